What follows belongs to an exercise in optimizing a design on an open flow for a short achievable clock period and few clock cycles; a production flow would make more cautious choices. Function was checked by simulation only, so behaviour that the tests miss may differ from the original. Order is by start time. A run may have started before the one above it ended, and the first run may already hold edits. Not every run is shown, and edits may drop behaviour that the tests do not exercise.

==> design/flow/design.v <==
`timescale 1ns / 1ps
module ADD4(
    input [31:0] in,
    output [31:0] out
    );
	assign out=in+4;
endmodule
`timescale 1ns / 1ps
module PC(
    input [31:0] in,
    input clk,
	 input reset,
    output [31:0] out,
	 input en
    );
	reg[31:0] pc_reg;
	assign out=pc_reg;
	always @(posedge clk)begin
		if(reset==1) pc_reg<=32'h00003000;
		else if(en==1) pc_reg<=in;
	end
endmodule
`timescale 1ns / 1ps
module MUX32(
    input [1:0] sel,
    input [31:0] a,
    input [31:0] b,
    input [31:0] c,
	 output reg [31:0] out
    );
	always @(*)begin
		case(sel)
		0:out<=a;
		1:out<=b;
		2:out<=c;
		default:out<=a;
		endcase
	end
endmodule
`timescale 1ns / 1ps
module MUX5(
    input [1:0] sel,
    input [4:0] a,
    input [4:0] b,
    input [4:0] c,
	 output reg [4:0] out
    );
	always @(*)begin
		case(sel)
		0:out<=a;
		1:out<=b;
		2:out<=c;
		default:out<=a;
		endcase
	end
endmodule
`timescale 1ns / 1ps
module F(
    input pc_sel1_D,
    input clk,
    input reset,
    input [31:0] npc_D,
    output [31:0] PC4,
    output [31:0] IR,
	 input stall,
	 output [31:0] i_addr,
	 input [31:0] i_data
    );
	wire [31:0] npc,pc_out;
	PC pc(npc,clk,reset,pc_out,!stall );
	ADD4 add4(pc_out,PC4);
	assign i_addr=pc_out;
	assign IR=i_data;
	MUX32 pc_sel({1'b0,pc_sel1_D},PC4,npc_D,32'b0,npc);
endmodule
`timescale 1ns / 1ps
module F_D_pipe(
    input [31:0] IR_in,
    input [31:0] ADD4_out,
    output [31:0] IR_D,
    output [31:0] PC4_D,
	 output [31:0] PC8_D,
    input clk,
	 input en,
	 input reset,
	 output excode_D,
	 input bd,
	 output reg BD_D
    );
	reg [31:0] IR,PC4;
	assign IR_D=IR;
	assign PC4_D=PC4;
	assign PC8_D=PC4+4;
	always @(posedge clk)begin
		if(reset==1)begin
			IR<=0;
			PC4<=0;
		end
		else if(en==1)begin
			IR<=IR_in;
			PC4<=ADD4_out;
			BD_D<=bd;
		end
	end
	wire RI; 
	assign RI = (IR_D[31:26]==6'b000010)||(IR_D[31:26]==6'b000011)
	||(IR_D[31:26]==6'b000100)||(IR_D[31:26]==6'b000101)||(IR_D[31:26]==6'b000110)||(IR_D[31:26]==6'b000111)||(IR_D[31:26]==6'b000001&&IR_D[20:16]==5'b00000)||(IR_D[31:26]==6'b000001&&IR_D[20:16]==5'b00001)	
	||IR_D[31:26]==6'b001111||IR_D[31:26]==6'b001101||IR_D[31:26]==6'b001000||IR_D[31:26]==6'b001001||IR_D[31:26]==6'b001100||IR_D[31:26]==6'b001110||IR_D[31:26]==6'b001010||IR_D[31:26]==6'b001011
	||IR_D[31:26]==6'b100011||IR_D[31:26]==6'b100000||IR_D[31:26]==6'b100100||IR_D[31:26]==6'b100001||IR_D[31:26]==6'b100101
	||IR_D[31:26]==6'b101011||IR_D[31:26]==6'b101001||IR_D[31:26]==6'b101000
	||(IR_D[31:26]==6'b010000&&(IR_D[25:21]==5'b00000||IR_D[25:21]==5'b00100))
	||(IR_D==32'h42000018)
	||(IR_D[31:26]==6'b000000&&(IR_D[5:0]==6'b001000||IR_D[5:0]==6'b001001||IR_D[5:0]==6'b100001||IR_D[5:0]==6'b100011||IR_D[5:0]==6'b100000||IR_D[5:0]==6'b100010||IR_D[5:0]==6'b000000||IR_D[5:0]==6'b000010||IR_D[5:0]==6'b000011
		||IR_D[5:0]==6'b000100||IR_D[5:0]==6'b000110||IR_D[5:0]==6'b000111||IR_D[5:0]==6'b100100||IR_D[5:0]==6'b100101||IR_D[5:0]==6'b100111||IR_D[5:0]==6'b100110||IR_D[5:0]==6'b101010||IR_D[5:0]==6'b101011
		||IR_D[5:0]==6'b011000||IR_D[5:0]==6'b011001||IR_D[5:0]==6'b011010||IR_D[5:0]==6'b011011||IR_D[5:0]==6'b010000||IR_D[5:0]==6'b010010||IR_D[5:0]==6'b010001||IR_D[5:0]==6'b010011));		  
	assign excode_D = (RI===0) ? 10 : 0; 
endmodule
`timescale 1ns / 1ps
module control(
    input [31:0] IR,
    output reg [1:0] RegDst,
    output reg ALUSrc,
    output reg MemtoReg,
    output reg RegWrite,
    output reg MemWrite,
    output reg [1:0] Extop,
    output reg [3:0] ALUop,
    output reg pc_sel1,
    output reg [1:0] pc_sel2,
    output reg Cal_r,
    output reg Cal_i,
    output reg B,
    output reg Load,
    output reg Save,
    output reg J
    );
	always @(*)begin
		case(IR[31:26])
		6'b000000:
			begin
			RegDst<=1;
			ALUSrc<=0;
			MemtoReg<=0;
			RegWrite<=1;
			MemWrite<=0;
			Extop<=0;
			if(IR[5:0]==6'b100001||IR[5:0]==6'b100000) ALUop <= 0; 
			else if(IR[5:0]==6'b100011||IR[5:0]==6'b100010) ALUop<=1; 
			else if(IR[5:0]==6'b000000) ALUop<=4; 
			else if(IR[5:0]==6'b000010) ALUop<=5; 
			else if(IR[5:0]==6'b000011) ALUop<=6; 
			else if(IR[5:0]==6'b000100) ALUop<=7; 
			else if(IR[5:0]==6'b000110) ALUop<=8; 
			else if(IR[5:0]==6'b000111) ALUop<=9; 
			else if(IR[5:0]==6'b100100) ALUop<=10; 
			else if(IR[5:0]==6'b100101) ALUop<=2; 
			else if(IR[5:0]==6'b100110) ALUop<=11; 
			else if(IR[5:0]==6'b100111) ALUop<=12; 
			else if(IR[5:0]==6'b101010) ALUop<=13; 
			else if(IR[5:0]==6'b101011) ALUop<=14; 
			else ALUop<=0;
			pc_sel1<=0;
			pc_sel2<=0;
			if(IR[15:11]==0)Cal_r<=0;
			else Cal_r<=1;
			Cal_i<=0;
			B<=0;
			Load<=0;
			Save<=0;
			J<=0;
			if(IR[5:0]==6'b001000)begin 
				RegDst<=2;
				ALUSrc<=0;
				MemtoReg<=0;
				RegWrite<=0;
				MemWrite<=0;
				Extop<=0;
				ALUop<=3;
				pc_sel1<=1;
				pc_sel2<=2;
				Cal_r<=1;
				Cal_i<=0;
				B<=1;
				Load<=0;
				Save<=0;
				J<=1;
			 end
			 if(IR[5:0]==6'b001001)begin 
				RegDst<=1;
				ALUSrc<=0;
				MemtoReg<=0;
				RegWrite<=1;
				MemWrite<=0;
				Extop<=0;
				ALUop<=3;
				pc_sel1<=1;
				pc_sel2<=2;
				Cal_r<=1;
				Cal_i<=0;
				B<=1;
				Load<=1;
				Save<=0;
				J<=1;
			 end
			 if(IR[5:0]==6'b011000||IR[5:0]==6'b011001||IR[5:0]==6'b011010||IR[5:0]==6'b011011)begin 
				RegDst<=1;
				ALUSrc<=0;
				MemtoReg<=0;
				RegWrite<=0;
				MemWrite<=0;
				Extop<=0;
				ALUop<=3;
				pc_sel1<=0;
				pc_sel2<=0;
				Cal_r<=1;
				Cal_i<=0;
				B<=0;
				Load<=0;
				Save<=0;
				J<=0;
			 end
			 if(IR[5:0]==6'b010000||IR[5:0]==6'b010010)begin 
				RegDst<=1;
				ALUSrc<=0;
				MemtoReg<=0;
				RegWrite<=1;
				MemWrite<=0;
				Extop<=0;
				ALUop<=3;
				pc_sel1<=0;
				pc_sel2<=0;
				Cal_r<=1;
				Cal_i<=0;
				B<=0;
				Load<=0;
				Save<=0;
				J<=0;
			 end
			 if(IR[5:0]==6'b010001||IR[5:0]==6'b010011)begin 
				RegDst<=1;
				ALUSrc<=0;
				MemtoReg<=0;
				RegWrite<=0;
				MemWrite<=0;
				Extop<=0;
				ALUop<=3;
				pc_sel1<=0;
				pc_sel2<=0;
				Cal_r<=1;
				Cal_i<=0;
				B<=0;
				Load<=0;
				Save<=0;
				J<=0;
			 end
			end
		6'b001101: 
			begin
			RegDst<=0;
			ALUSrc<=1;
			MemtoReg<=0;
			RegWrite<=1;
			MemWrite<=0;
			Extop<=0;
			ALUop<=2;
			pc_sel1<=0;
			pc_sel2<=0;
			Cal_r<=0;
			Cal_i<=1;
			B<=0;
			Load<=0;
			Save<=0;
			J<=0;
			end
		6'b001110: 
			begin
			RegDst<=0;
			ALUSrc<=1;
			MemtoReg<=0;
			RegWrite<=1;
			MemWrite<=0;
			Extop<=0;
			ALUop<=11;
			pc_sel1<=0;
			pc_sel2<=0;
			Cal_r<=0;
			Cal_i<=1;
			B<=0;
			Load<=0;
			Save<=0;
			J<=0;
			end
		6'b001010: 
			begin
			RegDst<=0;
			ALUSrc<=1;
			MemtoReg<=0;
			RegWrite<=1;
			MemWrite<=0;
			Extop<=1;
			ALUop<=13;
			pc_sel1<=0;
			pc_sel2<=0;
			Cal_r<=0;
			Cal_i<=1;
			B<=0;
			Load<=0;
			Save<=0;
			J<=0;
			end
		6'b001011: 
			begin
			RegDst<=0;
			ALUSrc<=1;
			MemtoReg<=0;
			RegWrite<=1;
			MemWrite<=0;
			Extop<=1;
			ALUop<=14;
			pc_sel1<=0;
			pc_sel2<=0;
			Cal_r<=0;
			Cal_i<=1;
			B<=0;
			Load<=0;
			Save<=0;
			J<=0;
			end
		6'b001000: 
			begin
			RegDst<=0;
			ALUSrc<=1;
			MemtoReg<=0;
			RegWrite<=1;
			MemWrite<=0;
			Extop<=1;
			ALUop<=0;
			pc_sel1<=0;
			pc_sel2<=0;
			Cal_r<=0;
			Cal_i<=1;
			B<=0;
			Load<=0;
			Save<=0;
			J<=0;
			end
		6'b001001: 
			begin
			RegDst<=0;
			ALUSrc<=1;
			MemtoReg<=0;
			RegWrite<=1;
			MemWrite<=0;
			Extop<=1;
			ALUop<=0;
			pc_sel1<=0;
			pc_sel2<=0;
			Cal_r<=0;
			Cal_i<=1;
			B<=0;
			Load<=0;
			Save<=0;
			J<=0;
			end
		6'b001100: 
			begin
			RegDst<=0;
			ALUSrc<=1;
			MemtoReg<=0;
			RegWrite<=1;
			MemWrite<=0;
			Extop<=0;
			ALUop<=10;
			pc_sel1<=0;
			pc_sel2<=0;
			Cal_r<=0;
			Cal_i<=1;
			B<=0;
			Load<=0;
			Save<=0;
			J<=0;
			end
		6'b100011: 
			begin
			RegDst<=0;
			ALUSrc<=1;
			MemtoReg<=1;
			RegWrite<=1;
			MemWrite<=0;
			Extop<=1;
			ALUop<=0;
			pc_sel1<=0;
			pc_sel2<=0;
			Cal_r<=0;
			Cal_i<=0;
			B<=0;
			Load<=1;
			Save<=0;
			J<=0;
			end
		6'b101011: 
			begin
			RegDst<=0;
			ALUSrc<=1;
			MemtoReg<=0;
			RegWrite<=0;
			MemWrite<=1;
			Extop<=1;
			ALUop<=0;
			pc_sel1<=0;
			pc_sel2<=0;
			Cal_r<=0;
			Cal_i<=0;
			B<=0;
			Load<=0;
			Save<=1;
			J<=0;
			end
		6'b000101, 
		6'b000001, 
		6'b000110, 
		6'b000111, 
		6'b000100: 
			begin
			RegDst<=0;
			ALUSrc<=0;
			MemtoReg<=0;
			RegWrite<=0;
			MemWrite<=0;
			Extop<=1;
			ALUop<=0;
			pc_sel1<=1;
			pc_sel2<=1;
			Cal_r<=0;
			Cal_i<=0;
			B<=1;
			Load<=0;
			Save<=0;
			J<=0;
			end
		6'b001111: 
			begin
			RegDst<=0;
			ALUSrc<=1;
			MemtoReg<=0;
			RegWrite<=1;
			MemWrite<=0;
			Extop<=2;
			ALUop<=0;
			pc_sel1<=0;
			pc_sel2<=0;
			Cal_r<=0;
			Cal_i<=1;
			B<=0;
			Load<=0;
			Save<=0;
			J<=0;
			end
		6'b000011: 
			begin
			RegDst<=2;
			ALUSrc<=0;
			MemtoReg<=0;
			RegWrite<=1;
			MemWrite<=0;
			Extop<=0;
			ALUop<=0;
			pc_sel1<=1;
			pc_sel2<=0;
			Cal_r<=0;
			Cal_i<=0;
			B<=0;
			Load<=1;
			Save<=0;
			J<=1;
			end
		6'b000010: 
			begin
			RegDst<=0;
			ALUSrc<=0;
			MemtoReg<=0;
			RegWrite<=0;
			MemWrite<=0;
			Extop<=0;
			ALUop<=0;
			pc_sel1<=1;
			pc_sel2<=0;
			Cal_r<=0;
			Cal_i<=0;
			B<=0;
			Load<=0;
			Save<=0;
			J<=1;
			end
		6'b100000: 
			begin
			RegDst<=0;
			ALUSrc<=1;
			MemtoReg<=1;
			RegWrite<=1;
			MemWrite<=0;
			Extop<=1;
			ALUop<=0;
			pc_sel1<=0;
			pc_sel2<=0;
			Cal_r<=0;
			Cal_i<=0;
			B<=0;
			Load<=1;
			Save<=0;
			J<=0;
			end
		6'b100100: 
			begin
			RegDst<=0;
			ALUSrc<=1;
			MemtoReg<=1;
			RegWrite<=1;
			MemWrite<=0;
			Extop<=1;
			ALUop<=0;
			pc_sel1<=0;
			pc_sel2<=0;
			Cal_r<=0;
			Cal_i<=0;
			B<=0;
			Load<=1;
			Save<=0;
			J<=0;
			end
		6'b100001: 
			begin
			RegDst<=0;
			ALUSrc<=1;
			MemtoReg<=1;
			RegWrite<=1;
			MemWrite<=0;
			Extop<=1;
			ALUop<=0;
			pc_sel1<=0;
			pc_sel2<=0;
			Cal_r<=0;
			Cal_i<=0;
			B<=0;
			Load<=1;
			Save<=0;
			J<=0;
			end
		6'b100101: 
			begin
			RegDst<=0;
			ALUSrc<=1;
			MemtoReg<=1;
			RegWrite<=1;
			MemWrite<=0;
			Extop<=1;
			ALUop<=0;
			pc_sel1<=0;
			pc_sel2<=0;
			Cal_r<=0;
			Cal_i<=0;
			B<=0;
			Load<=1;
			Save<=0;
			J<=0;
			end
		6'b101000: 
			begin
			RegDst<=0;
			ALUSrc<=1;
			MemtoReg<=0;
			RegWrite<=0;
			MemWrite<=1;
			Extop<=1;
			ALUop<=0;
			pc_sel1<=0;
			pc_sel2<=0;
			Cal_r<=0;
			Cal_i<=0;
			B<=0;
			Load<=0;
			Save<=1;
			J<=0;
			end
		6'b101001: 
			begin
			RegDst<=0;
			ALUSrc<=1;
			MemtoReg<=0;
			RegWrite<=0;
			MemWrite<=1;
			Extop<=1;
			ALUop<=0;
			pc_sel1<=0;
			pc_sel2<=0;
			Cal_r<=0;
			Cal_i<=0;
			B<=0;
			Load<=0;
			Save<=1;
			J<=0;
			end
		default:
			begin
			RegDst<=0;
			ALUSrc<=0;
			MemtoReg<=0;
			RegWrite<=0;
			MemWrite<=0;
			Extop<=0;
			ALUop<=0;
			pc_sel1<=0;
			pc_sel2<=0;
			Cal_r<=0;
			Cal_i<=0;
			B<=0;
			Load<=0;
			Save<=0;
			J<=0;
			end
		endcase
	end
endmodule
`timescale 1ns / 1ps
module RF(
    input [31:0] IR_W,
	 input reset,
    input we,
    input [4:0] a1,
    input [4:0] a2,
    input [4:0] a3,
    input [31:0] WD,
    input clk,
	 input [31:0] wpc,
    output [31:0] RD1,
    output [31:0] RD2
    );
	reg [1023:0] grf;
	assign RD1=grf[a1*32 +: 32];
	assign RD2=grf[a2*32 +: 32];
	integer k;
	always @(posedge clk)begin
		if(reset==1) grf<=0;
		else if(we==1&&a3!=0) grf[a3*32 +: 32]<=WD;
	end
endmodule
`timescale 1ns / 1ps
module EXT(
    input [31:0] data,
    input [1:0] Extop,
    output [31:0] out
    );
	wire [15:0] one,two;
	wire [31:0] zero_ext,sign_ext,lui_ext,three;
	assign {one,two}=data;
	assign zero_ext={16'h0000,two};
	assign sign_ext={{16{two[15]}},two};
	assign lui_ext={two,16'h0000};
	MUX32 extMux(Extop,zero_ext,sign_ext,lui_ext,out);
endmodule
`timescale 1ns / 1ps
module NPC_beq(
    input [31:0] ins,
    input [31:0] extended,
    input [31:0] PC4_D,
    input zero,
    output reg [31:0] npc_beq
    );
	always @(*)begin
		if(zero==1) npc_beq<= PC4_D+extended*4;
		else  npc_beq<= PC4_D+4;
	end
endmodule
`timescale 1ns / 1ps
module NPC_j(
    input [31:0] IR,
    input [31:0] PC4_D,
    output [31:0] npc_j
    );
	assign npc_j={PC4_D[31:26],IR[25:0],2'b00};
endmodule
`timescale 1ns / 1ps
module CMP(
	 input [31:0] IR,
    input [31:0] RFRD1,
    input [31:0] RFRD2,
    output reg equal
    );
	always @(*)begin
		if(IR[31:26]==6'b000100) equal<=(RFRD1==RFRD2); 
		else if(IR[31:26]==6'b000101) equal<=~(RFRD1==RFRD2); 
		else if(IR[31:26]==6'b000110) equal<=($signed(RFRD1)<=0); 
		else if(IR[31:26]==6'b000111) equal<=($signed(RFRD1)>0); 
		else if(IR[31:26]==6'b000001) begin
			if(IR[20:16]==5'b00000)
				equal<=($signed(RFRD1)<0); 
			else if(IR[20:16]==5'b00001)
				equal<=($signed(RFRD1)>=0); 
			else equal<=0;
		end
		else equal<=0;
	end
endmodule
`timescale 1ns / 1ps
module D(
    input [31:0] IR_W,
	 input [31:0] IR,
	 input [31:0] PC4_W,
	 input [31:0] PC4_D,
	 input [31:0] PC8_D,
	 input clk,
	 input reset,
	 input RF_we,
    input [4:0] RF_a3,
    input [31:0] RF_WD,
    output [31:0] RF_D_RD1out,
    output [31:0] RF_D_RD2out,
	 output [31:0] EXT_D_out,
	 output [31:0] NPC_D_out,
	 output [31:0] PC4,
	 output [31:0] PC8,
	 output [31:0] IRout,
	 output pc_sel1,
	 output Cal_r,
	 output Cal_i,
	 output B,
	 output Load, 
	 output Save,
	 output J,
	 input [31:0]rs_F_mD,
	 input [31:0]rt_F_mD,
	 input interrupt
    );
	 wire ALUSrc,MemtoReg,RegWrite,MemWrite,zero;
	 wire [1:0] RegDst, Extop,pc_sel2;
	 wire [3:0] ALUop;
	 wire [31:0] npc_beq,npc_j,npc_nor;
	control D_control(IR,RegDst,ALUSrc,MemtoReg,RegWrite,MemWrite, Extop,ALUop,pc_sel1,pc_sel2, Cal_r,Cal_i, B,Load, Save, J);
	RF rf(IR_W,reset,RF_we,IR[25:21],IR[20:16],RF_a3,RF_WD,clk,PC4_W-4, RF_D_RD1out, RF_D_RD2out);
	EXT extender(IR, Extop,EXT_D_out);
	NPC_beq pc_beq(IR,EXT_D_out,PC4_D,zero,npc_beq);
	NPC_j pc_j(IR,PC4_D,npc_j);
	MUX32 npc_D(pc_sel2,npc_j,npc_beq,rs_F_mD,npc_nor);
	assign NPC_D_out=(interrupt)?32'h00004180:npc_nor;
	CMP cmp(IR,rs_F_mD, rt_F_mD,zero);
	assign PC4=PC4_D;
	assign PC8=PC8_D;
	assign IRout=IR;
endmodule
`timescale 1ns / 1ps
module D_E_pipe(
    input clk,
    input reset,
    input stall,
    input [31:0] IR,
    input [31:0] PC_4_Ein,
    input [31:0] PC_8Ein,
    input [31:0] rs_Ein,
    input [31:0] rt_Ein,
    input [31:0] EXT_Ein,
    output reg [31:0] IR_E,
    output reg[31:0] PC4_E,
    output reg[31:0] PC8_E,
    output reg [31:0] rs_E,
    output reg [31:0] rt_E,
    output reg  [31:0] EXT_E
    );
	always @(posedge clk)begin
		if(reset==1)begin
			 IR_E<=0;
			 PC4_E<=0;
			 PC8_E<=0;
			 rs_E<= 0;
			 rt_E<=0;
			 EXT_E<=0;
		end
		else begin
			 IR_E<=IR;
			 PC4_E<=PC_4_Ein;
			 PC8_E<=PC_8Ein;
			 rs_E<= rs_Ein;
			 rt_E<=rt_Ein;
			 EXT_E<=EXT_Ein;
		end
	end
endmodule
`timescale 1ns / 1ps
module ALU(
	 input [31:0] IR,
    input [31:0] A,
    input [31:0] B,
    input [3:0] ALUop,
    output reg [31:0] result
    );
	always @(*)begin
		case(ALUop)
		0:result<=A+B;
		1:result<=A-B;
		2:result<=A|B;
		3:result<=A;
		4:result<=B<<IR[10:6];
		5:result<=B>>IR[10:6];
		6:result<=$signed(B)>>>IR[10:6];
		7:result<=B<<A[4:0];
		8:result<=B>>A[4:0];
		9:result<=$signed(B)>>>A[4:0];
		10:result<=A&B;
		11:result<=A^B;
		12:result<=~(A|B);
		13:result<=($signed(A)<$signed(B))?1:0;
		14:result<=({1'b0,A}<{1'b0,B})?1:0;
		default:result<=A+B;
		endcase
	end
endmodule
`timescale 1ns / 1ps
module mul_div(
	 input reset,
    input [31:0] data11,
    input [31:0] data22,
    input [31:0] IR,
	 input start,
	 input clk,
	 output reg busy,
    output [31:0] out
    );
	reg working_q,busy_q;
	reg [3:0] t_q;
	reg [1:0] option_q;
	reg [31:0] hi_q,lo_q,data1_q,data2_q;
	reg working;
	reg [3:0] t;
	reg [1:0] option;
	reg [31:0] hi,lo,data1,data2,hi0,lo0;
	wire is_r=(IR[31:26]==6'b000000);
	wire [32:0] m_a={option_q==2'd0 ? data1_q[31] : 1'b0, data1_q};
	wire [32:0] m_b={option_q==2'd0 ? data2_q[31] : 1'b0, data2_q};
	wire [65:0] prod=$signed(m_a)*$signed(m_b);
	wire d_sgn=(option_q==2'd2);
	wire neg1=d_sgn&data1_q[31];
	wire neg2=d_sgn&data2_q[31];
	wire [31:0] ua=neg1 ? -data1_q : data1_q;
	wire [31:0] ub=neg2 ? -data2_q : data2_q;
	reg [31:0] uq,ur;
	reg [32:0] rem;
	integer k;
	always @(*)begin
		rem=0;
		uq=0;
		for(k=31;k>=0;k=k-1)begin
			rem={rem[31:0],ua[k]};
			if(rem>={1'b0,ub})begin
				rem=rem-{1'b0,ub};
				uq[k]=1'b1;
			end
		end
		ur=rem[31:0];
	end
	wire [31:0] q_res=(data2_q==0) ? 32'hffffffff : ((neg1^neg2) ? -uq : uq);
	wire [31:0] r_res=(data2_q==0) ? data1_q : (neg1 ? -ur : ur);
	assign out=(IR[5:0]==6'b010000) ? hi0 : lo0;
	always @(*)begin
		hi=hi_q;
		lo=lo_q;
		busy=busy_q;
		working=working_q;
		t=t_q;
		option=option_q;
		data1=data1_q;
		data2=data2_q;
		if(reset==1)begin
			hi=0;
			lo=0;
			busy=0;
			working=0;
		end
		hi0=hi;
		lo0=lo;
		if(reset==0&&is_r&&IR[5:0]==6'b010001) hi=data11;
		else if(reset==0&&is_r&&IR[5:0]==6'b010011) lo=data11;
		if(reset==0&&start==1)begin
			data1=data11;
			data2=data22;
			working=1;
			if(IR[5:0]==6'b011000)  option=0; 
			else if(IR[5:0]==6'b011001) option=1; 
			else if(IR[5:0]==6'b011010)  option=2; 
			else option=3; 
			t=0;
			busy=1;
		end
		else if(working==1) begin
			t=t+1;
			if(option_q[1]==1'b0&&t==5)begin
				{hi,lo}=prod[63:0];
				working=0;
				busy=0;
			end
			if(option_q[1]==1'b1&&t==10)begin
				lo=q_res;
				hi=r_res;
				working=0;
				busy=0;
			end
		end
	end
	always @(posedge clk)begin
		hi_q<=hi;
		lo_q<=lo;
		busy_q<=busy;
		working_q<=working;
		t_q<=t;
		option_q<=option;
		data1_q<=data1;
		data2_q<=data2;
	end
endmodule
`timescale 1ns / 1ps
module E(
	 input reset,
	 input clk,
    input [31:0] IR_E,
    input [31:0] PC4_E,
    input [31:0] PC8_E,
    input [31:0] rs_E,
    input [31:0] rt_E,
    input [31:0] EXT_E,
    output [31:0] ALU_E_out,
    output [31:0] rt_E_out,
    output [4:0] RDst_E_out,
    output [31:0] PC4_E_out,
    output [31:0] PC8_E_out,
	 output [31:0] IR_E_out,
	 output Cal_r,
	 output Cal_i,
	 output B,
	 output Load, 
	 output Save,
	 output J,
	 output busy
    );
	 wire ALUSrc,MemtoReg,MemWrite,pc_sel1,RegWrite,start,mf_sign;
	 wire [1:0] RegDst, Extop,pc_sel2;
	 wire [31:0] ALU_in2,ALU_out,m_dout,alu1;
	 wire [3:0] ALUop;
	assign mf_sign=((IR_E[5:0]==6'b010000||IR_E[5:0]==6'b010010)&&(IR_E[31:26]==6'b000000));
	assign start=(IR_E[31:26]==6'b000000&&(IR_E[5:0]==6'b011000||IR_E[5:0]==6'b011001||IR_E[5:0]==6'b011010||IR_E[5:0]==6'b011011));
	control D_control(IR_E,RegDst,ALUSrc,MemtoReg,RegWrite,MemWrite, Extop,ALUop,pc_sel1,pc_sel2, Cal_r,Cal_i, B,Load, Save, J);
	MUX32 alu_in2({1'b0,ALUSrc},rt_E,EXT_E,32'b0,ALU_in2);
	ALU alu(IR_E,rs_E,ALU_in2,ALUop,ALU_out );
	MUX32 alu_out({1'b0,J},ALU_out,PC8_E,32'b0,alu1);
	MUX32 alu2({1'b0,mf_sign},alu1,m_dout,32'b0,ALU_E_out);
	mul_div m_d(reset,rs_E,ALU_in2,IR_E,start,clk,busy,m_dout );
	MUX5 rDst(RegDst,IR_E[20:16],IR_E[15:11],5'b11111,RDst_E_out);
	assign rt_E_out=rt_E;
	assign PC4_E_out=PC4_E;
	assign PC8_E_out=PC8_E;
	assign IR_E_out=IR_E;
endmodule
`timescale 1ns / 1ps
module E_M_pipe(
    input clk,
    input reset,
    input [31:0] IR,
    input [31:0] PC4,
    input [31:0] PC8,
    input [31:0] ALUout,
    input [31:0] rt,
    input [4:0] RDst,
    output reg [31:0] IR_M,
    output reg [31:0] PC4_M,
    output reg [31:0] PC8_M,
    output reg [31:0] ALUout_M,
    output reg [31:0] rt_M,
    output reg [4:0] RDst_M
    );
	always @(posedge clk)begin
		if(reset==1)begin
			 IR_M<=0;
			 PC4_M<=0;
			 PC8_M<=0;
			 ALUout_M<=0;
			 rt_M<=0;
			 RDst_M<=5'b00000;
		end
		else begin
			 IR_M<=IR;
			 PC4_M<=PC4;
			 PC8_M<=PC8;
			 ALUout_M<=ALUout;
			 rt_M<=rt;
			 RDst_M<=RDst;
		end
	end
endmodule
`timescale 1ns / 1ps
module DM(
	input [31:0]IR,
    input clk,
    input reset,
    input [31:0] pc4,
    input [31:0] addr,
    input en,
    input [31:0] MemData,
    output reg [31:0] DMout,
	 output [31:0] d_addr,
	 output reg [31:0] d_wdata,
	 output reg [3:0] d_be,
	 input [31:0] d_rdata
    );
	wire [31:0] temp_D=d_rdata;
	assign d_addr=addr;
	always @(*)begin
		if(IR[31:26]==6'b100000||IR[31:26]==6'b100100)begin 
			DMout=temp_D>>(addr[1:0]*8);
			if(IR[31:26]==6'b100000) DMout={{24{DMout[7]}},DMout[7:0]};
			else DMout={24'h000000,DMout[7:0]};
		end
		else if(IR[31:26]==6'b100001||IR[31:26]==6'b100101)begin 
			DMout=temp_D>>(addr[1]*16);
			if(IR[31:26]==6'b100001) DMout={{16{DMout[15]}},DMout[15:0]};
			else DMout={16'h0000,DMout[15:0]};
		end
		else	DMout=temp_D;
	end
	always @(*)begin
		d_be=4'b0000;
		d_wdata=MemData;
		if(en==1&&reset==0)begin
			if(IR[31:26]==6'b101011)begin 
				d_be=4'b1111;
				d_wdata=MemData;
			end
			else if(IR[31:26]==6'b101000)begin 
				d_be=4'b0001<<addr[1:0];
				d_wdata={4{MemData[7:0]}};
			end
			else if(IR[31:26]==6'b101001)begin 
				d_be=addr[1] ? 4'b1100 : 4'b0011;
				d_wdata={2{MemData[15:0]}};
			end
		end
	end
endmodule
`timescale 1ns / 1ps
module M(
    input clk,
    input reset,
    input [31:0] IR_M,
    input [31:0] PC4_M,
    input [31:0] PC8_M,
    input [31:0] ALUout_M,
    input [31:0] rt_M,
    input [4:0] RDst_M,
    output [31:0] IR,
    output [31:0] PC4,
    output [31:0] PC8,
    output [31:0] ALUout,
    output [31:0] DMout,
    output [4:0] RDst,
	 output Cal_r,
	 output Cal_i,
	 output B,
	 output Load, 
	 output Save,
	 output J,
	 output RegWrite,
	 output [31:0] d_addr,
	 output [31:0] d_wdata,
	 output [3:0] d_be,
	 input [31:0] d_rdata
    );
	 wire ALUSrc,MemtoReg,MemWrite,pc_sel1;
	 wire [1:0] RegDst, Extop,pc_sel2;
	 wire [3:0] ALUop;
	control D_control(IR,RegDst,ALUSrc,MemtoReg,RegWrite,MemWrite, Extop,ALUop,pc_sel1,pc_sel2, Cal_r,Cal_i, B,Load, Save, J);
	DM dm(IR_M,clk,reset,PC4_M,ALUout_M,MemWrite, rt_M,DMout,d_addr,d_wdata,d_be,d_rdata);
	assign IR=IR_M;
	assign PC4=PC4_M;
	assign PC8=PC8_M;
	assign ALUout=ALUout_M;
	assign RDst=RDst_M;
endmodule
`timescale 1ns / 1ps
module M_W_pipe(
    input clk,
    input reset,
    input [31:0] IR,
    input [31:0] PC4,
    input [31:0] PC8,
    input [31:0] ALUout,
    input [31:0] DMout,
    input [4:0] RDst,
    output reg [31:0] IR_W,
    output  reg[31:0] PC4_W,
    output reg [31:0] PC8_W,
    output reg [31:0] ALUout_W,
    output reg [31:0] DMout_W,
    output reg [4:0] RDst_W
    );
	always @(posedge clk)begin
		if(reset==1)begin
			IR_W<=0;
			PC4_W<=0;
			PC8_W<=0;
			ALUout_W<=0;
			DMout_W<=0;
			RDst_W<=5'b00000;
		end
		else begin
			IR_W<=IR;
			PC4_W<=PC4;
			PC8_W<=PC8;
			ALUout_W<=ALUout;
			DMout_W<=DMout;
			RDst_W<=RDst;
		end
	end
endmodule
`timescale 1ns / 1ps
module W(
    input [31:0] IR,
    input [31:0] PC4,
    input [31:0] PC8,
    input [31:0] ALUout,
    input [31:0] DMout,
    input [4:0] RDst,
    input clk,
    output [31:0] WB_data,
    output regwrite,
    output [4:0] RDst_out,
	 output Cal_r,
	 output Cal_i,
	 output B,
	 output Load, 
	 output Save,
	 output J,
	 output RegWrite
    );
	 wire ALUSrc,MemtoReg,MemWrite,pc_sel1;
	 wire [1:0] RegDst, Extop,pc_sel2;
	 wire [3:0] ALUop;
	control D_control(IR,RegDst,ALUSrc,MemtoReg,RegWrite,MemWrite, Extop,ALUop,pc_sel1,pc_sel2, Cal_r,Cal_i, B,Load, Save, J);
	MUX32 WB_MUX({J,MemtoReg},ALUout,DMout,PC8,WB_data);
	assign regwrite=RegWrite;
	assign RDst_out=RDst;
endmodule
`timescale 1ns / 1ps
module Forward(
    input [31:0] ALUout_M,
	 input [31:0] rs_mD,
	 input [31:0] rt_mD,
	 input [31:0] rs_E,
	 input [31:0] rt_E,
    input [4:0] rsst_D,
    input [31:0] WB_mW,
    input [4:0] rtst_D,
    input [4:0] RDst_M,
    input [4:0] RDst_mW,
    input [4:0] rsst_E,
    input [4:0] rtst_E,
	 input reg1,
	 input reg2,
    output reg [31:0] rs_F_mD,
    output reg [31:0] rt_F_mD,
    output reg [31:0] rt_F_E,
    output reg [31:0] rs_F_E,
	 input [31:0] rt_M,
	 output reg [31:0] rt_F_M,
	 input [4:0] rtst_M
    );
	always @(*)begin
		if(rsst_D==RDst_M&&reg1==1&&RDst_M!=0) rs_F_mD<=ALUout_M;
		else if(rsst_D==RDst_mW&&reg2==1&&RDst_mW!=0) rs_F_mD<=WB_mW;
		else rs_F_mD<= rs_mD;
		if(rtst_D==RDst_M&&reg1==1&&RDst_M!=0) rt_F_mD<=ALUout_M;
		else if(rtst_D==RDst_mW&&reg2==1&&RDst_mW!=0) rt_F_mD<=WB_mW;
		else rt_F_mD<= rt_mD;
		if(rsst_E==RDst_M&&reg1==1&&RDst_M!=0) rs_F_E<=ALUout_M;
		else if(rsst_E==RDst_mW&&reg2==1&&RDst_mW!=0) rs_F_E<=WB_mW;
		else rs_F_E<= rs_E;
		if(rtst_E==RDst_M&&reg1==1&&RDst_M!=0) rt_F_E<=ALUout_M;
		else if(rtst_E==RDst_mW&&reg2==1&&RDst_mW!=0) rt_F_E<=WB_mW;
		else rt_F_E<= rt_E;
		if(rtst_M==RDst_mW&&reg2==1&&RDst_mW!=0) rt_F_M<=WB_mW;
		else rt_F_M<= rt_M;
	end
endmodule
`timescale 1ns / 1ps
module mips(
    input clk,
    input reset,
    output [31:0] i_addr,
    input [31:0] i_data,
    output [31:0] d_addr,
    output [31:0] d_wdata,
    output [3:0] d_be,
    input [31:0] d_rdata,
    output wb_en,
    output [4:0] wb_reg,
    output [31:0] wb_data,
    output [31:0] wb_pc
    );
	wire [31:0] npc_D,PC4_mF,IR_mF,IR_D,PC4_D,PC8_D,RF_D_RD1out,RF_D_RD2out,EXT_mD,NPC_mD,PC4_mD,PC8_mD,IR_mD;
	wire [31:0] IR_E,PC4_E,PC8_E,rs_E,rt_E,EXT_E,ALU_mE, rt_mE, PC4_mE, PC8_mE, IR_mE;
	wire [31:0] IR_M, PC4_M, PC8_M, ALUout_M, rt_M,IR_mM, PC4_mM, PC8_mM, ALUout_mM, DMout_mM;
	wire [31:0] IR_W, PC4_W, PC8_W, ALUout_W,DMout_W,WB_mW,rs_F_mD,rt_F_mD,rt_F_E,rs_F_E,rt_F_M;
	wire pc_sel1_mD,regwrite_mW,reg1,reg2,busy;
	wire [4:0]  RDst_mE, RDst_M,RDst_mM,RDst_W,RDst_mW;
	wire Cal_r_D,Cal_i_D, B_D,Load_D, Save_D, J_D;
	wire Cal_r_E,Cal_i_E, B_E,Load_E, Save_E, J_E;
	wire Cal_r_M,Cal_i_M, B_M,Load_M, Save_M, J_M;
	wire Cal_r_W,Cal_i_W, B_W,Load_W, Save_W, J_W;
	wire excode_D,BD_D;
	wire D_stall=1'b0;
	wire bd=1'b0;
	wire interrupt=1'b0;
	reg stall,stall_md,stall_B_Calr,stall_B_Cali,stall_B_Load1,stall_B_Load2,stall_Calr_Load,stall_Cali_Load,stall_Load_Load,stall_Save_Load ;
	F f(pc_sel1_mD,clk,reset,NPC_mD,PC4_mF,IR_mF,stall,i_addr,i_data);
	F_D_pipe f_d(IR_mF,PC4_mF,IR_D,PC4_D,PC8_D,clk,(!stall),reset, excode_D,bd,BD_D);
	D d(IR_W,IR_D,PC4_W,PC4_D,PC8_D,clk,reset,regwrite_mW,RDst_mW,WB_mW,RF_D_RD1out,RF_D_RD2out,EXT_mD,NPC_mD,PC4_mD,PC8_mD,IR_mD,pc_sel1_mD,Cal_r_D,Cal_i_D, B_D,Load_D, Save_D, J_D,rs_F_mD,rt_F_mD,interrupt);
	D_E_pipe d_e(clk,reset|stall,D_stall,IR_mD,PC4_mD,PC8_mD,rs_F_mD,rt_F_mD,EXT_mD,IR_E,PC4_E,PC8_E,rs_E,rt_E,EXT_E );
	E e(reset,clk,IR_E,PC4_E, PC8_E,rs_F_E, rt_F_E, EXT_E, ALU_mE, rt_mE, RDst_mE, PC4_mE, PC8_mE, IR_mE,Cal_r_E,Cal_i_E, B_E,Load_E, Save_E, J_E,busy);
	E_M_pipe e_m(clk,reset, IR_mE, PC4_mE, PC8_mE, ALU_mE, rt_mE, RDst_mE,IR_M, PC4_M, PC8_M, ALUout_M, rt_M, RDst_M );
	M m(clk, reset,IR_M, PC4_M, PC8_M, ALUout_M, rt_F_M, RDst_M, IR_mM, PC4_mM, PC8_mM, ALUout_mM, DMout_mM,RDst_mM ,Cal_r_M,Cal_i_M, B_M,Load_M, Save_M, J_M,reg1,d_addr,d_wdata,d_be,d_rdata);
	M_W_pipe m_w(clk, reset, IR_mM, PC4_mM, PC8_mM, ALUout_mM, DMout_mM, RDst_mM, IR_W, PC4_W, PC8_W, ALUout_W,DMout_W,RDst_W );
	W w(IR_W,PC4_W,PC8_W,ALUout_W,DMout_W,RDst_W,clk,WB_mW,regwrite_mW,RDst_mW,Cal_r_W,Cal_i_W, B_W,Load_W, Save_W, J_W,reg2);
	Forward forwarder(ALUout_M,RF_D_RD1out,RF_D_RD2out,rs_E,rt_E, IR_D[25:21],WB_mW,IR_D[20:16],RDst_M,RDst_mW,IR_E[25:21],IR_E[20:16],reg1,reg2,rs_F_mD,rt_F_mD,rt_F_E,rs_F_E,rt_M,rt_F_M ,IR_M[20:16]);
	assign wb_en=(!reset)&&regwrite_mW&&(RDst_mW!=0);
	assign wb_reg=RDst_mW;
	assign wb_data=WB_mW;
	assign wb_pc=PC4_W-4;
	 always @(*)begin
		 stall_B_Calr =(B_D&&Cal_r_E&&((IR_D[25:21]==IR_E[15:11])|(IR_D[20:16]==IR_E[15:11])));
		 stall_B_Cali=(B_D&&Cal_i_E&&((IR_D[25:21]==IR_E[20:16])|(IR_D[20:16]==IR_E[20:16])));
		 stall_B_Load1=(B_D&&Load_E&&((IR_D[25:21]==IR_E[20:16])|(IR_D[20:16]==IR_E[20:16])));
		 stall_B_Load2=(B_D&&Load_M&&((IR_D[25:21]==IR_M[20:16])|(IR_D[20:16]==IR_M[20:16])));
		 stall_Calr_Load=(Cal_r_D&&Load_E&&((IR_D[25:21]==IR_E[20:16])|(IR_D[20:16]==IR_E[20:16])));
		 stall_Cali_Load=(Cal_i_D&&Load_E&&(IR_D[25:21]==IR_E[20:16]));
		 stall_Load_Load =(Load_D&&Load_E&&(IR_D[25:21]==IR_E[20:16]));
		 stall_Save_Load =(Save_D&&Load_E&&(IR_D[25:21]==IR_E[20:16]));	  
		 stall_md=(busy&&((IR_D[5:0]==6'b011000||IR_D[5:0]==6'b011001||IR_D[5:0]==6'b011010||IR_D[5:0]==6'b011011)||(IR_D[5:0]==6'b010000||IR_D[5:0]==6'b010010)||(IR_D[5:0]==6'b010001||IR_D[5:0]==6'b010011)));
		 stall=1'b1&(stall_B_Calr|stall_B_Cali|stall_B_Load1|stall_B_Load2|stall_Calr_Load|stall_Cali_Load|stall_Load_Load|stall_Save_Load| stall_md);
	 end
endmodule
==> design/flow/run.sh <==
#!/bin/bash
# synth_recipe.tcl (not shown) runs the flow's synth.tcl, then flattens the netlist and writes it again
# the make line also repeats each setting of config.mk as NAME=value (left out here)
make -C /OpenROAD-flow-scripts/flow DESIGN_CONFIG=/design/flow/config.mk WORK_HOME=/design/flow/orfs CLKGATE_MAP_FILE= SYNTH_SCRIPT=/design/flow/synth_recipe.tcl finish
==> design/flow/config.mk <==
export PLATFORM = sky130hd
export DESIGN_NAME = mips
export DESIGN_NICKNAME = mips
export VERILOG_FILES = /design/flow/design.v
export SDC_FILE = /design/flow/constraint.sdc
export NUM_CORES = 4
export LEC_CHECK = 0
export CAP_MARGIN = 20
export CELL_PAD_IN_SITES_DETAIL_PLACEMENT = 1
export CELL_PAD_IN_SITES_GLOBAL_PLACEMENT = 2
export CORE_MARGIN = 2
export CORE_UTILIZATION = 30
export PLACE_DENSITY = 0.45
export SLEW_MARGIN = 20
==> design/flow/constraint.sdc <==
create_clock -name core_clock -period 200.0 [get_ports {clk}]
set_input_delay 40.0000 -clock core_clock [delete_from_list [all_inputs] [get_ports {clk}]]
set_output_delay 40.0000 -clock core_clock [all_outputs]
set_load 0.01 [all_outputs]
==> reports/results.ini, run 1 <==
[synth]
synth_seq_cells=1737
netlist_instances=23900
ys_seq_area_frac=0.184
synth-edff-count=66
synth_nets=26500
synthesis.area_sq_um=193000
avgSynthCellArea_sq_um=8.06
yosys-top-cells-area=dfxtp_1, fa_1, ha_1
yosysTopAreaCell=dfxtp_1
ys.flop_type=dfxtp_1
yosysWarnings=16
yosys.area.top_type_share=0.174
async_flop_share=0
ys_types=129

[clock_network]
htreeDepth=4
clock_path_buffers=4
clock-root-buffer=clkbuf_16
cts_made_buffers=210
cts.sinks=1737
postCtsHoldBufs=0
clkTransAtPathRegs_ns=0.07
clkLatencyLatePin_ns=1.00
cts_tree=yes

[critical_path]
rrSetupSlack_ns=19.47
crit_cells=917
cp.arrival_ns=181.29
crit_path_end_kind=flip-flop
ff2ff_path_depth=787
r2r-start=e.m_d.data1_q[5]
critPathMaxStageDelay_ns=0.89
worstPathRequired_ns=200.76
crit_path_end=e.m_d.lo_q[16]
crit_slowest_cell=xor2_1
crit_top_cell=o21ai_0
worst-path-buf-inv=56
critPathTopFamily=compound AO/OA/AOI/OAI gates
crit_type=flip-flop to flip-flop
cp-startpoint=e.m_d.data1_q[5]
path_max_fanout=67
startpoint_type=flip-flop
r2r_end=e.m_d.lo_q[16]

[placement]
routabilityCongestion=0.903
io_buffer_count=235
dp.final_hpwl_mm=781
dpl-instance-area_sq_um=207000

[route]
drtPass1Iterations=5
vias=179000
via_per_inst=5.54
routed_wl_mm=1030
first_iter_violations=12100
wl_per_cell_um=31.9
post-route-drc-count=0
antenna_left=0

[sta]
setup_viol=0
hold_slack_ns=0.432
skew_ns=0.103
finalMaxSlewViolations=0
fin_tns_setup_ns=0
max_freq_mhz=5.54
worst_pin_slew_ns=1.29
rsz0062_at_grt=no
slew_headroom=0.136
post-route-min-period_ns=180.53
period_share=0.903
final_hold_viol_count=0

[final_layout]
layout.nets=26200
layout.cells.most_common_list=nor2_1, a21oi_1, nand2_1
syn2layout_area_growth_pct=11.1
finalInstanceArea_sq_um=214000
largest_reg_flops=1024
regMostFlops=d.rf.grf
layout-drive-gt1-share=0.105
layout_commonest_cell=nor2_1
post-route-util=0.334

[hold_path]
holdPathEnd=m_w.PC8_W[7]
worst_hold_path_type=flip-flop to flip-flop
hold_start=e_m.PC8_M[7]
holdPathStages=1

[die]
core_area_sq_um=640000
rows=294
die_h_um=806
dieArea_sq_um=649000
start_util=0.301
pin_count=236
die_w_um=806

[grt]
grtUsageTotal=0.309
grt_pass1_vias=184000
grt_remaining_overflow=0
grt_pass1_wl_mm=1450
grt_max_degree=159
use_met1=0.401
grt.busiest_layer=met2
use_met2=0.537
antenna_found_initial=62
gr-usage-met3=0.0261

[flow_run]
max_cap_violations=0

[status]
status=finished clean

routing by layer:
metal	up-vias	share of wire
met5	-	0.00015
met4	24	0.045
met3	1092	0.034
met2	3655	0.48
met1	92500	0.44
li1	82000	-
kinds of logic after synthesis:
kind of cell / Yosys count / share of synthesized area
flops: 1737 / 0.184
mux: 1773 / 0.137
fa+ha+maj: 2511 / 0.208
compound gates: 5471 / 0.174
simple gates: 8143 / 0.186
buf+inv: 3263 / 0.0641
xor+xnor: 1026 / 0.0466
through the flow:
stage,setup WS (ns),cells
3_5_place_dp,15.40,32000
4_1_cts,13.88,32400
5_1_grt,0.176,32400
6_report,19.47,32400
3_3_place_gp,17.22,32000
2_1_floorplan,43.36,23900
area by class of cell:
| class | count | area (sq um) |
|---|---|---|
| repair buffers | 909 | 7590 |
| diodes | 28 | 70.1 |
| clock inverters | 65 | 683 |
| well taps | 8584 | 10700 |
| flip-flops and latches | 1737 | 35500 |
| fillers | 75700 | 426000 |
| inverters | 1826 | 6860 |
| multi-input cells | 18900 | 147000 |
| clock buffers | 316 | 6200 |
cell usage after synthesis (168+ instances only):
library cell  number
dfxtp_1         1671
xnor2_1          691
a211oi_1         267
a21o_1           311
nor3_1           286
nand4_1          220
and3_1           253
nand3_1          246
xor2_1           335
mux2_2           476
nor2b_1          384
nand2_1         2170
nor2_1          3739
o21ai_0          974
o21a_1           168
mux4_2           648
and2_1           302
clkbuf_1        1181
ha_1            1352
buf_1            202
fa_1            1159
a21oi_1         2283
inv_1           1819
a21boi_0         269
mux2i_1          638
what timing repair did:
action | in CTS | in global routing
setup buffers | 0 | 3
endpoints found under the setup margin | 0 | 64
gates resized for setup | 0 | 45
hold endpoints to repair | 0 | 0
Testbench counts, summed over its fixed seeds: cycles 81,102.
Power of run 1 is not shown: the default activity estimate is doubtful for this run.
==> inputs of run 2 (changes only) <==
==> design/flow/design.v (replaced) <==
`timescale 1ns / 1ps
module mul_div #(parameter DSTEP = 8) (
    input clk,
    input rst,
    input start,             
    input [1:0] op,          
    input [31:0] a,
    input [31:0] b,
    input mthi,
    input mtlo,
    output reg [31:0] hi,
    output reg [31:0] lo,
    output reg hi_pend,
    output reg lo_pend
    );
    reg mul_busy;
    reg [32:0] ma, mb;
    wire [65:0] prod = $signed(ma) * $signed(mb);
    localparam NIT = 32 / DSTEP;
    reg div_busy, div_fix;
    reg [5:0] dcnt;
    reg [31:0] drem, dq, dd;
    reg dnegq, dnegr, dzero;
    wire sgn = (op == 2'd2);
    wire neg1 = sgn & a[31];
    wire neg2 = sgn & b[31];
    wire [31:0] ua = neg1 ? -a : a;
    wire [31:0] ub = neg2 ? -b : b;
    reg [31:0] nrem, nq;
    reg [32:0] t;
    integer k;
    always @(*) begin
        nrem = drem;
        nq = dq;
        for (k = 0; k < DSTEP; k = k + 1) begin
            t = {nrem, nq[31]};
            nq = {nq[30:0], 1'b0};
            if (t >= {1'b0, dd}) begin
                t = t - {1'b0, dd};
                nq[0] = 1'b1;
            end
            nrem = t[31:0];
        end
    end
    always @(posedge clk) begin
        if (rst) begin
            hi <= 0; lo <= 0;
            hi_pend <= 0; lo_pend <= 0;
            mul_busy <= 0; div_busy <= 0; div_fix <= 0;
            dcnt <= 0;
        end else begin
            if (mul_busy) begin
                if (hi_pend) hi <= prod[63:32];
                if (lo_pend) lo <= prod[31:0];
                hi_pend <= 0; lo_pend <= 0;
                mul_busy <= 0;
            end
            if (div_busy) begin
                drem <= nrem;
                dq <= nq;
                dcnt <= dcnt - 1;
                if (dcnt == 1) begin
                    div_busy <= 0;
                    div_fix <= 1;
                end
            end
            if (div_fix) begin
                div_fix <= 0;
                if (hi_pend) hi <= dnegr ? -drem : drem;
                if (lo_pend) lo <= dzero ? 32'hffffffff : (dnegq ? -dq : dq);
                hi_pend <= 0; lo_pend <= 0;
            end
            if (mthi) begin hi <= a; hi_pend <= 0; end
            if (mtlo) begin lo <= a; lo_pend <= 0; end
            if (start) begin
                hi_pend <= 1; lo_pend <= 1;
                mul_busy <= ~op[1];
                div_busy <= op[1];
                div_fix <= 0;
                ma <= {~op[0] & a[31], a};
                mb <= {~op[0] & b[31], b};
                dcnt <= NIT;
                drem <= 0;
                dq <= ua;
                dd <= ub;
                dnegq <= neg1 ^ neg2;
                dnegr <= neg1;
                dzero <= (b == 0);
            end
        end
    end
endmodule
`timescale 1ns / 1ps
module mips(
    input clk,
    input reset,
    output [31:0] i_addr,
    input [31:0] i_data,
    output [31:0] d_addr,
    output [31:0] d_wdata,
    output [3:0] d_be,
    input [31:0] d_rdata,
    output wb_en,
    output [4:0] wb_reg,
    output [31:0] wb_data,
    output [31:0] wb_pc
    );
    reg rst;
    always @(posedge clk) rst <= reset;
    wire rst_out = reset | rst;
    reg [31:0] fpc;
    assign i_addr = fpc;
    reg x_valid;
    reg [31:0] x_ir, x_pc;
    wire [5:0] op = x_ir[31:26];
    wire [4:0] rs = x_ir[25:21];
    wire [4:0] rt = x_ir[20:16];
    wire [4:0] rd = x_ir[15:11];
    wire [4:0] sa = x_ir[10:6];
    wire [5:0] fn = x_ir[5:0];
    wire [15:0] imm = x_ir[15:0];
    wire is_r   = (op == 6'b000000);
    wire f_sll  = is_r & (fn == 6'b000000);
    wire f_srl  = is_r & (fn == 6'b000010);
    wire f_sra  = is_r & (fn == 6'b000011);
    wire f_sllv = is_r & (fn == 6'b000100);
    wire f_srlv = is_r & (fn == 6'b000110);
    wire f_srav = is_r & (fn == 6'b000111);
    wire f_jr   = is_r & (fn == 6'b001000);
    wire f_jalr = is_r & (fn == 6'b001001);
    wire f_mfhi = is_r & (fn == 6'b010000);
    wire f_mthi = is_r & (fn == 6'b010001);
    wire f_mflo = is_r & (fn == 6'b010010);
    wire f_mtlo = is_r & (fn == 6'b010011);
    wire f_md   = is_r & (fn[5:2] == 4'b0110);
    wire f_sub  = is_r & (fn[5:1] == 5'b10001);
    wire f_and  = is_r & (fn == 6'b100100);
    wire f_or   = is_r & (fn == 6'b100101);
    wire f_xor  = is_r & (fn == 6'b100110);
    wire f_nor  = is_r & (fn == 6'b100111);
    wire f_slt  = is_r & (fn == 6'b101010);
    wire f_sltu = is_r & (fn == 6'b101011);
    wire o_j     = (op == 6'b000010);
    wire o_jal   = (op == 6'b000011);
    wire o_beq   = (op == 6'b000100);
    wire o_bne   = (op == 6'b000101);
    wire o_blez  = (op == 6'b000110);
    wire o_bgtz  = (op == 6'b000111);
    wire o_rimm  = (op == 6'b000001);
    wire o_ialu  = (op[5:3] == 3'b001);
    wire o_slti  = (op == 6'b001010);
    wire o_sltiu = (op == 6'b001011);
    wire o_andi  = (op == 6'b001100);
    wire o_ori   = (op == 6'b001101);
    wire o_xori  = (op == 6'b001110);
    wire o_lui   = (op == 6'b001111);
    wire o_load  = (op[5:3] == 3'b100);
    wire o_store = (op[5:3] == 3'b101);
    wire shift_imm = f_sll | f_srl | f_sra;
    wire use_rs = ~(o_j | o_jal | o_lui | shift_imm | f_mfhi | f_mflo);
    wire use_rt = (is_r & ~(f_jr | f_jalr | f_mfhi | f_mflo | f_mthi | f_mtlo)) | o_store | o_beq | o_bne;
    wire wr_rd = is_r & ~(f_jr | f_md | f_mthi | f_mtlo);
    wire [4:0] dst = wr_rd ? rd : o_jal ? 5'd31 : rt;
    wire writes = (wr_rd | o_ialu | o_load | o_jal) & (dst != 5'd0);
    reg [1023:0] rf;
    wire [31:0] rf_rs = rf[rs*32 +: 32];
    wire [31:0] rf_rt = rf[rt*32 +: 32];
    reg m_we, m_load;
    reg [4:0] m_rd;
    reg [31:0] m_res, m_pc;
    reg [2:0] m_lt;
    reg [31:0] d_addr_r, d_wdata_r;
    reg [3:0] d_be_r;
    reg w_we, w_load;
    reg [4:0] w_rd;
    reg [31:0] w_res, w_pc, w_raw;
    reg [2:0] w_lt;
    reg [1:0] w_al;
    reg [31:0] w_val;
    always @(*) begin
        case (w_lt)
            3'b000: w_val = {{24{w_raw[w_al*8+7]}}, w_raw[w_al*8 +: 8]};
            3'b100: w_val = {24'd0, w_raw[w_al*8 +: 8]};
            3'b001: w_val = w_al[1] ? {{16{w_raw[31]}}, w_raw[31:16]} : {{16{w_raw[15]}}, w_raw[15:0]};
            3'b101: w_val = w_al[1] ? {16'd0, w_raw[31:16]} : {16'd0, w_raw[15:0]};
            default: w_val = w_raw;
        endcase
        if (!w_load) w_val = w_res;
    end
    wire [31:0] rs_v = (m_we & (m_rd == rs)) ? m_res : (w_we & (w_rd == rs)) ? w_val : rf_rs;
    wire [31:0] rt_v = (m_we & (m_rd == rt)) ? m_res : (w_we & (w_rd == rt)) ? w_val : rf_rt;
    wire [31:0] hi, lo;
    wire hi_pend, lo_pend;
    wire ld_haz = m_we & m_load & ((use_rs & (m_rd == rs)) | (use_rt & (m_rd == rt)));
    wire md_haz = (f_mfhi & hi_pend) | (f_mflo & lo_pend);
    wire stall = x_valid & (ld_haz | md_haz);
    wire go = x_valid & ~stall;
    wire [31:0] simm = {{16{imm[15]}}, imm};
    wire [31:0] zimm = {16'd0, imm};
    wire [31:0] bop = is_r ? rt_v : (o_andi | o_ori | o_xori) ? zimm : simm;
    wire [31:0] sum = rs_v + bop;
    wire [31:0] dif = rs_v - bop;
    wire lt_s = $signed(rs_v) < $signed(bop);
    wire lt_u = rs_v < bop;
    wire [4:0] shamt = shift_imm ? sa : rs_v[4:0];
    wire [31:0] pc8 = x_pc + 32'd8;
    reg [31:0] res;
    always @(*) begin
        if (f_sll | f_sllv) res = rt_v << shamt;
        else if (f_srl | f_srlv) res = rt_v >> shamt;
        else if (f_sra | f_srav) res = $signed(rt_v) >>> shamt;
        else if (f_sub) res = dif;
        else if (f_and | o_andi) res = rs_v & bop;
        else if (f_or | o_ori) res = rs_v | bop;
        else if (f_xor | o_xori) res = rs_v ^ bop;
        else if (f_nor) res = ~(rs_v | bop);
        else if (f_slt | o_slti) res = {31'd0, lt_s};
        else if (f_sltu | o_sltiu) res = {31'd0, lt_u};
        else if (o_lui) res = {imm, 16'd0};
        else if (f_jalr | o_jal) res = pc8;
        else if (f_mfhi) res = hi;
        else if (f_mflo) res = lo;
        else res = sum;
    end
    wire eq = (rs_v == rt_v);
    wire rs_z = (rs_v == 32'd0);
    wire cond = (o_beq & eq) | (o_bne & ~eq) | (o_blez & (rs_v[31] | rs_z)) |
                (o_bgtz & ~rs_v[31] & ~rs_z) |
                (o_rimm & (rt == 5'd0) & rs_v[31]) | (o_rimm & (rt == 5'd1) & ~rs_v[31]);
    wire jump = o_j | o_jal | f_jr | f_jalr;
    wire taken = x_valid & (cond | jump);
    wire [31:0] pc4 = x_pc + 32'd4;
    wire [31:0] btarget = pc4 + {simm[29:0], 2'b00};
    wire [31:0] target = (f_jr | f_jalr) ? rs_v : (o_j | o_jal) ? {pc4[29:26], x_ir[25:0], 2'b00} : btarget;
    wire [31:0] addr = sum;
    reg [3:0] be;
    reg [31:0] wdata;
    always @(*) begin
        case (op[1:0])
            2'b00: begin be = 4'b0001 << addr[1:0]; wdata = {4{rt_v[7:0]}}; end
            2'b01: begin be = addr[1] ? 4'b1100 : 4'b0011; wdata = {2{rt_v[15:0]}}; end
            default: begin be = 4'b1111; wdata = rt_v; end
        endcase
    end
    mul_div md(
        .clk(clk), .rst(rst),
        .start(go & f_md), .op(fn[1:0]), .a(rs_v), .b(rt_v),
        .mthi(go & f_mthi), .mtlo(go & f_mtlo),
        .hi(hi), .lo(lo), .hi_pend(hi_pend), .lo_pend(lo_pend));
    always @(posedge clk) begin
        if (rst) begin
            fpc <= 32'h00003000;
            x_valid <= 1'b0;
            x_ir <= 32'd0;
            x_pc <= 32'd0;
        end else if (!stall) begin
            fpc <= taken ? target : fpc + 32'd4;
            x_ir <= i_data;
            x_pc <= fpc;
            x_valid <= 1'b1;
        end
    end
    always @(posedge clk) begin
        if (rst) begin
            m_we <= 1'b0;
            m_load <= 1'b0;
        end else begin
            m_we <= go & writes;
            m_load <= o_load;
        end
        m_rd <= dst;
        m_res <= res;
        m_pc <= x_pc;
        m_lt <= op[2:0];
        d_addr_r <= addr;
        d_wdata_r <= wdata;
        d_be_r <= (rst_out | ~(go & o_store)) ? 4'b0000 : be;
    end
    assign d_addr = d_addr_r;
    assign d_wdata = d_wdata_r;
    assign d_be = d_be_r;
    always @(posedge clk) begin
        if (rst) w_we <= 1'b0;
        else w_we <= m_we;
        w_load <= m_load;
        w_rd <= m_rd;
        w_res <= m_res;
        w_pc <= m_pc;
        w_lt <= m_lt;
        w_al <= d_addr_r[1:0];
        w_raw <= d_rdata;
    end
    always @(posedge clk) begin
        if (rst) rf <= 1024'd0;
        else if (w_we) rf[w_rd*32 +: 32] <= w_val;
    end
    reg t_en;
    reg [4:0] t_reg;
    reg [31:0] t_data, t_pc;
    always @(posedge clk) begin
        t_en <= rst_out ? 1'b0 : w_we;
        t_reg <= w_rd;
        t_data <= w_val;
        t_pc <= w_pc;
    end
    assign wb_en = t_en;
    assign wb_reg = t_reg;
    assign wb_data = t_data;
    assign wb_pc = t_pc;
endmodule
==> reports/results.ini, run 2 <==
[critical_path]
worstPathRequired_ns=160.00
crit_path_end_kind=primary output
crit_path_cell_trace=clkdlybuf4s50_1
critPathTopFamily=buffers and inverters
rrSetupSlack_ns=166.18
crit_slowest_cell=clkdlybuf4s50_1
worst-path-buf-inv=1
critPathMaxStageDelay_ns=0.66
ff2ff_path_depth=103
cp.arrival_ns=2.08
crit_type=flip-flop to primary output
startpoint_type=flip-flop
path_max_fanout=7
r2r_end=md.drem[21]
r2r-start=md.dd[1]
cp-startpoint=fpc[23]

[die]
rows=252
core_area_sq_um=471000
pin_count=236
start_util=0.301
dieArea_sq_um=478000
die_w_um=692
die_h_um=692

[clock_network]
cts.sinks=1681
clock-root-buffer=clkbuf_16
cts_made_buffers=214
cts_tree=yes
postCtsSetupBuffers=0
htreeDepth=4
postCtsHoldBufs=0
cts_resized=0
clkLatencyLatePin_ns=0.99
clock_path_buffers=4
clkTransAtPathRegs_ns=0.06

[synth]
yosysTopAreaCell=dfxtp_1
ys.flop_type=dfxtp_1
synth_top_family_by_area=adder cells
synth_mux_area_frac=0.127
avgSynthCellArea_sq_um=9.01
yosys.area.top_type_share=0.214
synth_nets=17600
async_flop_share=0
synth_xor_xnor_area_share=0.0372
ys_seq_area_frac=0.249
synth_compound_area_frac=0.153
synth-edff-count=164
netlist_instances=15700
synth_seq_cells=1681
ys_types=108
yosys-top-cells-area=dfxtp_1, fa_1, mux4_2
yosysMostFrequentCell=nand2_1
synthAdderAreaFrac=0.214
yosys-top-cells-count=nand2_1, dfxtp_1, nor2_1, inv_1, fa_1
yosys.area_share.simple=0.154
synthesis.area_sq_um=142000
yosysWarnings=2

[final_layout]
layout.cells.most_common_list=nand2_1, dfxtp_1, nor2_1
largest_reg_flops=1024
seq_area_sq_um=35300
final_cells=21900
layout_commonest_cell=nand2_1
layout-drive-gt1-share=0.118
syn2layout_area_growth_pct=12.5
regMostFlops=rf
nFillCells=53700
post-route-util=0.339
layout.nets=17300
multi_input_area_sq_um=98200

[sta]
finalMaxSlewViolations=0
final_hold_viol_count=0
max_freq_mhz=23.8
fin_tns_setup_ns=0
period_share=0.210
worst_pin_slew_ns=1.24
rsz0062_at_grt=no
post-route-min-period_ns=42.08
hold_slack_ns=0.269
slew_headroom=0.150
skew_ns=0.151
setup_viol=0

[route]
vias=123000
drtPass1Iterations=6
first_iter_violations=9099
routed_wl_mm=723
wl_per_cell_um=33.0
via_per_inst=5.60
post-route-drc-count=0
antenna_left=0

[placement]
io_buffer_count=235
dp.cells=21500
dp.final_hpwl_mm=530
routabilityCongestion=0.935

[flow_run]
max_cap_violations=0

[grt]
grtUsageTotal=0.296
grt_max_degree=203
antenna_found_initial=77
grt_remaining_overflow=0
grt_pass1_vias=131000
grt_pass1_wl_mm=1020

[hold_path]
holdPathStages=0
holdPathEnd=w_pc[22]
worst_hold_path_type=flip-flop to flip-flop
hold_start=m_pc[22]

[status]
status=finished clean

## run 2: cell count changes in the layout (fill, tap and decap cells not counted), moves of 257 or more
cell | previous run | this run
a211oi_1 | 265 | 861
a21boi_0 | 269 | 12
a21oi_1 | 2276 | 1030
ha_1 | 1349 | 604
inv_1 | 1816 | 1291
mux2_2 | 475 | 140
mux2i_1 | 611 | 177
nor2_1 | 3727 | 1458
nor2b_1 | 384 | 84
o21ai_0 | 955 | 398
xnor2_1 | 677 | 374
## run 2: worst max-delay path by stage
stage / end / cells past startpoint
after floorplan: d_be_r[0] / 3
after global placement: d_be_r[2] / 4
after detailed placement: d_be_r[2] / 4
after CTS: i_addr[23] / 1
after global routing: i_addr[23] / 1
final: i_addr[23] / 1
## run 2: per-stage QoR
| step | cell area, sq um | setup WS, ns |
|---|---|---|
| CTS | 159000 | 157.84 |
| global route | 160000 | 157.83 |
| detailed placement | 152000 | 157.57 |
| floorplan | 142000 | 159.40 |
| finish | 160000 | 157.92 |
| global placement | 152000 | 157.61 |
## run 2: final cells by class
type / count / share of cell area
inverter: 1295 / 0.0305
clock inverter: 104 / 0.00779
clock buffer: 291 / 0.0386
multi-input combinational: 11600 / 0.615
antenna: 28 / 0.000439
timing repair buffer: 675 / 0.0370
sequential: 1681 / 0.222
tap: 6223 / 0.0488
## run 2: cells by family after synthesis
| kind of cell | after synthesis |
|---|---|
| DFF | 1681 |
| and+or+nand+nor | 4996 |
| AOI/OAI and AO/OA | 3314 |
| adders and majority gates | 1740 |
| xor gates and xnor gates | 602 |
| buffers and inverters | 2441 |
| muxes | 972 |
## run 2: metal layers
metal | track usage | vias to the layer above | wire length (um)
met5 | 0 | - | 33
met4 | 0.114 | 6 | 31700
met3 | 0.0343 | 952 | 31000
met2 | 0.509 | 3216 | 351000
met1 | 0.381 | 64700 | 309000
li1 | - | 53900 | -
Testbench counts for the RTL of run 2, summed over its fixed seeds: cycles 69,991.
Power of run 2 is not shown: default switching activity piles up to over one toggle a cycle in this logic, so the estimate is an artifact.
==> inputs of run 3 (changes only) <==
==> design/flow/design.v (replaced) <==
`timescale 1ns / 1ps
module mul_div #(parameter DSTEP = 4) (
    input clk,
    input rst,
    input start,             
    input [1:0] op,          
    input [31:0] a,
    input [31:0] b,
    input mthi,
    input mtlo,
    output reg [31:0] hi,
    output reg [31:0] lo,
    output reg hi_pend,
    output reg lo_pend
    );
    reg mul_busy;
    reg [32:0] ma, mb;
    wire [65:0] prod = $signed(ma) * $signed(mb);
    localparam NIT = 32 / DSTEP;
    reg div_busy, div_fix;
    reg [5:0] dcnt;
    reg [31:0] drem, dq, dd;
    reg dnegq, dnegr, dzero;
    wire sgn = (op == 2'd2);
    wire neg1 = sgn & a[31];
    wire neg2 = sgn & b[31];
    wire [31:0] ua = neg1 ? -a : a;
    wire [31:0] ub = neg2 ? -b : b;
    reg [31:0] nrem, nq;
    reg [32:0] t;
    integer k;
    always @(*) begin
        nrem = drem;
        nq = dq;
        for (k = 0; k < DSTEP; k = k + 1) begin
            t = {nrem, nq[31]};
            nq = {nq[30:0], 1'b0};
            if (t >= {1'b0, dd}) begin
                t = t - {1'b0, dd};
                nq[0] = 1'b1;
            end
            nrem = t[31:0];
        end
    end
    always @(posedge clk) begin
        if (rst) begin
            hi <= 0; lo <= 0;
            hi_pend <= 0; lo_pend <= 0;
            mul_busy <= 0; div_busy <= 0; div_fix <= 0;
            dcnt <= 0;
        end else begin
            if (mul_busy) begin
                if (hi_pend) hi <= prod[63:32];
                if (lo_pend) lo <= prod[31:0];
                hi_pend <= 0; lo_pend <= 0;
                mul_busy <= 0;
            end
            if (div_busy) begin
                drem <= nrem;
                dq <= nq;
                dcnt <= dcnt - 1;
                if (dcnt == 1) begin
                    div_busy <= 0;
                    div_fix <= 1;
                end
            end
            if (div_fix) begin
                div_fix <= 0;
                if (hi_pend) hi <= dnegr ? -drem : drem;
                if (lo_pend) lo <= dzero ? 32'hffffffff : (dnegq ? -dq : dq);
                hi_pend <= 0; lo_pend <= 0;
            end
            if (mthi) begin hi <= a; hi_pend <= 0; end
            if (mtlo) begin lo <= a; lo_pend <= 0; end
            if (start) begin
                hi_pend <= 1; lo_pend <= 1;
                mul_busy <= ~op[1];
                div_busy <= op[1];
                div_fix <= 0;
                ma <= {~op[0] & a[31], a};
                mb <= {~op[0] & b[31], b};
                dcnt <= NIT;
                drem <= 0;
                dq <= ua;
                dd <= ub;
                dnegq <= neg1 ^ neg2;
                dnegr <= neg1;
                dzero <= (b == 0);
            end
        end
    end
endmodule
`timescale 1ns / 1ps
module xu(
    input [31:0] ir,
    input [31:0] pc,
    input [31:0] rs_v,
    input [31:0] rt_v,
    input [31:0] hi,
    input [31:0] lo,
    output [4:0] rs,
    output [4:0] rt,
    output use_rs,
    output use_rt,
    output [4:0] dst,
    output writes,
    output is_load,
    output is_store,
    output is_md,            
    output f_md,             
    output f_mthi,
    output f_mtlo,
    output f_mfhi,
    output f_mflo,
    output is_cti,           
    output taken,
    output [31:0] target,
    output reg [31:0] res,
    output [31:0] addr,
    output reg [3:0] be,
    output reg [31:0] wdata
    );
    wire [5:0] op = ir[31:26];
    assign rs = ir[25:21];
    assign rt = ir[20:16];
    wire [4:0] rd = ir[15:11];
    wire [4:0] sa = ir[10:6];
    wire [5:0] fn = ir[5:0];
    wire [15:0] imm = ir[15:0];
    wire is_r   = (op == 6'b000000);
    wire f_sll  = is_r & (fn == 6'b000000);
    wire f_srl  = is_r & (fn == 6'b000010);
    wire f_sra  = is_r & (fn == 6'b000011);
    wire f_sllv = is_r & (fn == 6'b000100);
    wire f_srlv = is_r & (fn == 6'b000110);
    wire f_srav = is_r & (fn == 6'b000111);
    wire f_jr   = is_r & (fn == 6'b001000);
    wire f_jalr = is_r & (fn == 6'b001001);
    assign f_mfhi = is_r & (fn == 6'b010000);
    assign f_mthi = is_r & (fn == 6'b010001);
    assign f_mflo = is_r & (fn == 6'b010010);
    assign f_mtlo = is_r & (fn == 6'b010011);
    assign f_md   = is_r & (fn[5:2] == 4'b0110);
    assign is_md  = f_md | f_mfhi | f_mthi | f_mflo | f_mtlo;
    wire f_sub  = is_r & (fn[5:1] == 5'b10001);
    wire f_and  = is_r & (fn == 6'b100100);
    wire f_or   = is_r & (fn == 6'b100101);
    wire f_xor  = is_r & (fn == 6'b100110);
    wire f_nor  = is_r & (fn == 6'b100111);
    wire f_slt  = is_r & (fn == 6'b101010);
    wire f_sltu = is_r & (fn == 6'b101011);
    wire o_j     = (op == 6'b000010);
    wire o_jal   = (op == 6'b000011);
    wire o_beq   = (op == 6'b000100);
    wire o_bne   = (op == 6'b000101);
    wire o_blez  = (op == 6'b000110);
    wire o_bgtz  = (op == 6'b000111);
    wire o_rimm  = (op == 6'b000001);
    wire o_ialu  = (op[5:3] == 3'b001);
    wire o_slti  = (op == 6'b001010);
    wire o_sltiu = (op == 6'b001011);
    wire o_andi  = (op == 6'b001100);
    wire o_ori   = (op == 6'b001101);
    wire o_xori  = (op == 6'b001110);
    wire o_lui   = (op == 6'b001111);
    assign is_load  = (op[5:3] == 3'b100);
    assign is_store = (op[5:3] == 3'b101);
    wire shift_imm = f_sll | f_srl | f_sra;
    assign use_rs = ~(o_j | o_jal | o_lui | shift_imm | f_mfhi | f_mflo);
    assign use_rt = (is_r & ~(f_jr | f_jalr | f_mfhi | f_mflo | f_mthi | f_mtlo)) | is_store | o_beq | o_bne;
    wire wr_rd = is_r & ~(f_jr | f_md | f_mthi | f_mtlo);
    assign dst = wr_rd ? rd : o_jal ? 5'd31 : rt;
    assign writes = (wr_rd | o_ialu | is_load | o_jal) & (dst != 5'd0);
    wire [31:0] simm = {{16{imm[15]}}, imm};
    wire [31:0] zimm = {16'd0, imm};
    wire [31:0] bop = is_r ? rt_v : (o_andi | o_ori | o_xori) ? zimm : simm;
    wire [31:0] sum = rs_v + bop;
    wire [31:0] dif = rs_v - bop;
    wire lt_s = $signed(rs_v) < $signed(bop);
    wire lt_u = rs_v < bop;
    wire [4:0] shamt = shift_imm ? sa : rs_v[4:0];
    wire [31:0] pc4 = pc + 32'd4;
    wire [31:0] pc8 = pc + 32'd8;
    always @(*) begin
        if (f_sll | f_sllv) res = rt_v << shamt;
        else if (f_srl | f_srlv) res = rt_v >> shamt;
        else if (f_sra | f_srav) res = $signed(rt_v) >>> shamt;
        else if (f_sub) res = dif;
        else if (f_and | o_andi) res = rs_v & bop;
        else if (f_or | o_ori) res = rs_v | bop;
        else if (f_xor | o_xori) res = rs_v ^ bop;
        else if (f_nor) res = ~(rs_v | bop);
        else if (f_slt | o_slti) res = {31'd0, lt_s};
        else if (f_sltu | o_sltiu) res = {31'd0, lt_u};
        else if (o_lui) res = {imm, 16'd0};
        else if (f_jalr | o_jal) res = pc8;
        else if (f_mfhi) res = hi;
        else if (f_mflo) res = lo;
        else res = sum;
    end
    wire eq = (rs_v == rt_v);
    wire rs_z = (rs_v == 32'd0);
    wire cond = (o_beq & eq) | (o_bne & ~eq) | (o_blez & (rs_v[31] | rs_z)) |
                (o_bgtz & ~rs_v[31] & ~rs_z) |
                (o_rimm & (rt == 5'd0) & rs_v[31]) | (o_rimm & (rt == 5'd1) & ~rs_v[31]);
    wire jump = o_j | o_jal | f_jr | f_jalr;
    assign is_cti = jump | o_beq | o_bne | o_blez | o_bgtz | o_rimm;
    assign taken = cond | jump;
    wire [31:0] btarget = pc4 + {simm[29:0], 2'b00};
    assign target = (f_jr | f_jalr) ? rs_v : (o_j | o_jal) ? {pc4[29:26], ir[25:0], 2'b00} : btarget;
    assign addr = rs_v + simm;
    always @(*) begin
        case (op[1:0])
            2'b00: begin be = 4'b0001 << addr[1:0]; wdata = {4{rt_v[7:0]}}; end
            2'b01: begin be = addr[1] ? 4'b1100 : 4'b0011; wdata = {2{rt_v[15:0]}}; end
            default: begin be = 4'b1111; wdata = rt_v; end
        endcase
    end
endmodule
`timescale 1ns / 1ps
module mips(
    input clk,
    input reset,
    output [31:0] i_addr,
    input [31:0] i_data,
    output [31:0] d_addr,
    output [31:0] d_wdata,
    output [3:0] d_be,
    input [31:0] d_rdata,
    output wb_en,
    output [4:0] wb_reg,
    output [31:0] wb_data,
    output [31:0] wb_pc
    );
    localparam QB = 5;       
    localparam QN = 1 << QB;
    localparam PF = 22;       
    localparam CB = 5;       
    reg rst;
    always @(posedge clk) rst <= reset;
    wire rst_out = reset | rst;
    reg [31:0] ia;
    assign i_addr = ia;
    reg fq_v;
    reg [31:0] fq_pc, fq_ir;
    always @(posedge clk) begin
        fq_v <= ~reset;
        fq_pc <= ia;
        fq_ir <= i_data;
    end
    localparam TB = 15;
    reg [(1<<CB)-1:0] c_v;
    reg [TB-CB-3:0] c_tag [0:(1<<CB)-1];
    reg [31-TB:0] ctop;
    reg [31:0] c_ir [0:(1<<CB)-1];
    always @(posedge clk) begin
        if (rst) c_v <= 0;
        else if (fq_v && fq_pc[31:TB] != ctop) c_v <= 1 << fq_pc[CB+1:2];
        else if (fq_v) c_v[fq_pc[CB+1:2]] <= 1'b1;
        if (fq_v) ctop <= fq_pc[31:TB];
        if (fq_v) begin
            c_tag[fq_pc[CB+1:2]] <= fq_pc[TB-1:CB+2];
            c_ir[fq_pc[CB+1:2]] <= fq_ir;
        end
    end
    function hit;
        input [31:0] a;
        hit = c_v[a[CB+1:2]] & (c_tag[a[CB+1:2]] == a[TB-1:CB+2]) & (a[31:TB] == ctop);
    endfunction
    reg [31:0] pc;           
    reg redir;               
    reg [31:0] rtgt;
    wire [31:0] a0 = pc;
    wire [31:0] a1 = redir ? rtgt : pc + 32'd4;
    wire fq0 = fq_v & (fq_pc == a0);
    wire fq1 = fq_v & (fq_pc == a1);
    wire av0 = fq0 | hit(a0);
    wire av1 = fq1 | hit(a1);
    wire [31:0] ir0 = fq0 ? fq_ir : c_ir[a0[CB+1:2]];
    wire [31:0] ir1 = fq1 ? fq_ir : c_ir[a1[CB+1:2]];
    reg [1023:0] rf;
    reg m_v0, m_v1, m_ld0, m_ld1;
    reg [4:0] m_rd0, m_rd1;
    reg [31:0] m_res0, m_res1;
    reg [QB-1:0] m_qi;
    reg [2:0] m_lt;
    reg [31:0] d_addr_r, d_wdata_r;
    reg [3:0] d_be_r;
    reg w_v0, w_v1, w_ld0, w_ld1;
    reg [4:0] w_rd0, w_rd1;
    reg [31:0] w_res0, w_res1, w_raw;
    reg [QB-1:0] w_qi;
    reg [2:0] w_lt;
    reg [1:0] w_al;
    reg [31:0] ldv;
    always @(*) begin
        case (w_lt)
            3'b000: ldv = {{24{w_raw[w_al*8+7]}}, w_raw[w_al*8 +: 8]};
            3'b100: ldv = {24'd0, w_raw[w_al*8 +: 8]};
            3'b001: ldv = w_al[1] ? {{16{w_raw[31]}}, w_raw[31:16]} : {{16{w_raw[15]}}, w_raw[15:0]};
            3'b101: ldv = w_al[1] ? {16'd0, w_raw[31:16]} : {16'd0, w_raw[15:0]};
            default: ldv = w_raw;
        endcase
    end
    wire [31:0] w_val0 = w_ld0 ? ldv : w_res0;
    wire [31:0] w_val1 = w_ld1 ? ldv : w_res1;
    function [31:0] fwd;
        input [4:0] r;
        if (r == 5'd0) fwd = 32'd0;
        else if (m_v1 & (m_rd1 == r)) fwd = m_res1;
        else if (m_v0 & (m_rd0 == r)) fwd = m_res0;
        else if (w_v1 & (w_rd1 == r)) fwd = w_val1;
        else if (w_v0 & (w_rd0 == r)) fwd = w_val0;
        else fwd = rf[r*32 +: 32];
    endfunction
    function ldhaz;
        input [4:0] r;
        ldhaz = (m_v1 & (m_rd1 == r)) ? m_ld1 : (m_v0 & (m_rd0 == r) & m_ld0);
    endfunction
    wire [31:0] hi, lo;
    wire hi_pend, lo_pend;
    wire [4:0] rs0, rt0, dst0;
    wire use_rs0, use_rt0, wr0, ld0, st0, md0, fmd0, mthi0, mtlo0, mfhi0, mflo0, cti0, tk0;
    wire [31:0] tgt0, res0, addr0, wdata0;
    wire [3:0] be0;
    wire [31:0] rs0_v = fwd(rs0);
    wire [31:0] rt0_v = fwd(rt0);
    xu x0(.ir(ir0), .pc(a0), .rs_v(rs0_v), .rt_v(rt0_v), .hi(hi), .lo(lo),
          .rs(rs0), .rt(rt0), .use_rs(use_rs0), .use_rt(use_rt0), .dst(dst0), .writes(wr0),
          .is_load(ld0), .is_store(st0), .is_md(md0), .f_md(fmd0), .f_mthi(mthi0), .f_mtlo(mtlo0),
          .f_mfhi(mfhi0), .f_mflo(mflo0), .is_cti(cti0), .taken(tk0), .target(tgt0),
          .res(res0), .addr(addr0), .be(be0), .wdata(wdata0));
    wire [4:0] rs1, rt1, dst1;
    wire use_rs1, use_rt1, wr1, ld1, st1, md1, fmd1, mthi1, mtlo1, mfhi1, mflo1, cti1, tk1;
    wire [31:0] tgt1, res1, addr1, wdata1;
    wire [3:0] be1;
    wire dep_rs1 = wr0 & (dst0 == rs1);
    wire dep_rt1 = wr0 & (dst0 == rt1);
    wire [31:0] rs1_v = dep_rs1 ? res0 : fwd(rs1);
    wire [31:0] rt1_v = dep_rt1 ? res0 : fwd(rt1);
    xu x1(.ir(ir1), .pc(a1), .rs_v(rs1_v), .rt_v(rt1_v), .hi(hi), .lo(lo),
          .rs(rs1), .rt(rt1), .use_rs(use_rs1), .use_rt(use_rt1), .dst(dst1), .writes(wr1),
          .is_load(ld1), .is_store(st1), .is_md(md1), .f_md(fmd1), .f_mthi(mthi1), .f_mtlo(mtlo1),
          .f_mfhi(mfhi1), .f_mflo(mflo1), .is_cti(cti1), .taken(tk1), .target(tgt1),
          .res(res1), .addr(addr1), .be(be1), .wdata(wdata1));
    reg [QB:0] qc;
    wire haz0 = (use_rs0 & ldhaz(rs0)) | (use_rt0 & ldhaz(rt0)) |
                (mfhi0 & hi_pend) | (mflo0 & lo_pend);
    wire iss0 = av0 & ~haz0 & (qc + wr0 <= QN);
    wire haz1 = (use_rs1 & (dep_rs1 ? ld0 : ldhaz(rs1))) | (use_rt1 & (dep_rt1 ? ld0 : ldhaz(rt1))) |
                (mfhi1 & hi_pend) | (mflo1 & lo_pend);
    wire iss1 = iss0 & av1 & ~haz1 & ~((ld0 | st0) & (ld1 | st1)) & ~(md0 & md1) &
                (qc + wr0 + wr1 <= QN);
    reg [31:0] pc_n, rtgt_n;
    reg redir_n;
    always @(*) begin
        pc_n = pc; redir_n = redir; rtgt_n = rtgt;
        if (iss1) begin
            if (tk0) begin pc_n = tgt0; redir_n = 1'b0; end
            else if (tk1) begin pc_n = a1 + 32'd4; redir_n = 1'b1; rtgt_n = tgt1; end
            else begin pc_n = a1 + 32'd4; redir_n = 1'b0; end
        end else if (iss0) begin
            if (tk0) begin pc_n = a0 + 32'd4; redir_n = 1'b1; rtgt_n = tgt0; end
            else if (redir) begin pc_n = rtgt; redir_n = 1'b0; end
            else begin pc_n = a0 + 32'd4; redir_n = 1'b0; end
        end
    end
    wire [31:0] after1 = redir_n ? rtgt_n : pc_n + 32'd4;
    reg [31:0] pf, pf_n, ia_n;
    wire [31:0] pfd = pf - after1;
    wire pf_behind = pfd[31] | (pfd == 32'd0);
    wire pf_far = ~pf_behind & (pfd > 4 * PF);
    wire [31:0] a1p4 = after1 + 32'd4;
    wire [31:0] pfb = pf_behind ? a1p4 : pf;
    wire ok0 = !hit(pc_n) && (pc_n != ia) && !(fq_v && (pc_n == fq_pc));
    wire ok1 = !hit(after1) && (after1 != ia) && !(fq_v && (after1 == fq_pc));
    wire okpa = !hit(a1p4) && (a1p4 != ia) && !(fq_v && (a1p4 == fq_pc));
    wire okpf = !hit(pf) && (pf != ia) && !(fq_v && (pf == fq_pc));
    wire okp = pf_behind ? okpa : okpf;
    always @(*) begin
        if (ok0) begin
            ia_n = pc_n;
            pf_n = (pc_n == pfb) ? pfb + 32'd4 : pfb;
        end else if (ok1) begin
            ia_n = after1;
            pf_n = pfb;
        end else if (pf_far) begin
            ia_n = pfb;
            pf_n = pfb;
        end else if (okp) begin
            ia_n = pfb;
            pf_n = pfb + 32'd4;
        end else begin
            ia_n = pfb + 32'd4;
            pf_n = pfb + 32'd8;
        end
    end
    always @(posedge clk) begin
        if (reset) ia <= 32'h00003000;
        else if (rst) ia <= 32'h00003004;
        else ia <= ia_n;
        if (rst) begin
            pc <= 32'h00003000;
            redir <= 1'b0;
            rtgt <= 32'd0;
            pf <= 32'h00003008;
        end else begin
            pc <= pc_n;
            redir <= redir_n;
            rtgt <= rtgt_n;
            pf <= pf_n;
        end
    end
    wire md_s1 = iss1 & md1;
    mul_div md(
        .clk(clk), .rst(rst),
        .start(md_s1 ? fmd1 : iss0 & fmd0), .op(md_s1 ? ir1[1:0] : ir0[1:0]),
        .a(md_s1 ? rs1_v : rs0_v), .b(md_s1 ? rt1_v : rt0_v),
        .mthi(md_s1 ? mthi1 : iss0 & mthi0), .mtlo(md_s1 ? mtlo1 : iss0 & mtlo0),
        .hi(hi), .lo(lo), .hi_pend(hi_pend), .lo_pend(lo_pend));
    wire mem1 = iss1 & (ld1 | st1);
    always @(posedge clk) begin
        if (rst) begin
            m_v0 <= 1'b0;
            m_v1 <= 1'b0;
        end else begin
            m_v0 <= iss0 & wr0;
            m_v1 <= iss1 & wr1;
        end
        m_ld0 <= ld0;
        m_ld1 <= ld1;
        m_rd0 <= dst0;
        m_rd1 <= dst1;
        m_res0 <= res0;
        m_res1 <= res1;
        m_qi <= ld_qi;
        m_lt <= mem1 ? ir1[28:26] : ir0[28:26];
        d_addr_r <= mem1 ? addr1 : addr0;
        d_wdata_r <= mem1 ? wdata1 : wdata0;
        d_be_r <= rst_out ? 4'b0000 : (iss0 & st0) ? be0 : (iss1 & st1) ? be1 : 4'b0000;
    end
    assign d_addr = d_addr_r;
    assign d_wdata = d_wdata_r;
    assign d_be = d_be_r;
    always @(posedge clk) begin
        if (rst) begin
            w_v0 <= 1'b0;
            w_v1 <= 1'b0;
        end else begin
            w_v0 <= m_v0;
            w_v1 <= m_v1;
        end
        w_ld0 <= m_ld0;
        w_ld1 <= m_ld1;
        w_rd0 <= m_rd0;
        w_rd1 <= m_rd1;
        w_res0 <= m_res0;
        w_res1 <= m_res1;
        w_qi <= m_qi;
        w_lt <= m_lt;
        w_al <= d_addr_r[1:0];
        w_raw <= d_rdata;
    end
    genvar g;
    generate
        for (g = 1; g < 32; g = g + 1) begin : regs
            always @(posedge clk) begin
                if (rst) rf[g*32 +: 32] <= 32'd0;
                else if (w_v1 & (w_rd1 == g)) rf[g*32 +: 32] <= w_val1;
                else if (w_v0 & (w_rd0 == g)) rf[g*32 +: 32] <= w_val0;
            end
        end
    endgenerate
    reg [31:0] q_pc [0:QN-1];
    reg [4:0] q_rd [0:QN-1];
    reg [31:0] q_data [0:QN-1];
    reg [QN-1:0] q_rdy;
    reg [QB-1:0] qh;
    reg t_en;
    reg [4:0] t_reg;
    reg [31:0] t_data, t_pc;
    wire ev0 = iss0 & wr0;
    wire ev1 = iss1 & wr1;
    wire qe = (qc == 0);
    wire byp0 = qe & ev0 & ~ld0;
    wire byp1 = qe & ~ev0 & ev1 & ~ld1;
    wire push0 = ev0 & ~byp0;
    wire push1 = ev1 & ~byp1;
    wire [QB-1:0] qt = qh + qc[QB-1:0];
    wire [QB-1:0] pos0 = qt;
    wire [QB-1:0] pos1 = qt + push0;
    wire [QB-1:0] ld_qi = ld0 ? pos0 : pos1;
    wire fill = w_v0 & w_ld0 | w_v1 & w_ld1;
    wire head_fill = fill & (w_qi == qh);
    wire pop = ~qe & (q_rdy[qh] | head_fill);
    genvar e;
    generate
        for (e = 0; e < QN; e = e + 1) begin : tq
            always @(posedge clk) begin
                if (push0 && pos0 == e) begin
                    q_pc[e] <= a0; q_rd[e] <= dst0; q_data[e] <= res0; q_rdy[e] <= ~ld0;
                end else if (push1 && pos1 == e) begin
                    q_pc[e] <= a1; q_rd[e] <= dst1; q_data[e] <= res1; q_rdy[e] <= ~ld1;
                end else if (fill && w_qi == e) begin
                    q_data[e] <= ldv; q_rdy[e] <= 1'b1;
                end
            end
        end
    endgenerate
    always @(posedge clk) begin
        if (rst) begin
            qh <= 0;
            qc <= 0;
        end else begin
            qh <= qh + pop;
            qc <= qc + push0 + push1 - pop;
        end
        t_en <= rst_out ? 1'b0 : (pop | byp0 | byp1);
        if (pop) {t_pc, t_reg, t_data} <= {q_pc[qh], q_rd[qh], q_rdy[qh] ? q_data[qh] : ldv};
        else if (byp0) {t_pc, t_reg, t_data} <= {a0, dst0, res0};
        else {t_pc, t_reg, t_data} <= {a1, dst1, res1};
    end
    assign wb_en = t_en;
    assign wb_reg = t_reg;
    assign wb_data = t_data;
    assign wb_pc = t_pc;
endmodule
==> design/flow/flow/run.sh (new file) <==
#!/bin/bash
# The standard ORFS layout, with these changes to how it is made:
#  - ports get sky130 buf_4 cells as their buffers instead of delay cells;
export BUFFER_PORTS_ARGS="-buffer_cell sky130_fd_sc_hd__buf_4"
bash standard.sh SETUP_SLACK_MARGIN=159 SKIP_BUFFER_REMOVAL=1 FASTROUTE_TCL=$PWD/flow/fastroute.tcl finish > standard.log 2>&1
==> design/flow/flow/fastroute.tcl (new file) <==
# Global routing layers for this design: the standard sky130hd set-up, but
# with less of met1 and met2 offered to the global router (the row power
# rails and cell pins crowd them), so that more wiring goes to met3/met4.
set_global_routing_layer_adjustment met1 0.6
set_global_routing_layer_adjustment met2 0.35
set_global_routing_layer_adjustment met3-met5 0.2

set_routing_layers -clock met3-met5
set_routing_layers -signal met1-met5
==> design/flow/standard.sh (new file) <==
#!/bin/bash
# synth_recipe.tcl (not shown) runs the flow's synth.tcl, then flattens the netlist and writes it again
# the make line also repeats each setting of config.mk as NAME=value (left out here)
make -C /OpenROAD-flow-scripts/flow DESIGN_CONFIG=/design/flow/config.mk WORK_HOME=/design/flow/orfs CLKGATE_MAP_FILE= SYNTH_SCRIPT=/design/flow/synth_recipe.tcl "${@:-finish}"
--- a/design/flow/config.mk
+++ b/design/flow/config.mk
@@ -7,8 +7,8 @@
 export LEC_CHECK = 0
 export CAP_MARGIN = 20
 export CELL_PAD_IN_SITES_DETAIL_PLACEMENT = 1
-export CELL_PAD_IN_SITES_GLOBAL_PLACEMENT = 2
+export CELL_PAD_IN_SITES_GLOBAL_PLACEMENT = 3
 export CORE_MARGIN = 2
 export CORE_UTILIZATION = 30
-export PLACE_DENSITY = 0.45
+export PLACE_DENSITY = 0.4
 export SLEW_MARGIN = 20
removed: design/flow/run.sh
==> reports/results.ini, run 3 <==
[die]
rows=425
die_h_mm=1.16
core_area_sq_um=1340000
start_util=0.301
dieArea_sq_um=1350000
pin_count=236
die_w_mm=1.16

[critical_path]
rrSetupSlack_ns=166.36
crit_path_end_kind=primary output
critPathTopFamily=flip-flops
worst-path-buf-inv=1
crit_path_cell_trace=buf_6
worstPathRequired_ns=160.00
crit_slowest_cell=dfxtp_2
cp.arrival_ns=1.76
path_max_fanout=2
startpoint_type=flip-flop
crit_type=flip-flop to primary output
critPathMaxStageDelay_ns=0.33

[route]
drtPass1Iterations=6
post-route-drc-count=0
first_iter_violations=25600
wl_per_cell_um=49.7
vias=419000
antenna_left=0
via_per_inst=6.42
routed_wl_mm=3240

[synth]
ys_types=145
ys_seq_area_frac=0.359
netlist_instances=46400
yosys-top-cells-count=nand2_1, nor2_1, o21ai_0, edfxtp_1, clkbuf_1
ys.flop_type=edfxtp_1
synth_nets=48400
avgSynthCellArea_sq_um=8.66
synth_seq_cells=5350
yosys-top-cells-area=edfxtp_1, dfxtp_1, nand2_1
yosysMostFrequentCell=nand2_1
async_flop_share=0
yosys.area.top_type_share=0.276
yosysTopAreaCell=edfxtp_1
synth-edff-count=3701
yosysWarnings=38
synthesis.area_sq_um=402000

[grt]
antenna_found_initial=624
grt_pass1_wl_mm=4230
grt_remaining_overflow=0
grt_max_degree=183
grtUsageTotal=0.612
grt_pass1_vias=450000

[clock_network]
clkLatencyLatePin_ns=1.33
clkTransAtPathRegs_ns=0.07
clock_path_buffers=5
clock-root-buffer=clkbuf_16
htreeDepth=6
cts.sinks=5350
postCtsHoldBufs=0
cts_made_buffers=701
cts_tree=yes

[final_layout]
multi_input_area_sq_um=240000
seq_area_sq_um=145000
layout.cells.most_common_list=nand2_1, nor2_1, edfxtp_1
layout_commonest_cell=nand2_1
layout-drive-gt1-share=0.141
layout.nets=47500
final_cells=65300
post-route-util=0.347
syn2layout_area_growth_pct=15.4
nFillCells=153000

[placement]
io_buffer_count=235
dp.final_hpwl_mm=2270
routabilityCongestion=1.09
dp.cells=62500

[sta]
post-route-min-period_ns=41.76
setup_viol=0
finalMaxSlewViolations=24
slew_headroom=-0.0636
rsz0062_at_grt=yes
period_share=0.209
max_freq_mhz=23.9
fin_tns_setup_ns=0
final_hold_viol_count=0
skew_ns=0.136
worst_pin_slew_ns=1.60

[status]
status=failed layout checks
so.violations=max-capacitance violations, max-slew violations

[hold_path]
worst_hold_path_type=flip-flop to flip-flop

[flow_run]
max_cap_violations=3

## run 3: cells by family (layout without fill, tap and decap cells)
kind of cell | Yosys count | count (layout) | share of synthesized area
AO/OA/AOI/OAI | 13700 | 13700 | 0.218
AND/OR/NAND/NOR | 15300 | 15300 | 0.163
XOR/XNOR | 1298 | 1298 | 0.0287
buffers and inverters | 6243 | 5962 | 0.0621
flip-flops | 5350 | 5350 | 0.359
other | 0 | 1377 | 0
multiplexers | 2677 | 2677 | 0.0899
adder cells (fa/ha/maj) | 1872 | 1872 | 0.0796
## run 3: final cells by class
type / instances / area share
well taps: 17700 / 0.0478
diodes: 1377 / 0.00743
clock inverters: 356 / 0.00863
inverters: 1848 / 0.0150
repair buffers: 2822 / 0.0496
flip-flops and latches: 5350 / 0.312
multi-input cells: 34800 / 0.518
clock buffers: 936 / 0.0416
## run 3: path summary, 6_finish.rpt
check | to | start | cells past startpoint
worst min-delay path | w_qi[3] | m_qi[3] | 0
worst max-delay path | d_addr[1] | d_addr_r[1] | 1
worst max register to register | pf[28] | pc[2] | 81
worst min register to register | w_qi[3] | m_qi[3] | 0
## run 3: metrics by stage
step	area, sq um	setup slack [ns]	hold WS [ns]
6_report	464000	158.24	0.326
2_1_floorplan	402000	159.19	0.310
3_3_place_gp	434000	158.69	0.314
5_1_grt	463000	158.24	0.336
3_5_place_dp	435000	158.71	0.315
4_1_cts	460000	158.19	0.327
## run 3: layer usage
| metal | vias to the layer above | GRT usage | part of all wire |
|---|---|---|---|
| met2 | 35600 | 0.728 | 0.38 |
| met1 | 202000 | 0.737 | 0.29 |
| met5 | - | 0.156 | 0.0071 |
| met4 | 640 | 0.516 | 0.12 |
| met3 | 12400 | 0.518 | 0.21 |
| li1 | 168000 | - | - |
## run 3: what timing repair did
action | in CTS | in global routing
buffers inserted | 34 | 1
resized for setup | 353 | 19
endpoints found under the setup margin | 170 | 170
cloned | 0 | 0
Testbench counts for the RTL of run 3, summed over its fixed seeds: cycles 50,516.
Power of run 3 is left out for the same reason.
==> inputs of run 4 (changes only) <==
--- a/design/flow/config.mk
+++ b/design/flow/config.mk
@@ -9,6 +9,6 @@
 export CELL_PAD_IN_SITES_DETAIL_PLACEMENT = 1
 export CELL_PAD_IN_SITES_GLOBAL_PLACEMENT = 3
 export CORE_MARGIN = 2
-export CORE_UTILIZATION = 30
-export PLACE_DENSITY = 0.4
+export CORE_UTILIZATION = 40
+export PLACE_DENSITY = 0.5
 export SLEW_MARGIN = 20
==> reports/results.ini, run 4 <==
[die]
die_h_mm=1.01
start_util=0.401
pin_count=236
die_w_mm=1.01
rows=368

[synth]
synth_mux_area_frac=0.0899
synth-edff-count=3701
synthesis.area_sq_um=402000
ys.flop_type=edfxtp_1
yosys.area.top_type_share=0.276
synth_top_family_by_area=compound AO/OA/AOI/OAI gates
ys_types=145
yosysWarnings=38
ys_seq_area_frac=0.359
synth_xor_xnor_area_share=0.0287
async_flop_share=0
yosys-top-cells-count=nand2_1, nor2_1, o21ai_0, edfxtp_1, clkbuf_1
yosysTopAreaCell=edfxtp_1
synth_compound_area_frac=0.218
yosys.area_share.simple=0.163
synth_seq_cells=5350
yosysMostFrequentCell=nand2_1
avgSynthCellArea_sq_um=8.66
yosys-top-cells-area=edfxtp_1, dfxtp_1, nand2_1
synth_nets=48400
synthAdderAreaFrac=0.0796
netlist_instances=46400

[grt]
grtUsageTotal=0.739
grt_remaining_overflow=3
grt_max_degree=154
grt_pass1_vias=475000
grt_pass1_wl_mm=3950

[clock_network]
cts.sinks=5350
cts_made_buffers=659
clock-root-buffer=clkbuf_16
clock_path_buffers=5
postCtsHoldBufs=0
htreeDepth=6

[placement]
dpl-instance-area_sq_um=427000
dp.final_hpwl_mm=1990
io_buffer_count=235
pre_cts_slack_ns=158.82
routabilityCongestion=1.15

[status]
toolErrorMsg=[ERROR GRT-0116] Global routing finished with congestion. Check the congestion regions in the DRC Viewer.
status=stopped before the end
stop_stage=global routing

==> run 4: kinds of logic after synthesis <==
logic type / after synthesis
compound gates: 13700
flops: 5350
simple gates: 15300
buf+inv: 6243
mux: 2677
fa+ha+maj: 1872
xor+xnor: 1298
==> run 4: per-layer routing <==
layer,GRT overflow,track usage
met1,0,0.800
met2,0,0.830
met3,0,0.680
met4,1,0.673
met5,2,0.447
==> run 4: worst max-delay path by stage <==
stage / startpoint / to / slack, ns / cells past startpoint
after global placement: reset / t_en / 158.83 / 3
after floorplan: reset / ia[15] / 159.19 / 4
after detailed placement: reset / ia[18] / 158.82 / 3
after CTS: ia[25] / i_addr[25] / 158.29 / 1
==> run 4: stage by stage <==
step / hold slack (ns) / instances
CTS: 0.327 / 59100
global placement: 0.314 / 57800
floorplan: 0.310 / 46400
detailed placement: 0.313 / 57800
==> run 4: timing repair <==
action	4_1_cts
gates resized for setup	359
setup buffers	33
hold endpoints to repair	0
endpoints found under the setup margin	170
==> inputs of run 5 (changes only) <==
==> design/flow/design.v: back to that of run 2 <==
==> design/flow/flow/run.sh (replaced) <==
#!/bin/bash
export BUFFER_PORTS_ARGS="-buffer_cell sky130_fd_sc_hd__buf_4"
bash standard.sh SETUP_SLACK_MARGIN=159 SKIP_BUFFER_REMOVAL=1 finish > standard.log 2>&1
--- a/design/flow/config.mk
+++ b/design/flow/config.mk
@@ -7,8 +7,8 @@
 export LEC_CHECK = 0
 export CAP_MARGIN = 20
 export CELL_PAD_IN_SITES_DETAIL_PLACEMENT = 1
-export CELL_PAD_IN_SITES_GLOBAL_PLACEMENT = 3
+export CELL_PAD_IN_SITES_GLOBAL_PLACEMENT = 2
 export CORE_MARGIN = 2
-export CORE_UTILIZATION = 40
-export PLACE_DENSITY = 0.5
+export CORE_UTILIZATION = 30
+export PLACE_DENSITY = 0.45
 export SLEW_MARGIN = 20
removed: design/flow/flow/fastroute.tcl
==> reports/results.ini, run 5 <==
[synth]
yosysTopAreaCell=dfxtp_1
yosysWarnings=2
synth_seq_cells=1681
synth_nets=17600
yosys.area.top_type_share=0.214
ys.flop_type=dfxtp_1
avgSynthCellArea_sq_um=9.01
yosys-top-cells-count=nand2_1, dfxtp_1, nor2_1, inv_1, fa_1
yosysMostFrequentCell=nand2_1
ys_types=108
synth-edff-count=164
synthesis.area_sq_um=142000
netlist_instances=15700
yosys-top-cells-area=dfxtp_1, fa_1, mux4_2
ys_seq_area_frac=0.249
async_flop_share=0

[die]
core_area_sq_um=471000
die_h_um=692
die_w_um=692
dieArea_sq_um=478000
start_util=0.301
pin_count=236
rows=252

[flow_run]
max_cap_violations=0

[status]
status=finished clean

[final_layout]
layout.cells.most_common_list=nand2_1, nor2_1, dfxtp_1
layout_commonest_cell=nand2_1
seq_area_sq_um=35600
syn2layout_area_growth_pct=12.8
nFillCells=53700
multi_input_area_sq_um=98200
layout.nets=17400
regMostFlops=rf
largest_reg_flops=1024
layout-drive-gt1-share=0.146

[route]
wl_per_cell_um=33.0
wl_met2_mm=350
via_per_inst=5.58
drtPass1Iterations=5
antenna_left=0
wl_met3_mm=32.1
highest_layer=met5
post-route-drc-count=0
drt-met1-wl_mm=310
first_iter_violations=9186
vias=123000
routed_wl_mm=725

[clock_network]
clkLatencyLatePin_ns=0.95
cts.sinks=1681
clock-root-buffer=clkbuf_16
clock_path_buffers=4
htreeDepth=4
cts_made_buffers=214
clkTransAtPathRegs_ns=0.06
cts_tree=yes

[critical_path]
worst-path-buf-inv=1
crit_slowest_cell=dfxtp_4
path_max_fanout=2
worstPathRequired_ns=160.00
critPathMaxStageDelay_ns=0.35
crit_path_end_kind=primary output
cp.arrival_ns=1.41
critPathTopFamily=flip-flops
crit_path_cell_trace=buf_6
crit_type=flip-flop to primary output
startpoint_type=flip-flop

[sta]
max_freq_mhz=24.1
final_hold_viol_count=0
fin_tns_setup_ns=0
post-route-min-period_ns=41.41
skew_ns=0.112
finalMaxSlewViolations=0
setup_viol=0
rsz0062_at_grt=yes
worst_pin_slew_ns=1.32
slew_headroom=0.118
period_share=0.207

[placement]
dp.final_hpwl_mm=531
routabilityCongestion=0.933
io_buffer_count=235

[grt]
grt_pass1_vias=130000
grt_remaining_overflow=0
grt_pass1_wl_mm=1020
grtUsageTotal=0.297
antenna_found_initial=60
grt_max_degree=220

[hold_path]
worst_hold_path_type=flip-flop to flip-flop

-- run 5: kinds of logic (layout without fill, tap and decap cells) --
group,count (synthesis),after routing,share of synthesized area
muxes,972,972,0.127
and+or+nand+nor,4996,4996,0.154
buffers and inverters,2441,2417,0.0672
other,0,31,0
adders and majority gates,1740,1740,0.214
AOI/OAI and AO/OA,3314,3314,0.153
DFF,1681,1681,0.249
xor gates and xnor gates,602,602,0.0372
-- run 5: cell type report --
type                    instances  area share
multi-input cells           11600       0.614
flip-flops and latches       1681       0.223
well taps                    6223      0.0487
repair buffers                732      0.0395
clock buffers                 306      0.0388
inverters                    1295      0.0304
clock inverters                84     0.00597
diodes                         31    0.000485
-- run 5: what timing repair did --
action	CTS	global route
hold buffers	0	0
gates resized for setup	339	23
endpoints found under the setup margin	171	170
pin swaps	1	0
setup buffers	35	3
-- run 5: routing by layer --
layer,vias up,track usage
met5,-,0
met4,18,0.113
met3,945,0.0362
met2,3100,0.507
met1,64700,0.383
li1,54000,-
-- run 5: worst paths after layout --
path | startpoint | to | slack (ns) | depth (start not counted)
worst max-delay path | fpc[23] | i_addr[23] | 158.59 | 1
worst min-delay path | m_lt[2] | w_lt[2] | 0.32 | 0
worst max register to register | md.dd[1] | md.drem[4] | 165.78 | 103
worst min register to register | m_lt[2] | w_lt[2] | 0.32 | 0
-- run 5: metrics by stage --
step | instances | area [sq um] | utilization | setup WS (ns) | hold slack (ns)
2_1_floorplan | 15700 | 142000 | - | 159.40 | 0.310
3_3_place_gp | 21500 | 151000 | 0.321 | 158.09 | 0.314
3_5_place_dp | 21500 | 151000 | 0.322 | 158.00 | 0.313
4_1_cts | 21900 | 160000 | 0.339 | 158.51 | 0.318
5_1_grt | 22000 | 160000 | 0.340 | 158.53 | 0.323
6_report | 22000 | 160000 | 0.340 | 158.59 | 0.315
Testbench counts for the RTL of run 5, summed over its fixed seeds: cycles 69,991.
Power of run 5 is left out for the same reason.

## what the ideal ports hide
The flow's constraints put no driver on any port. The routed layouts listed below were extracted and timed again, unchanged, in two steps. Step 1 sets driving cells, clkbuf_16 on the clock port and buf_2 on the other inputs (assumed; they add their load-dependent delay and slew). Step 2 times the ports against the registers' clock, not the clock port: input delays grow and output delays shrink by t, the midpoint of the rising clock arrivals with the driver on. Slacks: ideal ports / drivers / drivers and shift; pairs: ideal ports / drivers.
run | t, ns | setup WS [ns] | worst hold slack (ns) | worst setup path after step 2 | worst data-port slew with drivers (ns)
run 1 | 1.054 | 19.467 / 19.467 / 19.467 | 0.432 / 0.432 / 0.432 | register to register | 0.14
run 2 | 1.034 | 157.921 / 157.805 / 157.460 | 0.269 / 0.269 / 0.269 | input to register | 0.05
run 3 | 1.449 | 158.242 / 158.051 / 158.674 | 0.326 / 0.326 / 0.326 | input to register | 0.06
run 5 | 1.014 | 158.587 / 158.467 / 158.754 | 0.315 / 0.315 / 0.315 | input to register | 0.05
The setup slack of run 2, which loses most, moves by -0.116 ns with the drivers and by -0.461 ns with both steps.
